Background: an optimization exercise with open tools, aiming at small area, a short achievable clock period and few clock cycles. Do not read the settings as production practice. Only simulation tests tie the RTL to the original design; equivalence was not proved. The runs stand in the order in which they began. Some may have run side by side, so a run need not build on the results above it, and the first need not be the original design. Some runs may be left out. An edit can pass the tests and still lose a function that they never use. No activity file was given, so power comes from the tool's default toggle rates.

File: config.mk
export PLATFORM = sky130hd
export DESIGN_NAME = dm_cache_controller
export DESIGN_NICKNAME = dm_cache_controller
export VERILOG_FILES = /design/flow/design.v
export SDC_FILE = /design/flow/constraint.sdc
export NUM_CORES = 4
export LEC_CHECK = 0
export CAP_MARGIN = 20
export CORE_MARGIN = 2
export CORE_UTILIZATION = 40
export SLEW_MARGIN = 20
File: constraint.sdc
create_clock -name core_clock -period 5.0 [get_ports {clk}]
set_input_delay 1.0000 -clock core_clock [delete_from_list [all_inputs] [get_ports {clk}]]
set_output_delay 1.0000 -clock core_clock [all_outputs]
set_load 0.01 [all_outputs]
File: design.v
module dm_cache_tag #(
    parameter   TAGMSB= 31, 
    parameter   TAGLSB= 14 
)(
    input           clk,
    input           rst,
    input [TAGLSB-5:0]     tag_req_index,
    input           tag_req_we,
    input           tag_write_valid,
    input           tag_write_dirty,
    input [TAGMSB-TAGLSB:0]   tag_write_tag,
    output          tag_read_valid,
    output          tag_read_dirty,
    output [TAGMSB-TAGLSB:0]  tag_read_tag
);
parameter TAG_WIDTH = TAGMSB - TAGLSB + 2;
parameter LINES = 1 << (TAGLSB - 4);
reg [TAG_WIDTH-1:0] tag_mem[0:LINES-1];
reg [LINES-1:0] valid_mem;
assign tag_read_valid = valid_mem[tag_req_index];
assign {tag_read_dirty, tag_read_tag} = tag_mem[tag_req_index];
always@(posedge clk) begin
    if (tag_req_we)
        tag_mem[tag_req_index] <= {tag_write_dirty, tag_write_tag};
end
always@(posedge clk) begin
    if (rst)
        valid_mem <= {LINES{1'b0}};
    else if (tag_req_we)
        valid_mem[tag_req_index] <= tag_write_valid;
end
endmodule
module dm_cache_data #(
    parameter   INDEX_BITS = 10
)(
    input           clk,
    input [INDEX_BITS-1:0]     data_req_index,
    input           data_req_we,
    input [127:0]   data_write,
    output[127:0]   data_read
);
reg [127:0] data_mem[0:(1<<INDEX_BITS)-1];
assign data_read = data_mem[data_req_index];
always@(posedge(clk)) begin
    if (data_req_we)
        data_mem[data_req_index] <= data_write;
end 
endmodule
`timescale 1ns/1ns
module dm_cache_controller (
    input clk,
    input rst,
    input               cpu_req_valid_i,
    input               cpu_req_rw_i,
    input [31:0]        cpu_req_addr_i,
    input [31:0]        cpu_req_data_i,
    output reg          cpu_data_ready_o,
    output reg [31:0]   cpu_data_o,
    input               mem_ready_i,
    input  [127:0]      mem_data_i,
    output reg          mem_req_valid_o,
    output reg          mem_req_rw_o,
    output reg [31:0]   mem_req_addr_o,
    output reg [127:0]  mem_req_data_o
);
parameter idle          = 2'b00;
parameter compare_tag   = 2'b01;
parameter allocate      = 2'b10;
parameter write_back    = 2'b11;
wire [8-5:0] req_index;
reg [31:0] cpu_req_addr_latch;
reg [31:0] cpu_req_data_latch;
reg cpu_req_rw_latch;
reg tag_req_we, tag_write_valid, tag_write_dirty;
reg [31-8:0] tag_write_tag;
wire tag_read_valid, tag_read_dirty;
wire [31-8:0] tag_read_tag;
reg         data_req_we;
reg[127:0]  data_write;
wire[127:0] data_read;
reg[1:0] state, next_state;
assign req_index = cpu_req_addr_latch[8-1:4];
dm_cache_tag # (
    .TAGMSB(31),
    .TAGLSB(8)
) cache_tag (
    .clk(clk),
    .rst(rst),
    .tag_req_index(req_index),
    .tag_req_we(tag_req_we),
    .tag_write_valid(tag_write_valid),
    .tag_write_dirty(tag_write_dirty),
    .tag_write_tag(tag_write_tag),
    .tag_read_valid(tag_read_valid),
    .tag_read_dirty(tag_read_dirty),
    .tag_read_tag(tag_read_tag)
);
dm_cache_data # (
    .INDEX_BITS(8-4)
) cache_data (
    .clk(clk),
    .data_req_index(req_index),
    .data_req_we(data_req_we),
    .data_write(data_write),
    .data_read(data_read)
);
always@(posedge clk) begin
    if(rst)
        state <= idle;
    else
        state <= next_state;
end
always@(*) begin
    next_state = state;
    case(state)
    idle: begin
        if(cpu_req_valid_i)
            next_state = compare_tag; 
    end
    compare_tag: begin
        if(cpu_req_addr_latch[31:8] == tag_read_tag && tag_read_valid) begin
            next_state = idle;
        end else begin
            if(tag_read_valid == 1'b0 || tag_read_dirty == 1'b0)
                next_state = allocate;  
            else
                next_state = write_back;  
        end
    end
    allocate: begin
        if(mem_ready_i) next_state = compare_tag; 
    end
    write_back: begin
        if(mem_ready_i) next_state = allocate;
    end
    default: next_state = idle;
    endcase
end
always@(posedge clk) begin
    if(rst) begin
        cpu_data_ready_o    <= 1'b0;
        tag_req_we          <= 1'b0;
        data_req_we         <= 1'b0;
        data_write          <= 128'b0;
        mem_req_valid_o     <= 1'b0;
        mem_req_rw_o        <= 1'b0;
    end else begin
        cpu_data_ready_o    <= 1'b0;
        tag_req_we          <= 1'b0;
        data_req_we         <= 1'b0;
        mem_req_valid_o     <= 1'b0;
        mem_req_rw_o        <= 1'b0;
        mem_req_addr_o      <= {cpu_req_addr_latch[31:4], 4'b0};
        mem_req_data_o      <= data_read;
        case(cpu_req_addr_latch[3:2])
            2'b00: data_write <= {data_read[127:32], cpu_req_data_latch};
            2'b01: data_write <= {data_read[127:64], cpu_req_data_latch, data_read[31:0]};
            2'b10: data_write <= {data_read[127:96], cpu_req_data_latch, data_read[63:0]};
            2'b11: data_write <= {cpu_req_data_latch, data_read[95:0]};
        endcase
        case (state)
        idle: begin
            if(cpu_req_valid_i) begin
                cpu_req_rw_latch <= cpu_req_rw_i;
                cpu_req_addr_latch <= cpu_req_addr_i;
                cpu_req_data_latch <= cpu_req_data_i;
            end
        end
        compare_tag: begin
            if(cpu_req_addr_latch[31:8] == tag_read_tag && tag_read_valid) begin
                cpu_data_ready_o <= 1'b1;
                if(data_req_we) begin
                    if(cpu_req_rw_latch) begin
                        cpu_data_o <= cpu_req_data_i;
                        case(cpu_req_addr_latch[3:2])
                            2'b00: data_write <= {data_write[127:32], cpu_req_data_latch};
                            2'b01: data_write <= {data_write[127:64], cpu_req_data_latch, data_write[31:0]};
                            2'b10: data_write <= {data_write[127:96], cpu_req_data_latch, data_write[63:0]};
                            2'b11: data_write <= {cpu_req_data_latch, data_write[95:0]};
                        endcase
                    end else begin
                        case(cpu_req_addr_latch[3:2])
                            2'b00: cpu_data_o <= data_write[31:0];
                            2'b01: cpu_data_o <= data_write[63:32];
                            2'b10: cpu_data_o <= data_write[95:64];
                            2'b11: cpu_data_o <= data_write[127:96];
                        endcase
                    end
                end else begin
                    case(cpu_req_addr_latch[3:2])
                        2'b00: cpu_data_o <= data_read[31:0];
                        2'b01: cpu_data_o <= data_read[63:32];
                        2'b10: cpu_data_o <= data_read[95:64];
                        2'b11: cpu_data_o <= data_read[127:96];
                    endcase
                end
                if(cpu_req_rw_latch) begin
                    data_req_we <= 1'b1;
                    tag_req_we <= 1'b1;
                    tag_write_tag <= tag_read_tag;
                    tag_write_valid <= 1'b1;
                    tag_write_dirty <= 1'b1;
                end
            end else begin
                tag_req_we <= 1'b1;
                tag_write_tag <= cpu_req_addr_latch[31:8];
                tag_write_valid <= 1'b1;
                tag_write_dirty <= cpu_req_rw_latch;
                mem_req_valid_o <= 1'b1;
                if(tag_read_valid & tag_read_dirty) begin
                    mem_req_rw_o <= 1'b1;
                    mem_req_addr_o <= {tag_read_tag, cpu_req_addr_latch[8-1:4], 4'b0};
                end
            end
        end
        allocate: begin
            if(mem_ready_i) begin 
                data_req_we <= 1'b1;
                data_write <= mem_data_i;
            end
        end
        write_back: begin
            if(mem_ready_i)
                mem_req_valid_o <= 1'b1;
        end
        default: begin
            cpu_data_ready_o    <= 1'b0;
            tag_req_we          <= 1'b0;
            data_req_we         <= 1'b0;
            mem_req_valid_o     <= 1'b0;
            mem_req_rw_o        <= 1'b0;
        end
        endcase
    end
end
endmodule
File: run.sh
#!/bin/bash
# synth_recipe.tcl (not shown) runs the flow's synth.tcl, then flattens the netlist and writes it again
# the make line also repeats each setting of config.mk as NAME=value (left out here)
make -C /OpenROAD-flow-scripts/flow DESIGN_CONFIG=/design/flow/config.mk WORK_HOME=/design/flow/orfs CLKGATE_MAP_FILE= SYNTH_SCRIPT=/design/flow/synth_recipe.tcl finish
==> impl_metrics.tcl, run 1 <==
set metrics [dict create \
    initial_antenna_violation_count 13 \
    floorplan.die.height_um 535 \
    worstSetupStartpointType "flip-flop" \
    floorplan_die_area_um2 286000 \
    nets 6068 \
    dpl.hpwl_um 205000 \
    pin_count_of_the_biggest_net_entering_global_routing 106 \
    std_cell_rows 194 \
    grt_first_pass_wirelength_um 478000 \
    netSwitchingFraction_pct 27.8 \
    worst_ep_required_time_ns 5.76 \
    placed_cells 9276 \
    hold_buffers 0 \
    power_leakage_nw 43.1 \
    grt_util_overall_pct 24.0 \
    synth_flop_cell "sky130_fd_sc_hd__edfxtp_1" \
    max_cap_violations 0 \
    seq_power_share_pct 48.9 \
    synth_area_leaders "sky130_fd_sc_hd__edfxtp_1, sky130_fd_sc_hd__mux4_2, sky130_fd_sc_hd__dfxtp_1" \
    ys_ff_latch 2879 \
    timing.critical_path.fanout_max 71 \
    io_buffers 385 \
    drt-pass1-iter-count 6 \
    ys_seq_area_share_pct 75.4 \
    cts_htree_levels 5 \
    critical-path-max-stage-delay_ns 0.61 \
    vias 59371 \
    syn_inst 5269 \
    layoutNonFillerInstCount 9835 \
    initial_utilization_pct 40.3 \
    pwr-share-clk_pct 34.8 \
    layout-area-overhead-vs-synth_pct 17.6 \
    timing.max_slew.rel_slack_pct 23.3 \
    switchingPower_mw 18.3 \
    setup_buffers_after_cts 0 \
    timing.critical_path.slowest_stage_cell "sky130_fd_sc_hd__dfxtp_4" \
    number_of_global_route_vias_before_repair 58903 \
    drt_drc_violations_left 0 \
    hold_viol 0 \
    cts_resized 0 \
    comb_power_share_pct 16.3 \
    synth_most_common_cell "sky130_fd_sc_hd__edfxtp_1" \
    worst_ir_drop_vdd_mv 0.340 \
    max_freq_mhz 217 \
    fin_crit_sh_pct 92.1 \
    synthDominantCellAreaShare_pct 72.6 \
    grt-ovfl-total 0 \
    floorplan.die.width_um 535 \
    final.fill_count 22981 \
    yosysUniqueCellTypes 72 \
    drtAntennaViolNets 0 \
    avgRoutedWirePerCell_um 35.4 \
    timing.hold.worst.start "cache_tag.valid_mem[4]" \
    power_density_nw_per_um2 497 \
    async_flop_share_pct 0 \
    layout.core_utilization_pct 47.4 \
    avgViaCountPerCell 6.04 \
    worst_ep_arrival_time_ns 5.36 \
    tritoncts "yes" \
    synthDominantAreaCellType "sky130_fd_sc_hd__edfxtp_1" \
    synthesis.area_um2 113000 \
    initialDrtViolationCount 7907 \
    cts.clk_slew.worst_paths_ns 0.07 \
    r2r_cells 12 \
    post_route_cells_drive_above_1_share_pct 25.4 \
    final-setup-viol-count 0 \
    final_period_minus_worst_setup_slack_ns 4.61 \
    worst_slew_pin_slew_ns 1.15 \
    run_status "complete, no violations" \
    synth-warning-count 3 \
    path_cells "buf_12 -> mux2i_1 -> a221o_1 -> o22ai_1 -> xor2_1 -> nor3_1 -> buf_4 -> and4b_1 -> and4_4 -> buf_4 -> o21ai_0 -> a221oi_1" \
    ctsRootBufferMaster "sky130_fd_sc_hd__clkbuf_16" \
    synth-edff-count 2724 \
    hold_path_depth 2 \
    crit_top_cell "sky130_fd_sc_hd__buf_4" \
    power_report.internal_total_mw 47.5 \
    cts_inserted_buffers 308 \
    timing.hold.worst.class "reg -> reg" \
    grt_setup_unrepaired "no" \
    pin_count 392 \
    finalClockSkew_ns 0.0945 \
    cts.sinks 2879 \
    timing.final.max_slew_violations 0 \
    clock_buffer_depth 4 \
    postSynthAreaPerCell_um2 21.4 \
    gpl.final_weighted_congestion 0.827 \
    top_cell_types_by_occurrence_after_synthesis "sky130_fd_sc_hd__edfxtp_1, sky130_fd_sc_hd__mux4_2, sky130_fd_sc_hd__mux2i_1" \
    path_class "reg -> reg" \
    setup.worst_path.end_class "flip-flop" \
    worst_skew_pair.late_latency_ns 0.87 \
    routed_wirelength_um 348000 \
    fp.coreArea_um2 280000 \
]
cells in the final DEF (no fill, tap or decap), types with 6 or more instances in the layout:
cell type | netlist | final
sky130_fd_sc_hd__a211oi_1 | 14 | 14
sky130_fd_sc_hd__a21oi_1 | 106 | 106
sky130_fd_sc_hd__a221oi_1 | 34 | 34
sky130_fd_sc_hd__a22o_1 | 111 | 111
sky130_fd_sc_hd__a22oi_1 | 13 | 13
sky130_fd_sc_hd__a31oi_1 | 38 | 38
sky130_fd_sc_hd__and3_1 | 10 | 8
sky130_fd_sc_hd__buf_12 | 5 | 58
sky130_fd_sc_hd__buf_4 | 15 | 181
sky130_fd_sc_hd__bufinv_16 | 0 | 29
sky130_fd_sc_hd__clkbuf_1 | 189 | 67
sky130_fd_sc_hd__clkbuf_16 | 0 | 316
sky130_fd_sc_hd__clkbuf_8 | 0 | 24
sky130_fd_sc_hd__clkdlybuf4s50_1 | 0 | 384
sky130_fd_sc_hd__clkinv_1 | 2 | 45
sky130_fd_sc_hd__clkinv_2 | 0 | 51
sky130_fd_sc_hd__clkinvlp_4 | 0 | 10
sky130_fd_sc_hd__dfxtp_1 | 155 | 150
sky130_fd_sc_hd__edfxtp_1 | 2724 | 2724
sky130_fd_sc_hd__ha_1 | 9 | 8
sky130_fd_sc_hd__inv_1 | 49 | 48
sky130_fd_sc_hd__mux2_2 | 43 | 43
sky130_fd_sc_hd__mux2i_1 | 210 | 210
sky130_fd_sc_hd__mux4_1 | 12 | 12
sky130_fd_sc_hd__mux4_2 | 760 | 760
sky130_fd_sc_hd__nand2_1 | 195 | 195
sky130_fd_sc_hd__nand2b_1 | 13 | 12
sky130_fd_sc_hd__nand3_1 | 11 | 11
sky130_fd_sc_hd__nor2_1 | 121 | 92
sky130_fd_sc_hd__nor2_2 | 0 | 11
sky130_fd_sc_hd__nor2_4 | 0 | 18
sky130_fd_sc_hd__nor2b_1 | 21 | 20
sky130_fd_sc_hd__nor3_1 | 18 | 13
sky130_fd_sc_hd__o21ai_0 | 74 | 74
sky130_fd_sc_hd__o2bb2ai_1 | 74 | 74
sky130_fd_sc_hd__or3_1 | 6 | 6
sky130_fd_sc_hd__xnor2_1 | 17 | 17
sky130_fd_sc_hd__xor2_1 | 12 | 12
layer usage:
| metal | vias up | GRT usage [%] | routed length, um |
|---|---|---|---|
| met3 | 591 | 3.70 | 28700 |
| met5 | - | 0 | 0 |
| met1 | 32279 | 32.1 | 133000 |
| li1 | 23329 | - | - |
| met2 | 3172 | 39.1 | 169000 |
| met4 | 0 | 10.7 | 18000 |
final timing paths:
path | slack [ns] | end
worst max-delay path | 0.39 | data_write[54]
worst min-delay path | 0.48 | cache_tag.valid_mem[4]
worst min register to register | 0.48 | cache_tag.valid_mem[4]
worst max register to register | 0.39 | data_write[54]
worst max-delay path: cells and delay by family (launching register included):
kind                   cells  cell delay (ns)
AND/OR/NAND/NOR            3             1.31
AO/OA/AOI/OAI              4             1.30
buffers and inverters      3             0.95
flip-flops                 1             0.61
multiplexers               1             0.15
XOR/XNOR                   1             0.13
kinds of logic (layout without fill, tap and decap cells):
logic type      count (synthesis)  after routing  synth area share, %
mux                          1025           1025                 17.8
buf+inv                       400           1234                 1.65
other cells                     1              9              0.00333
compound gates                505            505                 3.26
xor+xnor                       29             29                0.225
flops                        2879           2879                 75.4
fa+ha+maj                       9              9                0.100
simple gates                  421            421                 1.62
area by class of cell:
class	count	area [um^2]	area share (%)
clock buffer	406	8480	6.40
multi-input combinational	1993	26200	19.7
clock inverter	148	1620	1.22
inverter	53	221	0.167
sequential	2879	84900	64.1
antenna	5	12.5	0.00944
timing repair buffer	627	6430	4.86
tap	3724	4660	3.52
stage by stage:
step | instance area, um^2 | setup TNS, ns | total power, mW | hold slack (ns) | setup slack (ns)
finish | 133000 | 0 | 65.8 | 0.475 | 0.393
global route | 133000 | 0 | 67.6 | 0.501 | 0.229
CTS | 133000 | 0 | 66.1 | 0.475 | 0.444
detailed placement | 122000 | 0 | 43.4 | 0.460 | 0.419
global placement | 122000 | 0 | 43.1 | 0.446 | 0.444
floorplan | 113000 | -2916.66 | 37.5 | 0.431 | -2.02
power by group through the flow:
stage / Sequential (mW) / Combinational (mW) / Clock, mW
5_1_grt: 32.5 / 11.1 / 24.0
3_3_place_gp: 32.5 / 10.6 / 0
6_report: 32.2 / 10.7 / 22.9
2_1_floorplan: 31.3 / 6.13 / 0
3_5_place_dp: 32.7 / 10.7 / 0
4_1_cts: 32.2 / 10.7 / 23.1
registers in the layout, indices dropped and copies added, names as in the netlist, named ones only:
register,flops
cache_data.data_mem,2048
cache_tag.tag_mem,400
cache_tag.valid_mem,16
cpu_data_o,32
cpu_data_ready_o,1
cpu_req_addr_latch,30
cpu_req_data_latch,32
cpu_req_rw_latch,1
data_req_we,1
data_write,128
mem_req_addr_o,28
mem_req_data_o,128
mem_req_rw_o,1
mem_req_valid_o,1
state,2
tag_req_we,1
tag_write_dirty,1
tag_write_tag,24
Testbench counts, summed over its fixed seeds: cycles 88,998.
==> run 2, diff against run 1 <==
==> design.v (replaced) <==
module dm_cache_tag (
    input           clk,
    input           rst,
    input  [15:0]   line_sel,      
    input           tag_we,        
    input  [23:0]   tag_in,
    input           set_dirty,
    input           clr_dirty,
    output [383:0]  tags,
    output [15:0]   valid,
    output [15:0]   dirty
);
reg [23:0] tag_mem [0:15];
reg [15:0] valid_r, dirty_r;
genvar i;
generate
    for (i = 0; i < 16; i = i + 1) begin : g_line
        always @(posedge clk)
            if (line_sel[i] & tag_we)
                tag_mem[i] <= tag_in;
        always @(posedge clk)
            if (rst)
                valid_r[i] <= 1'b0;
            else if (line_sel[i] & tag_we)
                valid_r[i] <= 1'b1;
        always @(posedge clk)
            if (line_sel[i] & (tag_we | clr_dirty))
                dirty_r[i] <= 1'b0;
            else if (line_sel[i] & set_dirty)
                dirty_r[i] <= 1'b1;
        assign tags[i*24 +: 24] = tag_mem[i];
    end
endgenerate
assign valid = valid_r;
assign dirty = dirty_r;
endmodule
module dm_cache_data (
    input           clk,
    input  [15:0]   line_sel,      
    input           fill,          
    input           wr_word,       
    input  [3:0]    word_sel,      
    input  [127:0]  fill_data,
    input  [31:0]   word_data,
    output [2047:0] lines
);
reg [127:0] mem [0:15];
wire [127:0] din = fill ? fill_data : {4{word_data}};
genvar i, w;
generate
    for (i = 0; i < 16; i = i + 1) begin : g_line
        for (w = 0; w < 4; w = w + 1) begin : g_word
            always @(posedge clk)
                if (line_sel[i] & (fill | (wr_word & word_sel[w])))
                    mem[i][w*32 +: 32] <= din[w*32 +: 32];
        end
        assign lines[i*128 +: 128] = mem[i];
    end
endgenerate
endmodule
`timescale 1ns/1ns
module dm_cache_controller (
    input clk,
    input rst,
    input               cpu_req_valid_i,
    input               cpu_req_rw_i,
    input [31:0]        cpu_req_addr_i,
    input [31:0]        cpu_req_data_i,
    output              cpu_data_ready_o,
    output [31:0]       cpu_data_o,
    input               mem_ready_i,
    input  [127:0]      mem_data_i,
    output              mem_req_valid_o,
    output              mem_req_rw_o,
    output [31:0]       mem_req_addr_o,
    output [127:0]      mem_req_data_o
);
reg  [23:0] rtag;
reg  [3:0]  ridx;
reg  [1:0]  roff;
reg         rrw;
reg  [31:0] rdata;
reg  [15:0] rsel;        
reg  [15:0] eq;          
reg         busy;        
reg         wait_wb;     
reg         wait_rd;     
reg         filled;      
wire [383:0]  tags;
wire [15:0]   valid, dirty;
wire [2047:0] lines;
wire lookup = busy & ~wait_wb & ~wait_rd;
wire hit    = filled | (|(eq & valid & rsel));
wire victim_dirty = |(valid & dirty & rsel);
wire fill     = wait_rd & mem_ready_i;
wire wb_done  = wait_wb & mem_ready_i;
wire wr_hit   = lookup & hit & rrw;
wire [127:0] line = lines[ridx*128 +: 128];
wire [23:0]  vtag = tags[ridx*24 +: 24];
assign cpu_data_ready_o = lookup & hit;
assign cpu_data_o       = line[roff*32 +: 32];
assign mem_req_valid_o  = lookup & ~hit;
assign mem_req_rw_o     = victim_dirty;
assign mem_req_addr_o   = {victim_dirty ? vtag : rtag, ridx, 4'b0};
assign mem_req_data_o   = line;
dm_cache_tag cache_tag (
    .clk(clk),
    .rst(rst),
    .line_sel(rsel),
    .tag_we(fill),
    .tag_in(rtag),
    .set_dirty(wr_hit),
    .clr_dirty(wb_done),
    .tags(tags),
    .valid(valid),
    .dirty(dirty)
);
dm_cache_data cache_data (
    .clk(clk),
    .line_sel(rsel),
    .fill(fill),
    .wr_word(wr_hit),
    .word_sel(4'b1 << roff),
    .fill_data(mem_data_i),
    .word_data(rdata),
    .lines(lines)
);
wire [15:0] eq_next;
genvar i;
generate
    for (i = 0; i < 16; i = i + 1) begin : g_eq
        assign eq_next[i] = tags[i*24 +: 24] == cpu_req_addr_i[31:8];
    end
endgenerate
always @(posedge clk) begin
    if (cpu_req_valid_i) begin
        rtag  <= cpu_req_addr_i[31:8];
        ridx  <= cpu_req_addr_i[7:4];
        roff  <= cpu_req_addr_i[3:2];
        rrw   <= cpu_req_rw_i;
        rdata <= cpu_req_data_i;
        rsel  <= 16'b1 << cpu_req_addr_i[7:4];
        eq    <= eq_next;
    end
end
always @(posedge clk) begin
    if (rst) begin
        busy    <= 1'b0;
        wait_wb <= 1'b0;
        wait_rd <= 1'b0;
        filled  <= 1'b0;
    end else begin
        if (cpu_req_valid_i) begin
            busy   <= 1'b1;
            filled <= 1'b0;
        end else if (lookup & hit)
            busy   <= 1'b0;
        if (lookup & ~hit) begin
            wait_wb <= victim_dirty;
            wait_rd <= ~victim_dirty;
        end else if (wb_done)
            wait_wb <= 1'b0;
        else if (fill) begin
            wait_rd <= 1'b0;
            filled  <= 1'b1;
        end
    end
end
endmodule
==> impl_metrics.tcl, run 2 <==
set metrics [dict create \
    run_status "complete, no violations" \
    timing.critical_path.fanout_max 97 \
    initialDrtViolationCount 7680 \
    ctsRootBufferMaster "sky130_fd_sc_hd__clkbuf_16" \
    hold-path-endpoint "cache_tag.dirty_r[11]" \
    std_cell_rows 185 \
    biggestRegsByFlops "cache_data.mem (2048), cache_tag.tag_mem (384), rdata (32)" \
    synth_most_common_cell "sky130_fd_sc_hd__edfxtp_1" \
    pin_count_of_the_biggest_net_entering_global_routing 98 \
    cts.clk_slew.worst_paths_ns 0.06 \
    floorplan_die_area_um2 260000 \
    rr_endpoint "cache_data.mem[1][104]" \
    tritoncts "yes" \
    synth_area_leaders "sky130_fd_sc_hd__edfxtp_1, sky130_fd_sc_hd__mux4_2, sky130_fd_sc_hd__a22oi_1" \
    synth_simple_gate_area_share_pct 3.15 \
    pin_count 392 \
    cts_inserted_buffers 288 \
    leading_cell_type_in_the_layout_fill_and_taps_excluded "sky130_fd_sc_hd__edfxtp_1" \
    synthDominantAreaCellType "sky130_fd_sc_hd__edfxtp_1" \
    ys_ff_latch 2563 \
    top_cell_types_by_occurrence_after_synthesis "sky130_fd_sc_hd__edfxtp_1, sky130_fd_sc_hd__mux4_2, sky130_fd_sc_hd__nand2_1" \
    path_delay_family "multiplexers" \
    drt_drc_violations_left 0 \
    r2r_cells 5 \
    hold_viol 0 \
    synth-compound-area-share_pct 3.07 \
    gpl.final_weighted_congestion 0.923 \
    number_of_global_route_vias_before_repair 54790 \
    p_total_mw 51.8 \
    clock_buffer_depth 4 \
    cts.sinks 2563 \
    worst_ir_drop_vdd_mv 0.321 \
    synth_top_family_by_area "multiplexers" \
    finalClockSkew_ns 0.0892 \
    synth-warning-count 5 \
    worstSetupStartpointType "flip-flop" \
    grt-ovfl-total 0 \
    yosysUniqueCellTypes 40 \
    layout-area-overhead-vs-synth_pct 20.3 \
    drtAntennaViolNets 0 \
    worst_ep_required_time_ns 4.00 \
    ys_seq_area_share_pct 74.9 \
    final-setup-viol-count 0 \
    worst_ep_arrival_time_ns 3.98 \
    path_cells "buf_4 -> buf_16 -> mux4_2 -> mux4_2 -> mux2_2 -> clkdlybuf4s50_1" \
    floorplan.die.height_um 510 \
    synth-edff-count 2527 \
    synth_flop_cell "sky130_fd_sc_hd__edfxtp_1" \
    synthesis.area_um2 102000 \
    fp.coreArea_um2 254000 \
    crit_top_cell "sky130_fd_sc_hd__mux4_2" \
    path_class "reg -> out" \
    worst_skew_pair.late_latency_ns 0.96 \
    post_route_cells_drive_above_1_share_pct 26.5 \
    synth-xor-area-share_pct 3.29 \
    grt_first_pass_wirelength_um 451000 \
    avgViaCountPerCell 5.95 \
    power_density_nw_per_um2 421 \
    cts_htree_levels 5 \
    syn_inst 5067 \
    io_buffers 385 \
    drt-pass1-iter-count 6 \
    timing.hold.worst.class "reg -> reg" \
    fin_crit_sh_pct 99.7 \
    vias 55836 \
    nets 5999 \
    worst_slew_pin_slew_ns 1.16 \
    most-common-layout-cells "sky130_fd_sc_hd__edfxtp_1, sky130_fd_sc_hd__mux4_2, sky130_fd_sc_hd__nand2_1" \
    post_synth_mux_area_share_pct 14.2 \
    timing.hold.worst.start "cache_tag.dirty_r[11]" \
    timing.max_slew.rel_slack_pct 22.5 \
    regToRegStartpoint "roff[1]" \
    max_freq_mhz 201 \
    max_cap_violations 0 \
    synthDominantCellAreaShare_pct 74.2 \
    regMostFlops "cache_data.mem" \
    power_leakage_nw 40.0 \
    fin_tns_setup_ns 0 \
    grt_util_overall_pct 25.3 \
    reg2reg_slack_ns 1.40 \
    routed_wirelength_um 334000 \
    cp_num_buf_inv 3 \
    async_flop_share_pct 0 \
    max_reg_flops 2048 \
    timing.final.max_slew_violations 0 \
    synth-adder-area-share_pct 0 \
    floorplan.die.width_um 510 \
    timing.critical_path.slowest_stage_cell "sky130_fd_sc_hd__mux4_2" \
    hold_path_depth 1 \
    avgRoutedWirePerCell_um 35.6 \
    setup.worst_path.end_class "output port" \
    postSynthAreaPerCell_um2 20.2 \
    initial_antenna_violation_count 15 \
    critical-path-max-stage-delay_ns 0.55 \
    dpl.hpwl_um 210000 \
    final_period_minus_worst_setup_slack_ns 4.98 \
    initial_utilization_pct 40.2 \
    grt_setup_unrepaired "yes" \
]
==> run 2: timing repair <==
item | 4_1_cts | 5_1_grt
resized for setup | 152 | 50
hold buffers | 0 | 0
endpoints found under the setup margin | 58 | 30
buffers inserted | 29 | 57
pin swaps | 13 | 18
gates cloned | 11 | 6
==> run 2: through the flow <==
| stage | worst slack, ns | cell area (um^2) | hold WS (ns) | util, % | std cells |
|---|---|---|---|---|---|
| 2_1_floorplan | 0.641 | 102000 | 0.442 | - | 5070 |
| 3_3_place_gp | 0.228 | 112000 | 0.458 | 44.2 | 8773 |
| 3_5_place_dp | 0.236 | 112000 | 0.457 | 44.3 | 8774 |
| 4_1_cts | -0.0680 | 122000 | 0.478 | 48.1 | 9303 |
| 5_1_grt | -0.0516 | 123000 | 0.504 | 48.4 | 9370 |
| 6_report | 0.0173 | 123000 | 0.478 | 48.4 | 9377 |
==> run 2: final cells by class <==
| class | instances | area, um^2 |
|---|---|---|
| antenna | 10 | 25.0 |
| sequential | 2563 | 76600 |
| clock buffer | 347 | 7530 |
| tap | 3366 | 4210 |
| multi-input combinational | 2186 | 25400 |
| clock inverter | 142 | 1100 |
| inverter | 3 | 11.3 |
| fill | 20847 | 131000 |
| timing repair buffer | 760 | 8140 |
==> run 2: power by group <==
| group | switching (mW) | internal [mW] | total [mW] |
|---|---|---|---|
| logic | 4.15 | 2.40 | 6.55 |
| registers | 0.346 | 25.0 | 25.4 |
| clock network | 8.37 | 11.5 | 19.9 |
==> run 2: layer usage <==
metal	vias up	GRT usage [%]	routed length (um)
met3	617	4.76	30200
li1	22262	-	-
met2	3038	40.1	159000
met1	29911	33.4	125000
met5	-	0	42
met4	8	13.0	19100
==> run 2: cells by family after synthesis <==
kind of cell / after synthesis
XOR/XNOR: 384
multiplexers: 656
flip-flops: 2563
AO/OA/AOI/OAI: 413
buffers and inverters: 321
other: 1
AND/OR/NAND/NOR: 729
==> run 2: worst max path at each step <==
stage / start / to / slack (ns) / depth (start not counted)
2_1_floorplan: mem_ready_i / cache_data.mem[15][100] / 0.64 / 4
3_5_place_dp: ridx[0] / cpu_data_o[22] / 0.24 / 10
6_report: ridx[1] / mem_req_addr_o[25] / 0.02 / 6
3_3_place_gp: ridx[0] / cpu_data_o[22] / 0.23 / 10
5_1_grt: ridx[0] / cpu_data_o[8] / -0.05 / 11
4_1_cts: ridx[0] / cpu_data_o[1] / -0.07 / 10
Testbench counts for the RTL of run 2, summed over its fixed seeds: cycles 59,010.
==> run 3, diff against run 2 <==
==> design.v (replaced) <==
module dm_cache_tag (
    input           clk,
    input           rst,
    input  [15:0]   req_line,      
    input           req_valid,
    input           req_write,
    input  [23:0]   req_tag,
    input  [15:0]   fill_line,     
    input           fill,
    input           fill_dirty,
    output [383:0]  tags,
    output [15:0]   valid,
    output [15:0]   dirty
);
reg [23:0] tag_mem [0:15];
reg [15:0] valid_r, dirty_r;
genvar i;
generate
    for (i = 0; i < 16; i = i + 1) begin : g_line
        always @(posedge clk)
            if (req_valid & req_line[i])
                tag_mem[i] <= req_tag;
        always @(posedge clk)
            if (rst)
                valid_r[i] <= 1'b0;
            else if (fill & fill_line[i])
                valid_r[i] <= 1'b1;
        always @(posedge clk)
            if (fill & fill_line[i])
                dirty_r[i] <= fill_dirty;
            else if (req_write & req_line[i])
                dirty_r[i] <= 1'b1;
        assign tags[i*24 +: 24] = tag_mem[i];
    end
endgenerate
assign valid = valid_r;
assign dirty = dirty_r;
endmodule
module dm_cache_data (
    input           clk,
    input  [15:0]   req_line,      
    input  [3:0]    req_word,      
    input           req_write,     
    input  [31:0]   req_data,
    input  [15:0]   fill_line,     
    input  [3:0]    fill_word,     
    input           fill,
    input  [127:0]  fill_data,
    output [2047:0] lines
);
reg [127:0] mem [0:15];
wire [127:0] din = fill ? fill_data : {4{req_data}};
genvar i, w;
generate
    for (i = 0; i < 16; i = i + 1) begin : g_line
        for (w = 0; w < 4; w = w + 1) begin : g_word
            always @(posedge clk)
                if ((fill & fill_line[i] & fill_word[w]) |
                    (req_write & req_line[i] & req_word[w]))
                    mem[i][w*32 +: 32] <= din[w*32 +: 32];
        end
        assign lines[i*128 +: 128] = mem[i];
    end
endgenerate
endmodule
`timescale 1ns/1ns
module dm_cache_controller (
    input clk,
    input rst,
    input               cpu_req_valid_i,
    input               cpu_req_rw_i,
    input [31:0]        cpu_req_addr_i,
    input [31:0]        cpu_req_data_i,
    output              cpu_data_ready_o,
    output [31:0]       cpu_data_o,
    input               mem_ready_i,
    input  [127:0]      mem_data_i,
    output              mem_req_valid_o,
    output              mem_req_rw_o,
    output [31:0]       mem_req_addr_o,
    output [127:0]      mem_req_data_o
);
wire [23:0] req_tag = cpu_req_addr_i[31:8];
wire [15:0] req_line = 16'b1 << cpu_req_addr_i[7:4];
wire [3:0]  req_word = 4'b1 << cpu_req_addr_i[3:2];
wire        req_write = cpu_req_valid_i & cpu_req_rw_i;
reg  [23:0] rtag;
reg  [3:0]  ridx;
reg  [15:0] rline;       
reg  [3:0]  rword;       
reg         rrw;
reg         wait_wb;     
reg         wait_rd;     
reg         ready_r;
reg  [31:0] data_r;
reg         mvalid_r;
reg         mrw_r;
reg  [27:0] maddr_r;
reg  [127:0] mdata_r;
wire [383:0]  tags;
wire [15:0]   valid, dirty;
wire [2047:0] lines;
wire fill    = wait_rd & mem_ready_i;
wire wb_done = wait_wb & mem_ready_i;
reg  [127:0] line;
reg  [23:0]  vtag;
reg          vvalid, vdirty;
integer k;
always @(*) begin
    line = 128'b0;
    vtag = 24'b0;
    vvalid = 1'b0;
    vdirty = 1'b0;
    for (k = 0; k < 16; k = k + 1) begin
        line   = line   | (lines[k*128 +: 128] & {128{req_line[k]}});
        vtag   = vtag   | (tags[k*24 +: 24]    & {24{req_line[k]}});
        vvalid = vvalid | (valid[k] & req_line[k]);
        vdirty = vdirty | (dirty[k] & req_line[k]);
    end
end
wire hit = vvalid & (vtag == req_tag);
wire victim_dirty = vvalid & vdirty;
wire [31:0] req_word_data = (line[31:0]   & {32{req_word[0]}}) | (line[63:32]  & {32{req_word[1]}}) |
                            (line[95:64]  & {32{req_word[2]}}) | (line[127:96] & {32{req_word[3]}});
wire [31:0] fill_word_data = (mem_data_i[31:0]   & {32{rword[0]}}) | (mem_data_i[63:32]  & {32{rword[1]}}) |
                             (mem_data_i[95:64]  & {32{rword[2]}}) | (mem_data_i[127:96] & {32{rword[3]}});
assign cpu_data_ready_o = ready_r;
assign cpu_data_o       = data_r;
assign mem_req_valid_o  = mvalid_r | wb_done;
assign mem_req_rw_o     = mrw_r;
assign mem_req_addr_o   = {maddr_r, 4'b0};
assign mem_req_data_o   = mdata_r;
dm_cache_tag cache_tag (
    .clk(clk),
    .rst(rst),
    .req_line(req_line),
    .req_valid(cpu_req_valid_i),
    .req_write(req_write),
    .req_tag(req_tag),
    .fill_line(rline),
    .fill(fill),
    .fill_dirty(rrw),
    .tags(tags),
    .valid(valid),
    .dirty(dirty)
);
dm_cache_data cache_data (
    .clk(clk),
    .req_line(req_line),
    .req_word(req_word),
    .req_write(req_write),
    .req_data(cpu_req_data_i),
    .fill_line(rline),
    .fill_word(rrw ? ~rword : 4'b1111),
    .fill(fill),
    .fill_data(mem_data_i),
    .lines(lines)
);
always @(posedge clk) begin
    if (cpu_req_valid_i) begin
        rtag  <= req_tag;
        ridx  <= cpu_req_addr_i[7:4];
        rline <= req_line;
        rword <= req_word;
        rrw   <= cpu_req_rw_i;
    end
end
always @(posedge clk) begin
    data_r  <= fill ? fill_word_data : req_word_data;
    mdata_r <= line;
    maddr_r <= cpu_req_valid_i ? (victim_dirty ? {vtag, cpu_req_addr_i[7:4]} : cpu_req_addr_i[31:4])
                               : {rtag, ridx};
    mrw_r   <= cpu_req_valid_i & victim_dirty;
end
always @(posedge clk) begin
    if (rst) begin
        ready_r  <= 1'b0;
        mvalid_r <= 1'b0;
        wait_wb  <= 1'b0;
        wait_rd  <= 1'b0;
    end else begin
        ready_r  <= (cpu_req_valid_i & hit) | fill;
        mvalid_r <= cpu_req_valid_i & ~hit;
        if (cpu_req_valid_i & ~hit) begin
            wait_wb <= victim_dirty;
            wait_rd <= ~victim_dirty;
        end else if (wb_done) begin
            wait_wb <= 1'b0;
            wait_rd <= 1'b1;
        end else if (fill)
            wait_rd <= 1'b0;
    end
end
endmodule
==> impl_metrics.tcl, run 3 <==
set metrics [dict create \
    run_status "complete, no violations" \
    floorplan_die_area_um2 252000 \
    setup_buffers_after_cts 0 \
    cts.clk_slew.worst_paths_ns 0.06 \
    ctsRootBufferMaster "sky130_fd_sc_hd__clkbuf_16" \
    ys_seq_area_share_pct 79.9 \
    grt-ovfl-total 0 \
    initial_utilization_pct 40.2 \
    most-common-layout-cells "sky130_fd_sc_hd__edfxtp_1, sky130_fd_sc_hd__a22oi_1, sky130_fd_sc_hd__nand2_1" \
    placed_cells 9480 \
    clock_buffer_depth 4 \
    cts_htree_levels 5 \
    postSynthAreaPerCell_um2 17.4 \
    worst_skew_pair.late_latency_ns 0.99 \
    final-setup-viol-count 0 \
    grt_util_overall_pct 28.0 \
    grt_first_pass_wirelength_um 487000 \
    worst_slew_pin_slew_ns 1.14 \
    hold_viol 0 \
    syn_inst 5699 \
    vias 62713 \
    synthesis.area_um2 99000 \
    crit_top_cell "sky130_fd_sc_hd__buf_4" \
    avgRoutedWirePerCell_um 35.9 \
    final.fill_count 20176 \
    number_of_global_route_vias_before_repair 59886 \
    layout-area-overhead-vs-synth_pct 21.9 \
    nets 6665 \
    biggestRegsByFlops "cache_data.mem (2048), cache_tag.tag_mem (384), mdata_r (128)" \
    avgViaCountPerCell 6.26 \
    finalClockSkew_ns 0.0998 \
    gpl.final_weighted_congestion 0.871 \
    worst_ep_required_time_ns 5.88 \
    hold_path_depth 2 \
    power_density_nw_per_um2 431 \
    regMostFlops "cache_data.mem" \
    r2r_cells 8 \
    worst_ir_drop_vdd_mv 0.355 \
    p_total_mw 52.0 \
    pin_count 392 \
    top_cell_types_by_occurrence_after_synthesis "sky130_fd_sc_hd__edfxtp_1, sky130_fd_sc_hd__a22oi_1, sky130_fd_sc_hd__nand2_1" \
    path_delay_family "simple AND/OR/NAND/NOR gates" \
    final_period_minus_worst_setup_slack_ns 3.99 \
    initialDrtViolationCount 11024 \
    finalWorstSetupSlack_ns 1.01 \
    ys_ff_latch 2706 \
    max_freq_mhz 251 \
    fin_crit_sh_pct 79.7 \
    timing.max_slew.rel_slack_pct 24.2 \
    synth-edff-count 2497 \
    cts_resized 0 \
    cts.sinks 2706 \
    synth_area_leaders "sky130_fd_sc_hd__edfxtp_1, sky130_fd_sc_hd__a22oi_1, sky130_fd_sc_hd__dfxtp_1" \
    drt-pass1-iter-count 8 \
    power_leakage_nw 39.1 \
    worstSetupStartpointType "primary input" \
    path_class "in -> reg" \
    synth-warning-count 5 \
    fp.coreArea_um2 246000 \
    dpl.hpwl_um 215000 \
    synth_flop_cell "sky130_fd_sc_hd__edfxtp_1" \
    timing.final.max_slew_violations 0 \
    pin_count_of_the_biggest_net_entering_global_routing 99 \
    synth_most_common_cell "sky130_fd_sc_hd__edfxtp_1" \
    reg2reg_slack_ns 1.85 \
    max_reg_flops 2048 \
    rr_endpoint "wait_wb" \
    timing.critical_path.fanout_max 29 \
    startpoint "cpu_req_addr_i[4]" \
    cp_num_buf_inv 4 \
    post_route_cells_drive_above_1_share_pct 15.5 \
    timing.hold.worst.start "rtag[7]" \
    timing.critical_path.slowest_stage_cell "sky130_fd_sc_hd__nor2b_4" \
    initial_antenna_violation_count 40 \
    critical-path-max-stage-delay_ns 0.70 \
    drt_drc_violations_left 0 \
    fin_tns_setup_ns 0 \
    yosysUniqueCellTypes 81 \
    grt_setup_unrepaired "no" \
    pre_cts_slack_ns 0.140 \
    leading_cell_type_in_the_layout_fill_and_taps_excluded "sky130_fd_sc_hd__edfxtp_1" \
    path_cells "buf_2 -> nor2b_4 -> nand2_1 -> inv_6 -> buf_4 -> a22oi_1 -> nand4_1 -> or3_1 -> nor2_1 -> nor3_1 -> buf_4 -> a211oi_1 -> a31oi_1" \
    tritoncts "yes" \
    max_cap_violations 0 \
    hold_buffers 0 \
    synthDominantAreaCellType "sky130_fd_sc_hd__edfxtp_1" \
    synthDominantCellAreaShare_pct 75.7 \
    io_buffers 385 \
    std_cell_rows 182 \
    timing.hold.worst.class "reg -> reg" \
    regToRegStartpoint "cache_tag.tag_mem[15][0]" \
    drtAntennaViolNets 0 \
    worst_ep_arrival_time_ns 4.86 \
    async_flop_share_pct 0 \
    floorplan.die.height_um 502 \
    finalHoldWorstSlack_ns 0.457 \
    setup.worst_path.end_class "flip-flop" \
    floorplan.die.width_um 502 \
    cts_inserted_buffers 297 \
    routed_wirelength_um 360000 \
    layoutNonFillerInstCount 10014 \
    hold-path-endpoint "maddr_r[11]" \
]
==> run 3: cell types whose count changed after synthesis, sizes merged, moves of 124 or more <==
cell and delta:
a221oi +200, a22o +185, a22oi +360, dfxtp +173, mux2i +124, mux4 -601
xor2 -254
==> run 3: worst max path at each step <==
| stage | to | slack, ns | cells past startpoint |
|---|---|---|---|
| after floorplan | cache_data.mem[0][0] | 0.08 | 11 |
| after global placement | data_r[29] | 0.22 | 10 |
| after detailed placement | data_r[29] | 0.14 | 10 |
| after CTS | data_r[29] | 1.15 | 10 |
| after global routing | data_r[19] | 1.01 | 13 |
| final | data_r[19] | 1.01 | 13 |
==> run 3: cell families (layout without fill, tap and decap cells) <==
kind of cell	after synthesis	count (layout)	share of synthesized area (%)
flip-flops	2706	2706	79.9
AND/OR/NAND/NOR	932	932	4.57
AO/OA/AOI/OAI	1466	1466	11.3
buffers and inverters	395	1371	1.74
XOR/XNOR	23	23	0.211
other	1	28	0.00379
multiplexers	176	176	2.20
==> run 3: cell type report <==
type	count	area, um^2	area share [%]
antenna	24	60.1	0.0498
clock buffer	382	8150	6.75
clock inverter	127	1310	1.08
inverter	25	135	0.112
multi-input combinational	2601	19200	15.9
sequential	2706	79200	65.6
tap	3312	4140	3.43
timing repair buffer	837	8580	7.11
==> run 3: report_power, final <==
group / total, mW / switching, mW / internal [mW]
combinational: 4.43 / 3.01 / 1.42
sequential: 26.0 / 0.249 / 25.8
clock: 21.6 / 8.78 / 12.8
total: 52.0 / 12.0 / 40.0
==> run 3: worst min-delay path, delay by kind of cell (launching register included) <==
| kind | cells | cell delay (ns) |
|---|---|---|
| simple gates | 1 | 0.04 |
| flops | 1 | 0.32 |
| compound gates | 1 | 0.06 |
==> run 3: layer usage <==
metal / global-route usage, % / vias to the layer above / wire [um]
met2: 42.9 / 4651 / 162000
li1: - / 24988 / -
met5: 0 / - / 331
met3: 7.20 / 793 / 45200
met4: 13.5 / 10 / 19700
met1: 37.3 / 32271 / 132000
==> run 3: metrics by stage <==
stage	utilization, %	area (um^2)
3_3_place_gp	45.2	111000
3_5_place_dp	45.2	111000
4_1_cts	49.0	121000
2_1_floorplan	-	99100
6_report	49.0	121000
5_1_grt	49.0	121000
Testbench counts for the RTL of run 3, summed over its fixed seeds: cycles 54,992.
==> run 4, diff against run 3 <==
--- a/config.mk
+++ b/config.mk
@@ -8,4 +8,7 @@
 export CAP_MARGIN = 20
 export CORE_MARGIN = 2
 export CORE_UTILIZATION = 40
+export CTS_CLUSTER_DIAMETER = 60
+export CTS_CLUSTER_SIZE = 24
+export SETUP_SLACK_MARGIN = 2.0
 export SLEW_MARGIN = 20
==> impl_metrics.tcl, run 4 <==
set metrics [dict create \
    most-common-layout-cells "sky130_fd_sc_hd__edfxtp_1, sky130_fd_sc_hd__a22oi_1, sky130_fd_sc_hd__buf_4" \
    drt_drc_violations_left 0 \
    fp.coreArea_um2 246000 \
    grt_util_overall_pct 28.0 \
    regMostFlops "cache_data.mem" \
    power_leakage_nw 39.5 \
    tritoncts "yes" \
    initialDrtViolationCount 10045 \
    postPlaceCellArea_um2 111000 \
    leading_cell_type_in_the_layout_fill_and_taps_excluded "sky130_fd_sc_hd__edfxtp_1" \
    syn_inst 5699 \
    synth_top_family_by_area "compound AO/OA/AOI/OAI gates" \
    worstSetupStartpointType "primary input" \
    nets 6749 \
    gpl.final_weighted_congestion 0.883 \
    synthesis.area_um2 99000 \
    drtAntennaViolNets 0 \
    final-setup-viol-count 0 \
    path_delay_family "simple AND/OR/NAND/NOR gates" \
    fin_area_um2 122000 \
    floorplan_die_area_um2 252000 \
    timing.max_slew.rel_slack_pct 23.8 \
    grt_setup_unrepaired "yes" \
    avgRoutedWirePerCell_um 36.9 \
    synth-compound-area-share_pct 11.3 \
    run_status "complete, no violations" \
    synth-warning-count 5 \
    timing.hold.worst.class "in -> reg" \
    fin_crit_sh_pct 67.1 \
    initial_utilization_pct 40.2 \
    ctsRootBufferMaster "sky130_fd_sc_hd__clkbuf_16" \
    ys_ff_latch 2706 \
    max_reg_flops 2048 \
    io_buffers 385 \
    vias 63583 \
    cts.clk_slew.worst_paths_ns 0.09 \
    dpl.hpwl_um 215000 \
    std_cell_rows 182 \
    finalWorstSetupSlack_ns 1.64 \
    yosysUniqueCellTypes 81 \
    pin_count 392 \
    synth-xor-area-share_pct 0.211 \
    pre_cts_slack_ns 0.262 \
    number_of_global_route_vias_before_repair 58748 \
    pin_count_of_the_biggest_net_entering_global_routing 121 \
    worst_slew_pin_slew_ns 1.14 \
    setup.worst_path.end_class "flip-flop" \
    synth_simple_gate_area_share_pct 4.57 \
    cts.sinks 2706 \
    hold_viol 0 \
    clock_buffer_depth 3 \
    max_freq_mhz 298 \
    synthDominantCellAreaShare_pct 75.7 \
    async_flop_share_pct 0 \
    timing.final.max_slew_violations 0 \
    path_class "in -> reg" \
    grt_first_pass_wirelength_um 485000 \
    p_total_mw 47.1 \
    drt-pass1-iter-count 8 \
    critical-path-max-stage-delay_ns 0.54 \
    layout-area-overhead-vs-synth_pct 22.8 \
    crit_top_cell "sky130_fd_sc_hd__or4_4" \
    post_route_cells_drive_above_1_share_pct 20.1 \
    grt-ovfl-total 0 \
    cts_htree_levels 4 \
    top_cell_types_by_occurrence_after_synthesis "sky130_fd_sc_hd__edfxtp_1, sky130_fd_sc_hd__a22oi_1, sky130_fd_sc_hd__nand2_1" \
    finalClockSkew_ns 0.0463 \
    floorplan.die.width_um 502 \
    synth_most_common_cell "sky130_fd_sc_hd__edfxtp_1" \
    power_density_nw_per_um2 387 \
    synth-edff-count 2497 \
    cp_num_buf_inv 3 \
    synthDominantAreaCellType "sky130_fd_sc_hd__edfxtp_1" \
    avgViaCountPerCell 6.34 \
    ys_seq_area_share_pct 79.9 \
    timing.critical_path.slowest_stage_cell "sky130_fd_sc_hd__or4_4" \
    post_synth_mux_area_share_pct 2.20 \
    fin_tns_setup_ns 0 \
    biggestRegsByFlops "cache_data.mem (2048), cache_tag.tag_mem (384), mdata_r (128)" \
    initial_antenna_violation_count 33 \
    synth-adder-area-share_pct 0 \
    floorplan.die.height_um 502 \
    worst_ep_required_time_ns 5.80 \
    worst_skew_pair.late_latency_ns 0.88 \
    worst_ep_arrival_time_ns 4.16 \
    max_cap_violations 0 \
    synth_flop_cell "sky130_fd_sc_hd__edfxtp_1" \
    postSynthAreaPerCell_um2 17.4 \
    path_cells "buf_16 -> buf_12 -> nor2b_2 -> buf_6 -> a22o_1 -> a222oi_1 -> nand3_2 -> xnor2_2 -> nand2_1 -> or4_4 -> or4_4 -> o211ai_2" \
    worst_ir_drop_vdd_mv 0.360 \
    cts_inserted_buffers 172 \
    timing.critical_path.fanout_max 11 \
    final_period_minus_worst_setup_slack_ns 3.36 \
    routed_wirelength_um 371000 \
    synth_area_leaders "sky130_fd_sc_hd__edfxtp_1, sky130_fd_sc_hd__a22oi_1, sky130_fd_sc_hd__dfxtp_1" \
]
==> run 4: cell types whose count changed in the layout (fill, tap and decap cells not counted), moves of 19 or more <==
cell                        previous run  this run
sky130_fd_sc_hd__a221oi_2              1        72
sky130_fd_sc_hd__clkinv_2             36         8
sky130_fd_sc_hd__inv_6                11        31
sky130_fd_sc_hd__buf_4               347       445
sky130_fd_sc_hd__o21ai_0              83        60
sky130_fd_sc_hd__nand2_1             444       425
sky130_fd_sc_hd__clkbuf_1             60         8
sky130_fd_sc_hd__clkinv_1             46         5
sky130_fd_sc_hd__o21ai_1               0        22
sky130_fd_sc_hd__a221oi_1            199       128
sky130_fd_sc_hd__buf_6                 0        54
sky130_fd_sc_hd__clkbuf_16           310       192
==> run 4: metal layers <==
layer	up-vias	GRT usage, %	share of wire (%)
met5	-	0	0.016
met1	32836	36.8	36
li1	25156	-	-
met3	789	5.81	12
met4	10	14.0	5.9
met2	4792	44.3	46
==> run 4: final cells by class <==
class                   count  area, um^2
clock inverters           132        1840
multi-input cells        2602       20500
fillers                 20152      125000
clock buffers             183        4400
well taps                3312        4140
inverters                  25         228
repair inverters            4        53.8
diodes                     29        72.6
flip-flops and latches   2706       79200
repair buffers           1041       11200
==> run 4: what timing repair did <==
item / 4_1_cts / 5_1_grt
hold buffers: 0 / 0
pin swaps: 41 / 75
gates cloned: 10 / 23
setup endpoints to repair: 978 / 263
gates resized for setup: 131 / 166
setup buffers: 121 / 100
==> run 4: worst register-to-register path, cell delays in order (launching register included) <==
cell and delay [ns]:
sky130_fd_sc_hd__edfxtp_1 0.39, sky130_fd_sc_hd__mux2_4 0.28, sky130_fd_sc_hd__a221oi_2 0.22, sky130_fd_sc_hd__a21oi_1 0.08
sky130_fd_sc_hd__or4_4 0.59, sky130_fd_sc_hd__xnor2_2 0.17, sky130_fd_sc_hd__nand4_1 0.14, sky130_fd_sc_hd__buf_6 0.16
sky130_fd_sc_hd__or4_4 0.42, sky130_fd_sc_hd__or4_4 0.54, sky130_fd_sc_hd__o211ai_2 0.07
==> run 4: power by group <==
part / switching (mW) / internal, mW
Sequential: 0.240 / 25.7
Clock: 8.59 / 7.62
Combinational: 3.19 / 1.74
Total: 12.0 / 35.1
==> run 4: cell families after synthesis <==
group / Yosys count
AOI/OAI and AO/OA: 1466
xor gates and xnor gates: 23
buffers and inverters: 395
DFF: 2706
muxes: 176
other: 1
and+or+nand+nor: 932
==> run 4: through the flow <==
| stage | util [%] | std cells | hold slack, ns |
|---|---|---|---|
| CTS | 48.5 | 9882 | 0.371 |
| detailed placement | 45.2 | 9436 | 0.436 |
| global route | 49.4 | 10018 | 0.355 |
| global placement | 45.2 | 9436 | 0.443 |
| finish | 49.4 | 10034 | 0.392 |
| floorplan | - | 5702 | 0.422 |
==> run 4: path summary, 6_finish.rpt <==
kind	start	end	slack, ns	cells past startpoint
min reg2reg	rtag[0]	maddr_r[4]	0.46	2
max	cpu_req_addr_i[6]	wait_wb	1.64	12
min	cpu_req_addr_i[5]	ridx[1]	0.39	1
max reg2reg	cache_tag.tag_mem[0][2]	wait_wb	1.87	10
==> run 5, diff against run 4 <==
--- a/config.mk
+++ b/config.mk
@@ -7,7 +7,7 @@
 export LEC_CHECK = 0
 export CAP_MARGIN = 20
 export CORE_MARGIN = 2
-export CORE_UTILIZATION = 40
+export CORE_UTILIZATION = 55
 export CTS_CLUSTER_DIAMETER = 60
 export CTS_CLUSTER_SIZE = 24
 export SETUP_SLACK_MARGIN = 2.0
==> impl_metrics.tcl, run 5 <==
set metrics [dict create \
    synthDominantCellAreaShare_pct 75.7 \
    cts.clk_slew.worst_paths_ns 0.08 \
    vias 64008 \
    synth_area_leaders "sky130_fd_sc_hd__edfxtp_1, sky130_fd_sc_hd__a22oi_1, sky130_fd_sc_hd__dfxtp_1" \
    hold_path_depth 2 \
    yosysUniqueCellTypes 81 \
    fin_area_um2 121000 \
    initial_antenna_violation_count 28 \
    synth_flop_cell "sky130_fd_sc_hd__edfxtp_1" \
    worst_ep_arrival_time_ns 4.27 \
    max_reg_flops 2048 \
    netSwitchingFraction_pct 25.2 \
    run_status "complete, no violations" \
    drt_drc_violations_left 0 \
    layoutNonFillerInstCount 9139 \
    cts_inserted_buffers 166 \
    grt_first_pass_wirelength_um 485000 \
    io_buffers 385 \
    worst_ep_required_time_ns 5.79 \
    avgRoutedWirePerCell_um 40.8 \
    post_route_cells_drive_above_1_share_pct 20.8 \
    postPlaceCellArea_um2 110000 \
    ys_seq_area_share_pct 79.9 \
    biggestRegsByFlops "cache_data.mem (2048), cache_tag.tag_mem (384), mdata_r (128)" \
    seq_power_share_pct 56.2 \
    most-common-layout-cells "sky130_fd_sc_hd__edfxtp_1, sky130_fd_sc_hd__a22oi_1, sky130_fd_sc_hd__buf_4" \
    pin_count 392 \
    final-setup-viol-count 0 \
    synthDominantAreaCellType "sky130_fd_sc_hd__edfxtp_1" \
    timing.max_slew.rel_slack_pct 27.6 \
    multi_input_comb_area_um2 20500 \
    grt-ovfl-total 0 \
    hold_viol 0 \
    combined_flip_flop_and_latch_cell_area_um2 79200 \
    grt_setup_unrepaired "yes" \
    regMostFlops "cache_data.mem" \
    synth_most_common_cell "sky130_fd_sc_hd__edfxtp_1" \
    initialDrtViolationCount 11434 \
    timing.hold.worst.start "rtag[7]" \
    floorplan.die.height_um 428 \
    power_density_nw_per_um2 382 \
    worst_skew_pair.late_latency_ns 0.88 \
    final_period_minus_worst_setup_slack_ns 3.48 \
    worstSetupStartpointType "primary input" \
    fin_crit_sh_pct 69.5 \
    timing.final.max_slew_violations 0 \
    regToRegStartpoint "cache_tag.tag_mem[15][0]" \
    ys_ff_latch 2706 \
    timing.critical_path.fanout_max 7 \
    rr_endpoint "wait_wb" \
    fin_tns_setup_ns 0 \
    placed_cells 8482 \
    startpoint "cpu_req_addr_i[4]" \
    worst_ir_drop_vdd_mv 0.419 \
    avgViaCountPerCell 7.00 \
    switchingPower_mw 11.6 \
    gpl.final_weighted_congestion 0.975 \
    grt_util_overall_pct 38.6 \
    pre_cts_slack_ns 0.255 \
    hold_buffers 0 \
    max_freq_mhz 288 \
    fp.coreArea_um2 179000 \
    pwr-share-clk_pct 32.8 \
    routed_wirelength_um 373000 \
    syn_inst 5699 \
    initial_utilization_pct 55.5 \
    ctsRootBufferMaster "sky130_fd_sc_hd__clkbuf_16" \
    comb_power_share_pct 11.0 \
    p_total_mw 46.2 \
    floorplan.die.width_um 428 \
    finalClockSkew_ns 0.0347 \
    std_cell_rows 155 \
    synthesis.area_um2 99000 \
    drt-pass1-iter-count 6 \
    cts.sinks 2706 \
    synth-warning-count 5 \
    hold-path-endpoint "maddr_r[11]" \
    dpl.hpwl_um 211000 \
    finalWorstSetupSlack_ns 1.52 \
    power_report.internal_total_mw 34.5 \
    drtAntennaViolNets 0 \
    tritoncts "yes" \
    power_leakage_nw 39.8 \
    pin_count_of_the_biggest_net_entering_global_routing 98 \
    floorplan_die_area_um2 183000 \
    path_class "in -> reg" \
    layout-area-overhead-vs-synth_pct 22.1 \
    setup.worst_path.end_class "flip-flop" \
    r2r_cells 9 \
    clock_buffer_depth 3 \
    cts_htree_levels 4 \
    reg2reg_slack_ns 1.67 \
    worst_slew_pin_slew_ns 1.08 \
    number_of_global_route_vias_before_repair 58413 \
    synth-edff-count 2497 \
    timing.hold.worst.class "reg -> reg" \
    final.fill_count 12064 \
    top_cell_types_by_occurrence_after_synthesis "sky130_fd_sc_hd__edfxtp_1, sky130_fd_sc_hd__a22oi_1, sky130_fd_sc_hd__nand2_1" \
    nets 6834 \
    leading_cell_type_in_the_layout_fill_and_taps_excluded "sky130_fd_sc_hd__edfxtp_1" \
    postSynthAreaPerCell_um2 17.4 \
    async_flop_share_pct 0 \
    max_cap_violations 0 \
]
## run 5: cell counts after synthesis
No cell type changed its count.
## run 5: cell families after synthesis
| group | after synthesis | share of synthesized area (%) |
|---|---|---|
| AOI/OAI and AO/OA | 1466 | 11.3 |
| xor gates and xnor gates | 23 | 0.211 |
| buffers and inverters | 395 | 1.74 |
| DFF | 2706 | 79.9 |
| muxes | 176 | 2.20 |
| other | 1 | 0.00379 |
| and+or+nand+nor | 932 | 4.57 |
## run 5: final cells by class
| class | instances | area share (%) |
|---|---|---|
| Timing Repair Buffer | 1125 | 10.1 |
| Clock inverter | 108 | 1.02 |
| Multi-Input combinational cell | 2604 | 17.0 |
| Clock buffer | 193 | 3.62 |
| Sequential cell | 2706 | 65.4 |
| Inverter | 25 | 0.218 |
| Timing Repair inverter | 9 | 0.112 |
| Tap cell | 2355 | 2.44 |
| Antenna cell | 14 | 0.0290 |
## run 5: per-layer routing
| metal | wire, um | vias to the layer above | GRT usage [%] |
|---|---|---|---|
| met4 | 22700 | 6 | 19.1 |
| met3 | 46400 | 807 | 7.04 |
| met1 | 133000 | 33087 | 53.3 |
| li1 | - | 25295 | - |
| met2 | 170000 | 4813 | 59.8 |
| met5 | 34 | - | 0 |
## run 5: worst max-delay path by stage
stage                                        to  slack, ns  cells after the start
final                                   wait_wb       1.52                     11
after CTS                               wait_wb       1.74                     12
after global placement                  wait_wb       0.28                     12
after detailed placement                wait_wb       0.26                     11
after floorplan           cache_data.mem[0][64]       1.27                     11
after global routing                    wait_wb       1.57                     12
## run 5: worst max-delay path, cell delays in order
cell                        delay (ns)
sky130_fd_sc_hd__buf_16           0.13
sky130_fd_sc_hd__buf_4            0.17
sky130_fd_sc_hd__nor3b_1          0.64
sky130_fd_sc_hd__a221oi_2         0.15
sky130_fd_sc_hd__o2111ai_2        0.41
sky130_fd_sc_hd__xnor2_1          0.19
sky130_fd_sc_hd__buf_4            0.16
sky130_fd_sc_hd__nand4_1          0.20
sky130_fd_sc_hd__or4_4            0.60
sky130_fd_sc_hd__or4_4            0.52
sky130_fd_sc_hd__o211ai_2         0.07
## run 5: power by group through the flow
stage | Combinational, mW | Sequential (mW) | Clock, mW
after floorplan | 1.69 | 26.5 | 0
after CTS | 4.68 | 26.0 | 15.1
after global placement | 4.36 | 26.4 | 0
after detailed placement | 4.40 | 26.5 | 0
final | 5.06 | 26.0 | 15.1
after global routing | 5.11 | 26.0 | 15.9
## run 5: per-stage QoR
step | hold WS [ns] | utilization (%)
final | 0.442 | 67.7
after global routing | 0.451 | 67.7
after CTS | 0.446 | 66.1
after detailed placement | 0.440 | 61.8
after global placement | 0.438 | 61.8
after floorplan | 0.422 | -
## run 5: what timing repair did
item / CTS / global route
buffers inserted: 134 / 156
gates cloned: 16 / 36
resized for setup: 122 / 145
endpoints found under the hold margin: 0 / 0
setup endpoints to repair: 477 / 499
pin swaps: 47 / 79
==> run 6, diff against run 5 <==
--- a/design.v
+++ b/design.v
@@ -86,7 +86,6 @@
 wire        req_write = cpu_req_valid_i & cpu_req_rw_i;
 reg  [23:0] rtag;
 reg  [3:0]  ridx;
-reg  [15:0] rline;       
 reg  [3:0]  rword;       
 reg         rrw;
 reg         wait_wb;     
@@ -100,6 +99,7 @@
 wire [383:0]  tags;
 wire [15:0]   valid, dirty;
 wire [2047:0] lines;
+wire [15:0] rline = 16'b1 << ridx;
 wire fill    = wait_rd & mem_ready_i;
 wire wb_done = wait_wb & mem_ready_i;
 reg  [127:0] line;
@@ -118,7 +118,12 @@
         vdirty = vdirty | (dirty[k] & req_line[k]);
     end
 end
-wire hit = vvalid & (vtag == req_tag);
+reg hit;
+always @(*) begin
+    hit = 1'b0;
+    for (k = 0; k < 16; k = k + 1)
+        hit = hit | (req_line[k] & valid[k] & (tags[k*24 +: 24] == req_tag));
+end
 wire victim_dirty = vvalid & vdirty;
 wire [31:0] req_word_data = (line[31:0]   & {32{req_word[0]}}) | (line[63:32]  & {32{req_word[1]}}) |
                             (line[95:64]  & {32{req_word[2]}}) | (line[127:96] & {32{req_word[3]}});
@@ -160,7 +165,6 @@
     if (cpu_req_valid_i) begin
         rtag  <= req_tag;
         ridx  <= cpu_req_addr_i[7:4];
-        rline <= req_line;
         rword <= req_word;
         rrw   <= cpu_req_rw_i;
     end
--- a/config.mk
+++ b/config.mk
@@ -7,8 +7,8 @@
 export LEC_CHECK = 0
 export CAP_MARGIN = 20
 export CORE_MARGIN = 2
-export CORE_UTILIZATION = 55
+export CORE_UTILIZATION = 40
 export CTS_CLUSTER_DIAMETER = 60
 export CTS_CLUSTER_SIZE = 24
-export SETUP_SLACK_MARGIN = 2.0
+export SETUP_SLACK_MARGIN = 2.2
 export SLEW_MARGIN = 20
==> impl_metrics.tcl, run 6 <==
set metrics [dict create \
    timing.max_slew.rel_slack_pct 10.3 \
    met3_usage_grt_pct 8.75 \
    ctsRootBufferMaster "sky130_fd_sc_hd__clkbuf_16" \
    biggestRegsByFlops "cache_data.mem (2048), cache_tag.tag_mem (384), mdata_r (128)" \
    hold_viol 0 \
    avgRoutedWirePerCell_um 41.8 \
    synth_flop_cell "sky130_fd_sc_hd__edfxtp_1" \
    drtAntennaViolNets 0 \
    grt-ovfl-total 0 \
    regMostFlops "cache_data.mem" \
    final-setup-viol-count 0 \
    worst_ep_required_time_ns 5.79 \
    finalWorstSetupSlack_ns 2.05 \
    drt_drc_violations_left 0 \
    cts_inserted_buffers 176 \
    cts.clk_slew.worst_paths_ns 0.08 \
    synthDominantAreaCellType "sky130_fd_sc_hd__edfxtp_1" \
    gpl.final_weighted_congestion 0.957 \
    pin_count_of_the_biggest_net_entering_global_routing 142 \
    leading_cell_type_in_the_layout_fill_and_taps_excluded "sky130_fd_sc_hd__edfxtp_1" \
    number_of_global_route_vias_before_repair 64393 \
    grt_setup_unrepaired "yes" \
    postSynthAreaPerCell_um2 16.3 \
    timing.hold.worst.class "reg -> reg" \
    yosysUniqueCellTypes 74 \
    grt_util_overall_pct 32.9 \
    synthDominantCellAreaShare_pct 72.2 \
    synthesis.area_um2 103000 \
    initial_antenna_violation_count 45 \
    max_freq_mhz 339 \
    routed_wirelength_um 445000 \
    hold_buffers 0 \
    cts_htree_levels 4 \
    floorplan_die_area_um2 262000 \
    worst_ir_drop_vdd_mv 0.389 \
    floorplan.die.height_um 512 \
    cts.sinks 2690 \
    clock_buffer_depth 3 \
    dpl.hpwl_um 268000 \
    initialDrtViolationCount 13380 \
    top_cell_types_by_occurrence_after_synthesis "sky130_fd_sc_hd__edfxtp_1, sky130_fd_sc_hd__a22oi_1, sky130_fd_sc_hd__nand2_1" \
    fp.coreArea_um2 257000 \
    worstSetupStartpointType "primary input" \
    io_buffers 385 \
    avgViaCountPerCell 6.60 \
    final_period_minus_worst_setup_slack_ns 2.95 \
    synth-edff-count 2481 \
    synth-warning-count 5 \
    fin_crit_sh_pct 59.1 \
    most-common-layout-cells "sky130_fd_sc_hd__edfxtp_1, sky130_fd_sc_hd__a22oi_1, sky130_fd_sc_hd__nand2_1" \
    drt-pass1-iter-count 8 \
    synth_area_leaders "sky130_fd_sc_hd__edfxtp_1, sky130_fd_sc_hd__a22oi_1, sky130_fd_sc_hd__dfxtp_1" \
    max_cap_violations 0 \
    async_flop_share_pct 0 \
    worst_slew_pin_slew_ns 1.35 \
    post_route_cells_drive_above_1_share_pct 18.6 \
    tritoncts "yes" \
    ys_seq_area_share_pct 76.3 \
    floorplan.die.width_um 512 \
    met2_usage_pct 48.7 \
    timing.final.max_slew_violations 0 \
    final.fill_count 21347 \
    fin_tns_setup_ns 0 \
    finalClockSkew_ns 0.0949 \
    vias 70315 \
    timing.critical_path.fanout_max 16 \
    max_reg_flops 2048 \
    p_total_mw 46.2 \
    pre_cts_slack_ns 0.408 \
    grt.met1_usage_pct 42.3 \
    syn_inst 6318 \
    path_class "in -> reg" \
    run_status "complete, no violations" \
    grt_first_pass_wirelength_um 582000 \
    combined_flip_flop_and_latch_cell_area_um2 78700 \
    setup.worst_path.end_class "flip-flop" \
    worst_ep_arrival_time_ns 3.74 \
    std_cell_rows 186 \
    ys_ff_latch 2690 \
    multi_input_comb_area_um2 24900 \
    initial_utilization_pct 40.2 \
    pin_count 392 \
    power_leakage_nw 40.6 \
    power_density_nw_per_um2 367 \
    most_congested_layer_reported_by_global_routing "met2" \
    worst_skew_pair.late_latency_ns 0.90 \
    layout-area-overhead-vs-synth_pct 21.8 \
    synth_most_common_cell "sky130_fd_sc_hd__edfxtp_1" \
    nets 7278 \
]
-- run 6: stage by stage --
stage / hold WS [ns] / area, um^2 / instances / util [%]
detailed placement: 0.438 / 116000 / 10074 / 45.0
global route: 0.474 / 126000 / 10639 / 49.0
CTS: 0.452 / 124000 / 10566 / 48.5
global placement: 0.438 / 116000 / 10074 / 45.0
floorplan: 0.421 / 105000 / 6321 / -
finish: 0.444 / 126000 / 10658 / 49.0
-- run 6: timing repair --
action | in CTS | in global routing
endpoints found under the setup margin | 2555 | 219
buffers inserted | 133 | 41
resized for setup | 265 | 124
cloned | 28 | 10
pin swaps | 63 | 58
-- run 6: worst paths after layout --
check                    start                     to  slack (ns)  cells past startpoint
max          cpu_req_addr_i[5]              data_r[5]        2.05                      8
min                   rtag[11]            maddr_r[15]        0.44                      2
max reg2reg           rword[2]  cache_data.mem[2][65]        2.14                      4
min reg2reg           rtag[11]            maddr_r[15]        0.44                      2
-- run 6: area by class of cell --
cell class                 count  area share [%]
antenna                       40          0.0796
clock buffer                 196            3.60
clock inverter               135            1.35
inverter                      47           0.152
multi-input combinational   3172            19.8
sequential                  2690            62.6
tap                         3384            3.37
timing repair buffer         994            9.03
-- run 6: kinds of logic (layout without fill, tap and decap cells) --
group	after synthesis	count (layout)	share of synthesized area, %
XOR/XNOR	384	384	3.26
other	1	44	0.00363
multiplexers	203	203	2.35
AO/OA/AOI/OAI	1413	1413	10.5
buffers and inverters	463	1372	2.08
flip-flops	2690	2690	76.3
AND/OR/NAND/NOR	1164	1168	5.52
-- run 6: worst max-delay path: stages --
cell	delay, ns
sky130_fd_sc_hd__buf_16	0.15
sky130_fd_sc_hd__buf_4	0.25
sky130_fd_sc_hd__and3b_2	0.70
sky130_fd_sc_hd__a22oi_1	0.13
sky130_fd_sc_hd__and4_1	0.32
sky130_fd_sc_hd__o211a_1	0.37
sky130_fd_sc_hd__mux4_2	0.59
sky130_fd_sc_hd__a21oi_1	0.16
-- run 6: routing by layer --
| metal | part of all wire, % | wire [um] | vias up |
|---|---|---|---|
| li1 | - | - | 26962 |
| met1 | 34 | 152000 | 35692 |
| met2 | 44 | 194000 | 6293 |
| met3 | 14 | 62200 | 1346 |
| met4 | 8.3 | 36800 | 22 |
| met5 | 0.030 | 135 | - |
-- run 6: power by group --
group          switching [mW]  internal [mW]  total, mW
clock                    8.68           7.52       16.2
sequential              0.236           25.1       25.4
combinational            3.06           1.53       4.59
total                    12.0           34.2       46.2
Testbench counts for the RTL of run 6, summed over its fixed seeds: cycles 54,992.
==> run 7, diff against run 6 <==
==> flow/run.sh (new file) <==
#!/bin/bash
# Standard layout (standard.sh: standard synthesis and the ORFS flow),
# with two changes: the port buffers are plain buffers instead of delay
# buffers, and clock tree synthesis inserts no dummy loads.
set -euo pipefail
export BUFFER_PORTS_ARGS="-buffer_cell sky130_fd_sc_hd__buf_1"
export CTS_ARGS="-sink_clustering_enable -repair_clock_nets -sink_clustering_size 24 -sink_clustering_max_diameter 60 -buf_list sky130_fd_sc_hd__clkbuf_16 -dont_use_dummy_load"
bash standard.sh > flow_standard.log 2>&1
==> standard.sh (new file) <==
#!/bin/bash
# synth_recipe.tcl (not shown) runs the flow's synth.tcl, then flattens the netlist and writes it again
# the make line also repeats each setting of config.mk as NAME=value (left out here)
make -C /OpenROAD-flow-scripts/flow DESIGN_CONFIG=/design/flow/config.mk WORK_HOME=/design/flow/orfs CLKGATE_MAP_FILE= SYNTH_SCRIPT=/design/flow/synth_recipe.tcl "${@:-finish}"
--- a/config.mk
+++ b/config.mk
@@ -10,5 +10,5 @@
 export CORE_UTILIZATION = 40
 export CTS_CLUSTER_DIAMETER = 60
 export CTS_CLUSTER_SIZE = 24
-export SETUP_SLACK_MARGIN = 2.2
+export SETUP_SLACK_MARGIN = 2.5
 export SLEW_MARGIN = 20
removed: run.sh
==> impl_metrics.tcl, run 7 <==
set metrics [dict create \
    postPlaceCellArea_um2 113000 \
    grt_setup_unrepaired "yes" \
    synth_flop_cell "sky130_fd_sc_hd__edfxtp_1" \
    hold_viol 0 \
    cp_num_buf_inv 3 \
    fp.coreArea_um2 257000 \
    critical-path-max-stage-delay_ns 0.44 \
    cts.clk_slew.worst_paths_ns 0.07 \
    final.fill_count 21098 \
    ctsRootBufferMaster "sky130_fd_sc_hd__clkbuf_16" \
    max_cap_violations 0 \
    synth_simple_gate_area_share_pct 5.52 \
    drt-pass1-iter-count 7 \
    max_freq_mhz 339 \
    cts_htree_levels 4 \
    worst_slew_pin_slew_ns 1.11 \
    final_period_minus_worst_setup_slack_ns 2.95 \
    postSynthAreaPerCell_um2 16.3 \
    fin_crit_sh_pct 58.9 \
    finalClockSkew_ns 0.156 \
    post_synth_mux_area_share_pct 2.35 \
    synthesis.area_um2 103000 \
    ys_seq_area_share_pct 76.3 \
    leading_cell_type_in_the_layout_fill_and_taps_excluded "sky130_fd_sc_hd__edfxtp_1" \
    pre_cts_slack_ns -0.00538 \
    finalHoldWorstSlack_ns 0.438 \
    synthDominantAreaCellType "sky130_fd_sc_hd__edfxtp_1" \
    async_flop_share_pct 0 \
    worstSetupStartpointType "primary input" \
    run_status "complete, no violations" \
    grt-ovfl-total 0 \
    clock_buffer_depth 3 \
    synth_top_family_by_area "compound AO/OA/AOI/OAI gates" \
    synth-warning-count 5 \
    post_route_cells_drive_above_1_share_pct 23.8 \
    pin_count 392 \
    ys_ff_latch 2690 \
    number_of_global_route_vias_before_repair 65702 \
    avgViaCountPerCell 6.68 \
    synth-adder-area-share_pct 0 \
    p_total_mw 43.9 \
    finalWorstSetupSlack_ns 2.05 \
    syn_inst 6318 \
    most-common-layout-cells "sky130_fd_sc_hd__edfxtp_1, sky130_fd_sc_hd__a22oi_1, sky130_fd_sc_hd__buf_4" \
    yosysUniqueCellTypes 74 \
    pin_count_of_the_biggest_net_entering_global_routing 164 \
    power_density_nw_per_um2 344 \
    floorplan.die.height_um 512 \
    nets 7593 \
    power_leakage_nw 41.2 \
    worst_ep_arrival_time_ns 3.61 \
    synth-compound-area-share_pct 10.5 \
    top_cell_types_by_occurrence_after_synthesis "sky130_fd_sc_hd__edfxtp_1, sky130_fd_sc_hd__a22oi_1, sky130_fd_sc_hd__nand2_1" \
    max_reg_flops 2048 \
    gpl.final_weighted_congestion 0.966 \
    multi_input_comb_area_um2 26300 \
    drt_drc_violations_left 0 \
    io_buffers 385 \
    initialDrtViolationCount 14161 \
    drtAntennaViolNets 0 \
    dpl.hpwl_um 273000 \
    fin_area_um2 127000 \
    vias 72154 \
    layout-area-overhead-vs-synth_pct 23.5 \
    worst_ir_drop_vdd_mv 0.465 \
    synth-edff-count 2481 \
    hold_buffers 0 \
    floorplan.die.width_um 512 \
    grt_util_overall_pct 34.6 \
    timing.hold.worst.class "reg -> reg" \
    synthDominantCellAreaShare_pct 72.2 \
    timing.critical_path.fanout_max 31 \
    routed_wirelength_um 467000 \
    cts_inserted_buffers 177 \
    path_cells "clkbuf_16 -> buf_12 -> nor2b_4 -> buf_6 -> a32oi_1 -> o21ai_1 -> nor4_4 -> nor3_4 -> o31a_1" \
    avgRoutedWirePerCell_um 43.2 \
    layout.core_utilization_pct 49.6 \
    path_delay_family "compound AO/OA/AOI/OAI gates" \
    worst_ep_required_time_ns 5.67 \
    combined_flip_flop_and_latch_cell_area_um2 78700 \
    biggestRegsByFlops "cache_data.mem (2048), cache_tag.tag_mem (384), mdata_r (128)" \
    tritoncts "yes" \
    initial_antenna_violation_count 41 \
    setup.worst_path.end_class "flip-flop" \
    regMostFlops "cache_data.mem" \
    timing.max_slew.rel_slack_pct 25.7 \
    cts.sinks 2690 \
    initial_utilization_pct 40.2 \
    floorplan_die_area_um2 262000 \
    timing.final.max_slew_violations 0 \
    grt_first_pass_wirelength_um 608000 \
    synth_area_leaders "sky130_fd_sc_hd__edfxtp_1, sky130_fd_sc_hd__a22oi_1, sky130_fd_sc_hd__dfxtp_1" \
    std_cell_rows 186 \
    final-setup-viol-count 0 \
    synth-xor-area-share_pct 3.26 \
    worst_skew_pair.late_latency_ns 0.94 \
    synth_most_common_cell "sky130_fd_sc_hd__edfxtp_1" \
    timing.critical_path.slowest_stage_cell "sky130_fd_sc_hd__nor3_4" \
    path_class "in -> reg" \
]
==> run 7: repair_timing <==
action,in CTS,in global routing
gates resized for setup,673,161
endpoints found under the setup margin,2568,418
buffers inserted,384,68
gates cloned,70,4
pin swaps,199,122
==> run 7: metal layers <==
layer | vias to the layer above | wire, um | track usage (%)
met1 | 36503 | 155000 | 43.6
li1 | 27418 | - | -
met4 | 24 | 40500 | 23.4
met2 | 6771 | 200000 | 51.1
met3 | 1438 | 70400 | 11.0
met5 | - | 161 | 0
==> run 7: logic make-up after synthesis <==
family          after synthesis
flops                      2690
compound gates             1413
buf+inv                     463
xor+xnor                    384
simple gates               1164
other cells                   1
mux                         203
==> run 7: worst paths after layout <==
check	startpoint	to	slack (ns)	cells after the start
min reg2reg	rtag[19]	maddr_r[23]	0.44	2
max reg2reg	cache_tag.tag_mem[2][6]	wait_wb	2.38	7
min	rtag[19]	maddr_r[23]	0.44	2
max	cpu_req_addr_i[7]	data_r[18]	2.05	9
==> run 7: power breakdown <==
group | internal [mW] | switching [mW]
logic | 1.58 | 3.35
clock network | 6.23 | 7.34
registers | 25.2 | 0.218
==> run 7: layout make-up <==
cell class / instances / share of cell area, %
sequential: 2690 / 61.8
multi-input combinational: 3174 / 20.7
timing repair buffer: 1306 / 10.6
clock buffer: 177 / 3.48
tap: 3384 / 3.32
inverter: 47 / 0.165
antenna: 20 / 0.0393
==> run 7: stage by stage <==
step	instances	TNS, ns
after floorplan	6321	0
after global placement	10075	0
after detailed placement	10075	-0.00538
after CTS	10706	0
after global routing	10781	0
final	10798	0
==> run 7: worst register-to-register path, stage by stage, from the launching register on <==
cell,delay [ns]
sky130_fd_sc_hd__edfxtp_1,0.41
sky130_fd_sc_hd__xnor2_1,0.61
sky130_fd_sc_hd__nand4_1,0.26
sky130_fd_sc_hd__nor4_2,0.31
sky130_fd_sc_hd__a22oi_1,0.14
sky130_fd_sc_hd__nand4_1,0.25
sky130_fd_sc_hd__or3_4,0.22
sky130_fd_sc_hd__mux2_4,0.29
==> run 8, diff against run 7 <==
--- a/config.mk
+++ b/config.mk
@@ -10,5 +10,5 @@
 export CORE_UTILIZATION = 40
 export CTS_CLUSTER_DIAMETER = 60
 export CTS_CLUSTER_SIZE = 24
-export SETUP_SLACK_MARGIN = 2.5
+export SETUP_SLACK_MARGIN = 2.2
 export SLEW_MARGIN = 20
==> impl_metrics.tcl, run 8 <==
set metrics [dict create \
    grt_setup_unrepaired "yes" \
    dpl.hpwl_um 270000 \
    netSwitchingFraction_pct 24.6 \
    synth_flop_cell "sky130_fd_sc_hd__edfxtp_1" \
    avgViaCountPerCell 6.66 \
    post_route_cells_drive_above_1_share_pct 19.2 \
    floorplan.die.width_um 512 \
    top_cell_types_by_occurrence_after_synthesis "sky130_fd_sc_hd__edfxtp_1, sky130_fd_sc_hd__a22oi_1, sky130_fd_sc_hd__nand2_1" \
    max_cap_violations 0 \
    std_cell_rows 186 \
    floorplan_die_area_um2 262000 \
    vias 70769 \
    most-common-layout-cells "sky130_fd_sc_hd__edfxtp_1, sky130_fd_sc_hd__a22oi_1, sky130_fd_sc_hd__nand2_1" \
    avgRoutedWirePerCell_um 42.2 \
    worst_skew_pair.late_latency_ns 0.90 \
    final_period_minus_worst_setup_slack_ns 3.07 \
    path_delay_family "compound AO/OA/AOI/OAI gates" \
    pin_count_of_the_biggest_net_entering_global_routing 142 \
    hold_path_depth 2 \
    worst_slew_pin_slew_ns 1.11 \
    postSynthAreaPerCell_um2 16.3 \
    synthesis.area_um2 103000 \
    finalWorstSetupSlack_ns 1.93 \
    timing.critical_path.fanout_max 9 \
    power_report.internal_total_mw 32.8 \
    finalClockSkew_ns 0.160 \
    max_freq_mhz 326 \
    worstSetupStartpointType "primary input" \
    worst_ir_drop_vdd_mv 0.441 \
    ys_seq_area_share_pct 76.3 \
    number_of_global_route_vias_before_repair 63828 \
    synth-edff-count 2481 \
    pre_cts_slack_ns 0.455 \
    fin_tns_setup_ns 0 \
    cp_num_buf_inv 5 \
    fin_crit_sh_pct 61.4 \
    initial_utilization_pct 40.2 \
    critical-path-max-stage-delay_ns 0.61 \
    grt_first_pass_wirelength_um 577000 \
    grt_util_overall_pct 32.5 \
    drt_drc_violations_left 0 \
    tritoncts "yes" \
    floorplan.die.height_um 512 \
    async_flop_share_pct 0 \
    met2_usage_pct 49.2 \
    path_class "in -> reg" \
    synth_area_leaders "sky130_fd_sc_hd__edfxtp_1, sky130_fd_sc_hd__a22oi_1, sky130_fd_sc_hd__dfxtp_1" \
    ctsRootBufferMaster "sky130_fd_sc_hd__clkbuf_16" \
    setup.worst_path.end_class "flip-flop" \
    synth-warning-count 5 \
    cts_inserted_buffers 180 \
    initial_antenna_violation_count 28 \
    routed_wirelength_um 449000 \
    r2r_cells 4 \
    power_density_nw_per_um2 353 \
    worst_ep_required_time_ns 5.64 \
    final-setup-viol-count 0 \
    most_congested_layer_reported_by_global_routing "met2" \
    switchingPower_mw 10.7 \
    drt-pass1-iter-count 8 \
    pwr-share-clk_pct 31.5 \
    max_reg_flops 2048 \
    crit_cells 11 \
    timing.critical_path.slowest_stage_cell "sky130_fd_sc_hd__o211ai_1" \
    cts_htree_levels 4 \
    path_cells "clkbuf_16 -> buf_4 -> buf_12 -> buf_4 -> nor2b_4 -> buf_4 -> a22o_1 -> a22oi_1 -> nand4_1 -> o211ai_1 -> a31oi_2" \
    clock_buffer_depth 3 \
    met3_usage_grt_pct 7.61 \
    worst_ep_arrival_time_ns 3.70 \
    yosysUniqueCellTypes 74 \
    nets 7420 \
    comb_power_share_pct 10.2 \
    syn_inst 6318 \
    regMostFlops "cache_data.mem" \
    pin_count 392 \
    hold_viol 0 \
    synth_most_common_cell "sky130_fd_sc_hd__edfxtp_1" \
    io_buffers 385 \
    run_status "complete, no violations" \
    timing.hold.worst.class "reg -> reg" \
    fp.coreArea_um2 257000 \
    power_leakage_nw 39.4 \
    crit_top_cell "sky130_fd_sc_hd__buf_4" \
    synthDominantAreaCellType "sky130_fd_sc_hd__edfxtp_1" \
    synthDominantCellAreaShare_pct 72.2 \
    layout-area-overhead-vs-synth_pct 19.6 \
    timing.max_slew.rel_slack_pct 26.1 \
    cts.sinks 2690 \
    drtAntennaViolNets 0 \
    timing.final.max_slew_violations 0 \
    biggestRegsByFlops "cache_data.mem (2048), cache_tag.tag_mem (384), mdata_r (128)" \
    ys_ff_latch 2690 \
    final.fill_count 21589 \
    gpl.final_weighted_congestion 0.940 \
    grt.met1_usage_pct 41.6 \
    cts.clk_slew.worst_paths_ns 0.06 \
    leading_cell_type_in_the_layout_fill_and_taps_excluded "sky130_fd_sc_hd__edfxtp_1" \
    initialDrtViolationCount 13627 \
    grt-ovfl-total 0 \
    seq_power_share_pct 58.3 \
]
[run 8: changes by cell type in the layout (fill, tap and decap cells not counted), sizes merged]
cell      change
inv           +1
clkinvlp      -1
and4          +2
buf         -158
diode         +7
and4bb        -1
clkbuf        +6
bufbuf       -21
and4b         -1
[run 8: cells by family (layout without fill, tap and decap cells)]
group	count (synthesis)	after routing	share of synthesized area [%]
compound gates	1413	1413	10.5
xor+xnor	384	384	3.26
buf+inv	463	1357	2.08
flops	2690	2690	76.3
mux	203	203	2.35
other cells	1	31	0.00363
simple gates	1164	1170	5.52
[run 8: per-layer routing]
metal  routed length [um]  share of wire [%]  vias to the layer above
met5                  182              0.041                        -
met1               151000                 34                    36029
li1                     -                  -                    27059
met3                61600                 14                     1310
met2               197000                 44                     6353
met4                38300                8.5                       18
[run 8: cell type report]
cell class	instances	area [um^2]	share of cell area, %
Sequential cell	2690	78700	63.8
Multi-Input combinational cell	3174	25200	20.4
Timing Repair Buffer	1130	10600	8.55
Clock buffer	180	4500	3.65
Tap cell	3384	4230	3.43
Inverter	47	189	0.153
Antenna cell	27	67.6	0.0548
[run 8: metrics by stage]
stage	cells	hold WS (ns)	total power, mW	utilization (%)	area [um^2]
4_1_cts	10417	0.451	43.1	46.9	120000
5_1_grt	10620	0.464	44.3	48.1	123000
3_5_place_dp	10085	0.437	29.7	44.2	113000
6_report	10632	0.448	43.5	48.1	123000
2_1_floorplan	6321	0.421	27.5	-	105000
3_3_place_gp	10085	0.433	29.6	44.2	113000
[run 8: path summary, 6_finish.rpt]
check | from | endpoint | slack, ns
setup / recovery | cpu_req_addr_i[7] | data_r[3] | 1.93
hold / removal | rtag[23] | maddr_r[27] | 0.45
setup reg to reg | rword[3] | cache_data.mem[10][97] | 2.20
hold reg to reg | rtag[23] | maddr_r[27] | 0.45
[run 8: worst min-delay path: cells and delay by family (launching register included)]
family	cells	cell delay (ns)
flops	1	0.32
simple gates	1	0.05
compound gates	1	0.05
[run 8: repair_timing]
item                        CTS  global route
resized for setup           143           224
buffers inserted            132           166
gates cloned                 20            22
pin swaps                    59            90
hold buffers                  0             0
setup endpoints to repair  1790           236
[run 8: power by group through the flow]
stage	Combinational, mW	Sequential, mW	Clock (mW)
final	4.46	25.4	13.7
after global routing	4.49	25.4	14.4
after CTS	4.09	25.4	13.6
after detailed placement	3.81	25.9	0
after global placement	3.77	25.9	0
after floorplan	1.65	25.9	0
==> run 9, diff against run 8 <==
==> run.sh (new file) <==
#!/bin/bash
# synth_recipe.tcl (not shown) runs the flow's synth.tcl, then flattens the netlist and writes it again
# the make line also repeats each setting of config.mk as NAME=value (left out here)
make -C /OpenROAD-flow-scripts/flow DESIGN_CONFIG=/design/flow/config.mk WORK_HOME=/design/flow/orfs CLKGATE_MAP_FILE= SYNTH_SCRIPT=/design/flow/synth_recipe.tcl finish
--- a/config.mk
+++ b/config.mk
@@ -7,8 +7,9 @@
 export LEC_CHECK = 0
 export CAP_MARGIN = 20
 export CORE_MARGIN = 2
-export CORE_UTILIZATION = 40
+export CORE_UTILIZATION = 50
 export CTS_CLUSTER_DIAMETER = 60
 export CTS_CLUSTER_SIZE = 24
+export PLACE_DENSITY = 0.65
 export SETUP_SLACK_MARGIN = 2.2
 export SLEW_MARGIN = 20
removed: flow/run.sh
removed: standard.sh
==> impl_metrics.tcl, run 9 <==
set metrics [dict create \
    ctsRootBufferMaster "sky130_fd_sc_hd__clkbuf_16" \
    async_flop_share_pct 0 \
    power_density_nw_per_um2 367 \
    finalHoldWorstSlack_ns 0.425 \
    cp_num_buf_inv 5 \
    grt_first_pass_wirelength_um 569000 \
    multi_input_comb_area_um2 25000 \
    grt_util_overall_pct 40.4 \
    clock_buffer_depth 3 \
    cts.sinks 2690 \
    vias 71010 \
    layout-area-overhead-vs-synth_pct 21.0 \
    max_cap_violations 0 \
    synth_flop_cell "sky130_fd_sc_hd__edfxtp_1" \
    combined_flip_flop_and_latch_cell_area_um2 78700 \
    number_of_global_route_vias_before_repair 64763 \
    gpl.final_weighted_congestion 0.978 \
    fp.coreArea_um2 205000 \
    top_cell_types_by_occurrence_after_synthesis "sky130_fd_sc_hd__edfxtp_1, sky130_fd_sc_hd__a22oi_1, sky130_fd_sc_hd__nand2_1" \
    cts_inserted_buffers 172 \
    ys_seq_area_share_pct 76.3 \
    initial_antenna_violation_count 42 \
    timing.max_slew.rel_slack_pct 20.9 \
    avgRoutedWirePerCell_um 43.7 \
    path_class "in -> reg" \
    comb_power_share_pct 10.1 \
    path_delay_family "buffers and inverters" \
    pwr-share-clk_pct 34.5 \
    netSwitchingFraction_pct 25.5 \
    biggestRegsByFlops "cache_data.mem (2048), cache_tag.tag_mem (384), mdata_r (128)" \
    path_cells "buf_16 -> buf_12 -> buf_4 -> nand3b_1 -> buf_12 -> buf_6 -> o32ai_1 -> a221o_1 -> nor3_1 -> mux4_2 -> a21oi_1" \
    drt_drc_violations_left 0 \
    cts.clk_slew.worst_paths_ns 0.09 \
    worst_ep_required_time_ns 5.74 \
    drt-pass1-iter-count 6 \
    synth-edff-count 2481 \
    initialDrtViolationCount 13227 \
    ys_ff_latch 2690 \
    tritoncts "yes" \
    nets 7331 \
    worst_skew_pair.late_latency_ns 0.89 \
    postSynthAreaPerCell_um2 16.3 \
    seq_power_share_pct 55.3 \
    finalClockSkew_ns 0.0512 \
    switchingPower_mw 11.7 \
    routed_wirelength_um 438000 \
    synthesis.area_um2 103000 \
    drtAntennaViolNets 0 \
    avgViaCountPerCell 7.09 \
    hold_viol 0 \
    leading_cell_type_in_the_layout_fill_and_taps_excluded "sky130_fd_sc_hd__edfxtp_1" \
    floorplan.die.width_um 458 \
    most-common-layout-cells "sky130_fd_sc_hd__edfxtp_1, sky130_fd_sc_hd__a22oi_1, sky130_fd_sc_hd__nand2_1" \
    synthDominantAreaCellType "sky130_fd_sc_hd__edfxtp_1" \
    synth-warning-count 5 \
    timing.critical_path.fanout_max 10 \
    synthDominantCellAreaShare_pct 72.2 \
    yosysUniqueCellTypes 74 \
    fin_tns_setup_ns 0 \
    crit_top_cell "sky130_fd_sc_hd__buf_12" \
    pin_count_of_the_biggest_net_entering_global_routing 185 \
    cts_htree_levels 4 \
    worst_ir_drop_vdd_mv 0.397 \
    power_leakage_nw 40.5 \
    setup.worst_path.end_class "flip-flop" \
    post_route_cells_drive_above_1_share_pct 19.0 \
    max_reg_flops 2048 \
    synth_most_common_cell "sky130_fd_sc_hd__edfxtp_1" \
    critical-path-max-stage-delay_ns 0.75 \
    hold_buffers 0 \
    final_period_minus_worst_setup_slack_ns 2.98 \
    floorplan_die_area_um2 210000 \
    timing.final.max_slew_violations 0 \
    worstSetupStartpointType "primary input" \
    syn_inst 6318 \
    floorplan.die.height_um 458 \
    synth_area_leaders "sky130_fd_sc_hd__edfxtp_1, sky130_fd_sc_hd__a22oi_1, sky130_fd_sc_hd__dfxtp_1" \
    max_freq_mhz 336 \
    io_buffers 385 \
    timing.critical_path.slowest_stage_cell "sky130_fd_sc_hd__nor3_1" \
    final.fill_count 14960 \
    grt_setup_unrepaired "yes" \
    worst_ep_arrival_time_ns 3.72 \
    regMostFlops "cache_data.mem" \
    worst_slew_pin_slew_ns 1.19 \
    fin_crit_sh_pct 59.6 \
    timing.hold.worst.class "in -> reg" \
    run_status "complete, no violations" \
    dpl.hpwl_um 266000 \
    pin_count 392 \
    initial_utilization_pct 50.4 \
    std_cell_rows 166 \
    final-setup-viol-count 0 \
    grt-ovfl-total 0 \
    power_report.internal_total_mw 34.1 \
]
## run 9: cell types whose count changed in the layout (fill, tap and decap cells not counted), sizes merged
cell	before	now
bufbuf	2	11
inv	47	106
clkdlybuf4s50	0	326
diode	27	62
bufinv	0	10
clkinv	0	40
buf	1079	648
dlymetal6s2s	0	10
clkbuf	229	216
and4	10	8
and4bb	1	2
dlygate4sd2	0	30
clkinvlp	0	6
clkdlybuf4s15	0	6
## run 9: path summary, 6_finish.rpt
check	start	to	slack [ns]	depth (start not counted)
setup / recovery	cpu_req_addr_i[6]	data_r[31]	2.02	11
setup reg to reg	ridx[1]	cache_data.mem[6][108]	2.16	4
hold reg to reg	cache_tag.valid_r[2]	cache_tag.valid_r[2]	0.45	2
hold / removal	cpu_req_addr_i[27]	rtag[19]	0.42	1
## run 9: cell type report
| class | instances | area share (%) |
|---|---|---|
| flip-flops and latches | 2690 | 63.0 |
| multi-input cells | 3173 | 20.0 |
| repair buffers | 1050 | 9.24 |
| clock buffers | 197 | 3.62 |
| well taps | 2688 | 2.69 |
| clock inverters | 115 | 1.15 |
| inverters | 47 | 0.151 |
| diodes | 62 | 0.124 |
## run 9: per-layer routing
| metal | track usage [%] | wire length [um] |
|---|---|---|
| met5 | 0 | 225 |
| met4 | 32.1 | 42300 |
| met3 | 10.4 | 63200 |
| met2 | 59.4 | 191000 |
| met1 | 50.9 | 141000 |
## run 9: stage by stage
stage          instances  utilization [%]  total power [mW]  setup slack (ns)  cell area (um^2)
2_1_floorplan       6321                -              27.5              1.90            105000
3_3_place_gp        9420             56.1              29.9             0.517            115000
3_5_place_dp        9421             56.1              30.0             0.485            115000
4_1_cts             9858             60.0              45.4              2.05            123000
5_1_grt             9997             60.9              46.5              2.12            125000
6_report           10022             61.0              45.8              2.02            125000
## run 9: timing repair
action | CTS | global route
setup buffers | 107 | 84
resized for setup | 191 | 174
cloned | 18 | 17
pin swaps | 44 | 61
setup endpoints to repair | 2301 | 128
hold endpoints to repair | 0 | 0
## run 9: cell families after synthesis
family / count (synthesis) / synth area share, %
buffers and inverters: 463 / 2.08
xor gates and xnor gates: 384 / 3.26
AOI/OAI and AO/OA: 1413 / 10.5
other: 1 / 0.00363
and+or+nand+nor: 1164 / 5.52
muxes: 203 / 2.35
DFF: 2690 / 76.3
## run 9: power by group through the flow
stage / sequential [mW] / combinational [mW] / clock (mW)
floorplan: 25.9 / 1.65 / 0
global placement: 25.8 / 4.07 / 0
detailed placement: 25.9 / 4.11 / 0
CTS: 25.3 / 4.32 / 15.7
global route: 25.4 / 4.66 / 16.5
finish: 25.4 / 4.65 / 15.8

-- static timing again, ports no longer ideal --
In the flow no input, the clock included, has a driving cell. The finished layouts below were timed again as built, in two steps. Step 1: set_driving_cell puts a clkbuf_16 on clk and a buf_2 on each other input, an assumption about the parent block. Step 2, shift: input delay + t, output delay - t, t = (earliest + latest rising clock arrival at the registers) / 2. This alone moves slack from input paths to output paths. a / b / c = no drivers / after step 1 / after step 2; a / b = the first two.
run | t, ns | slack for setup (ns) | worst slew at a driven data input, ns
run 1 | 0.935 | 0.393 / 0.393 / 0.393 | 0.23
run 2 | 1.007 | 0.017 / -0.077 / 0.447 | 0.15
run 3 | 1.032 | 1.014 / 1.078 / 0.047 | 0.25
run 4 | 0.957 | 1.645 / 1.541 / 0.584 | 0.30
run 5 | 0.951 | 1.524 / 1.400 / 0.449 | 0.27
run 6 | 0.952 | 2.046 / 1.794 / 0.842 | 0.56
run 7 | 0.954 | 2.054 / 1.769 / 0.815 | 0.38
run 8 | 0.927 | 1.931 / 1.870 / 0.942 | 0.29
run 9 | 0.953 | 2.020 / 1.962 / 1.010 | 0.29
After both steps setup and hold are still met in every run listed. The setup slack of run 7, which loses most, moves by -0.285 ns with the drivers and by -1.239 ns with both steps.
